This design comes from an exercise in tuning for small area and a short achievable clock period on the open sky130 flow, not from production work. Function was checked by simulation only, so behaviour that the tests miss may differ from the original. Order is by start time. A run may have started before the one above it ended, and the first run may already hold edits. Some runs may be left out. An edit can pass the tests and still lose a function that they never use. The flow treats the clock pin as an ideal source, which a real chip does not have.

[flow/config.mk]
export PLATFORM = sky130hd
export DESIGN_NAME = fifo
export DESIGN_NICKNAME = fifo
export VERILOG_FILES = /design/flow/design.v
export SDC_FILE = /design/flow/constraint.sdc
export NUM_CORES = 4
export LEC_CHECK = 0
export CAP_MARGIN = 20
export CORE_MARGIN = 2
export CORE_UTILIZATION = 40
export PLACE_DENSITY = 0.5
export SETUP_SLACK_MARGIN = 0.2
export SLEW_MARGIN = 20
[flow/constraint.sdc]
create_clock -name core_clock -period 4.5 [get_ports {clk_i}]
set_input_delay 0.9000 -clock core_clock [delete_from_list [all_inputs] [get_ports {clk_i}]]
set_output_delay 0.9000 -clock core_clock [all_outputs]
set_load 0.01 [all_outputs]
[flow/design.v]
module mem #(
  parameter int DWIDTH = 32,
  parameter int AWIDTH = 8
)(
  input  logic              clk_i,
  input  logic [DWIDTH-1:0] data_i,
  input  logic [AWIDTH-1:0] wr_addr_i,
  input  logic              wr_ena_i,
  input  logic [AWIDTH-1:0] rd_addr_i,
  output logic [DWIDTH-1:0] data_o
);
  localparam int DEPTH = 2 ** AWIDTH;
  (* ramstyle = "M10K" *)
  logic [DWIDTH-1:0] mem [DEPTH-1:0];
  always_ff @( posedge clk_i ) 
    begin
      if ( wr_ena_i )
        mem[wr_addr_i] <= data_i;
      data_o <= mem[rd_addr_i];
    end
endmodule
module fifo #(
  parameter int DWIDTH = 32,
  parameter int AWIDTH = 7,
  parameter bit SHOWAHEAD = 1,
  parameter int ALMOST_FULL_VALUE  = 2 ** AWIDTH - 3,
  parameter int ALMOST_EMPTY_VALUE = 3,
  parameter bit REGISTER_OUTPUT = 0
)(
  input  logic              clk_i,
  input  logic              srst_i,
  input  logic [DWIDTH-1:0] data_i,
  input  logic              wrreq_i,
  input  logic              rdreq_i,
  output logic [DWIDTH-1:0] q_o,
  output logic              empty_o,
  output logic              full_o,
  output logic [AWIDTH-1:0] usedw_o,
  output logic              almost_full_o,
  output logic              almost_empty_o
);
  localparam PTR_W = AWIDTH + 1;
  logic              full_o_next;
  logic              empty_o_next;
  logic              almost_full_o_next;
  logic              almost_empty_o_next;
  logic              hold_last_q;
  logic [AWIDTH-1:0] usedw_next;
  logic [PTR_W-1:0]  wr_idx;
  logic [PTR_W-1:0]  rd_idx;
  logic [PTR_W-1:0]  wr_idx_next;
  logic [PTR_W-1:0]  rd_idx_next;
  logic [PTR_W-1:0]  mem_rd_idx;
  mem #(
    .DWIDTH    ( DWIDTH                 ),
    .AWIDTH    ( AWIDTH                 )
  ) mem (
    .clk_i     ( clk_i                  ),
    .data_i    ( data_i                 ),
    .wr_addr_i ( wr_idx[AWIDTH-1:0]     ),
    .wr_ena_i  ( wrreq_i                ),
    .rd_addr_i ( mem_rd_idx[AWIDTH-1:0] ),
    .data_o    ( q_o                    )
  );
  assign wr_idx_next = wr_idx + ( (wrreq_i && !full_o)  ? PTR_W'(1) : PTR_W'(0) );
  assign rd_idx_next = rd_idx + ( (rdreq_i && !empty_o) ? PTR_W'(1) : PTR_W'(0) );
  assign full_o_next  = ( rd_idx_next[AWIDTH-1:0] == wr_idx_next[AWIDTH-1:0] ) &&
                        ( rd_idx_next[PTR_W-1]    != wr_idx_next[PTR_W-1]   );
  assign empty_o_next = ( rd_idx_next == wr_idx );
  assign almost_full_o_next  = ( usedw_next >= ALMOST_FULL_VALUE )  || full_o_next;
  assign almost_empty_o_next = ( usedw_next <  ALMOST_EMPTY_VALUE ) && !full_o_next;
  always_ff @( posedge clk_i )
    begin
      if( srst_i )
        wr_idx <= '0;
      else
        wr_idx <= wr_idx_next;
    end
  always_ff @( posedge clk_i )
    begin
      if( srst_i )
        rd_idx <= '0;
      else
        rd_idx <= rd_idx_next;
    end
  always_comb
    begin
      if ( usedw_o == 1 && rdreq_i )
        mem_rd_idx = rd_idx;
      else if ( hold_last_q )
        mem_rd_idx = rd_idx - PTR_W'(1);
      else 
        mem_rd_idx = rd_idx_next;
    end
  always_ff @( posedge clk_i )
    begin
      if( srst_i )
        hold_last_q <= 1'b0;
      else
        if( ( usedw_o == 1 ) && ( rdreq_i ) && ( !wrreq_i ) )
          hold_last_q <= 1'b1;
        else if ( wrreq_i )
          hold_last_q <= 1'b0;
    end
  always_ff @( posedge clk_i )
    begin
      if( srst_i )
        usedw_o <= '0;
      else
        case ( { wrreq_i, rdreq_i } )
          2'b10: 
            begin
              if ( !full_o )
                usedw_o <= usedw_o + AWIDTH'(1);
            end
          2'b01:
            begin
              if( !empty_o )
                usedw_o <= usedw_o - AWIDTH'(1);
            end
          default: usedw_o <= usedw_o;
        endcase
    end
  always_comb
  begin
    usedw_next = usedw_o;
    case ( { wrreq_i, rdreq_i } )
      2'b10:   usedw_next = usedw_o + AWIDTH'(1);
      2'b01:   usedw_next = usedw_o - AWIDTH'(1);
      default: usedw_next = usedw_o;
    endcase
  end
  always_ff @( posedge clk_i )
    begin
      almost_full_o    <= almost_full_o_next;
      almost_empty_o   <= almost_empty_o_next;
      full_o           <= full_o_next;
      empty_o          <= empty_o_next;
    end
endmodule
[flow/run.sh]
#!/bin/bash
# synth_recipe.tcl (not shown) runs the flow's synth.tcl, then flattens the netlist and writes it again
# the make line also repeats each setting of config.mk as NAME=value (left out here)
make -C /OpenROAD-flow-scripts/flow DESIGN_CONFIG=/design/flow/config.mk WORK_HOME=/design/flow/orfs CLKGATE_MAP_FILE= SYNTH_SCRIPT=/design/flow/synth_recipe.tcl finish
==> impl_metrics.csv, run 1 <==
group,metric,value,unit
clocking,cts_buffers,441,
clocking,cts_buffer_depth,4,
grt,grt-ovfl-total,0,
drt,post-route-drc-count,0,
place,io_buffers,78,
timing,fmax,0.235,GHz
clocking,clock_latency,1.01,ns
yosys,synth_xor_xnor_area_share,0.207,%
layout,layout_commonest_cell,"edfxtp_1",
critical_path,cp.required,5.33,ns
yosys,syn_inst,10643,
yosys,synth_cell_types,89,
timing,tightest_slew,1.15,ns
die,die_w,643,microns
drt,vias,106018,
clocking,h-tree-depth,5,
yosys,syn_area,164000,sq um
layout,drive_gt1_share,20.5,%
yosys,synth_warnings,2,
critical_path,crit_chain,"inv_1, ha_1, nand4bb_4, or4_4, buf_12, and2_4, buf_4, buf_4, a211oi_1, a311oi_1, a31oi_1, o21ai_0, buf_4, a221oi_1, a22oi_1",
timing,finClkSkew,0.0546,ns
critical_path,cp_max_fo,15,
grt,grt_pass1_vias,101254,
timing,slew_headroom,23.2,%
clocking,clkTransAtPathRegs,0.06,ns
min_path,hold_class,"input port to register",
grt,gr-usage-all-layers,29.3,%
place,dpl.hpwl,388,mm
drt,drt_iter0_drc,15636,
layout,area_growth,20.3,%
yosys,synth_compound_area_share,6.23,%
drt,wire_per_inst,35.1,microns
grt,antenna_found_initial,63,
grt,grt_max_degree,129,
die,die_h,643,microns
yosys,synthAdderAreaFrac,0.0765,%
drt,totalWireLength,619,mm
critical_path,slowest_delay,0.61,ns
outcome,status,"no timing/DRC/antenna violations",
layout,nFillCells,34504,
yosys,synth_seq_cells,4156,
timing,final-hold-violation-count,0,
yosys,syn_area_per_cell,15.4,sq um
layout,num-nets-final,11848,
yosys,ys_async_sr_fraction,0,%
layout,final_cell_mix,"4,096 x edfxtp_1, 2,302 x nand2_1, 1,073 x buf_4",
critical_path,critPathArrivalTime,5.09,ns
die,io_pins,79,
yosys,synth.area.mux_share,5.22,%
critical_path,crit_path_end_kind,"register",
place,place.gp.congestion,0.904,
timing,report.final.slew_viol_count,0,
timing,timing.hold.ws,0.295,ns
yosys,synth_edf_count,4096,
critical_path,slowest_stage,"a221oi_1",
yosys,yosys.area_share.simple,9.90,%
clocking,cts_sinks,4156,
timing,fin_crit_sh,94.6,%
drt,viasPerCell,6.02,
grt,grt_pass1_wl,843,mm
run,maxCapViolCount,0,
critical_path,crit_path_frequent_cell,"buf_4",
clocking,clockRootBuffer,"clkbuf_16",
clocking,tritoncts,"built",
die,coreArea,407000,sq um
yosys,synth_flop_cell,"edfxtp_1",
yosys,synth_top_family_by_area,"simple AND/OR/NAND/NOR gates",
timing,grt_setup_unrepaired,"no",
drt,firstDrtPassIters,6,
critical_path,critPathKind,"register to register",
timing,final.min_clock_period,4.26,ns
critical_path,cp-start-kind,"register",
timing,finalSetupViolations,0,
drt,antenna_left,0,
die,die-area,414000,sq um
yosys,synth-seq-area-share,76.0,%
die,initial_core_util,40.2,%
die,num_rows,234,
## worst max-delay path: cells and delay by family (launching register included)
family          cells  cell delay (ns)
compound gates      6             1.51
buf+inv             5             0.98
simple gates        3             0.98
flops               1             0.36
fa+ha+maj           1             0.22
## layout make-up
cell class	instances	area, sq um	share of cell area, %
multi-input cells	5752	36900	18.8
clock buffers	542	11500	5.84
repair buffers	1439	14900	7.58
diodes	27	67.6	0.0343
inverters	12	45.0	0.0229
flip-flops and latches	4156	124000	63.1
clock inverters	251	2320	1.18
well taps	5428	6790	3.45
## Yosys cell counts (all sizes together) (5+ instances only)
cell,number,share of area [%]
mux2i,241,1.5
o2111ai,22,0.12
nand2,2312,5.3
a32oi,124,0.66
a32o,7,0.043
a21oi,271,0.83
nand4,44,0.17
nand2b,7,0.027
o22ai,43,0.17
or4,8,0.039
o21ai,115,0.35
buf,537,1.9
nand3,728,2.2
and3,296,1.1
edfxtp,4096,75
nor4,30,0.12
dfxtp,60,0.73
or3,8,0.031
a311o,6,0.037
clkbuf,186,0.43
o211ai,19,0.096
xnor2,17,0.096
nor2b,14,0.054
a211o,8,0.043
o221ai,10,0.054
a22oi,71,0.33
a221oi,24,0.13
ha,10,0.077
a31oi,275,1.1
nor3,54,0.17
o311ai,6,0.032
and2,5,0.019
inv,12,0.028
xor2,20,0.11
a311oi,134,0.72
mux4,270,3.7
a211oi,266,1.2
a2111oi,23,0.13
nor2,205,0.49
## flip-flops by register name, summed over array words and instances (netlist names)
register / flops
mem.data_o: 32
wr_idx: 8
hold_last_q: 1
rd_idx: 8
usedw_o: 7
empty_o: 1
almost_full_o: 1
mem.mem: 4096
almost_empty_o: 1
full_o: 1
## kinds of logic after synthesis
kind of cell	count (synthesis)
flops	4156
simple gates	3730
compound gates	1460
buf+inv	735
mux	515
xor+xnor	37
fa+ha+maj	10
## per-layer routing
metal	global-route usage, %	share of wire, %	up-vias
met5	0	0.019	-
met4	12.4	4.9	20
met3	5.19	9.6	1010
met2	45.6	45	5847
met1	40.6	40	55504
li1	-	-	43637
## timing repair
item	4_1_cts	5_1_grt
gates resized for setup	28	25
hold buffers	0	0
pin swaps	3	5
setup buffers	8	9
setup endpoints to repair	26	31
gates cloned	0	0
## worst paths after layout
check                          start                        end  slack, ns  cells past startpoint
max          usedw_o[1]$_SDFFE_PP0P_     mem.data_o[15]$_DFF_P_       0.24                     15
min reg2reg     rd_idx[7]$_SDFF_PP0_       rd_idx[7]$_SDFF_PP0_       0.53                      2
max reg2reg  usedw_o[1]$_SDFFE_PP0P_     mem.data_o[15]$_DFF_P_       0.24                     15
min                       data_i[15]  mem.mem[80][15]$_DFFE_PP_       0.29                      1
## metrics by stage
step           setup TNS (ns)  cell area (sq um)  std cells  setup slack (ns)  utilization, %
2_1_floorplan               0             164000      10643             0.331               -
3_5_place_dp           -32.31             182000      16770             -1.44            44.9
4_1_cts                     0             196000      17571             0.146            48.3
6_report                    0             197000      17607             0.243            48.4
5_1_grt                     0             197000      17583             0.188            48.4
3_3_place_gp           -35.55             182000      16768             -2.19            44.8
Power of run 1 is not shown: the default activity estimate is doubtful for this run.
==> inputs of run 2 (changes only) <==
==> flow/design.v (replaced) <==
module mem #(
  parameter int DWIDTH = 32,
  parameter int AWIDTH = 7
)(
  input  logic                         clk_i,
  input  logic [DWIDTH-1:0]            data_i,
  input  logic [AWIDTH-1:0]            wr_addr_i,
  input  logic                         wr_ena_i,
  output logic [2**AWIDTH*DWIDTH-1:0]  words_o
);
  localparam int DEPTH = 2 ** AWIDTH;
  logic [DEPTH-1:0] wr_dec;
  always_comb
    for( int i = 0; i < DEPTH; i++ )
      wr_dec[i] = ( wr_addr_i == AWIDTH'(i) );
  for( genvar i = 0; i < DEPTH; i++ )
    begin : g_word
      always_ff @( posedge clk_i )
        if( wr_ena_i && wr_dec[i] )
          words_o[i*DWIDTH +: DWIDTH] <= data_i;
    end
endmodule
module fifo #(
  parameter int DWIDTH = 32,
  parameter int AWIDTH = 7,
  parameter bit SHOWAHEAD = 1,
  parameter int ALMOST_FULL_VALUE  = 2 ** AWIDTH - 3,
  parameter int ALMOST_EMPTY_VALUE = 3,
  parameter bit REGISTER_OUTPUT = 0
)(
  input  logic              clk_i,
  input  logic              srst_i,
  input  logic [DWIDTH-1:0] data_i,
  input  logic              wrreq_i,
  input  logic              rdreq_i,
  output logic [DWIDTH-1:0] q_o,
  output logic              empty_o,
  output logic              full_o,
  output logic [AWIDTH-1:0] usedw_o,
  output logic              almost_full_o,
  output logic              almost_empty_o
);
  localparam int PTR_W = AWIDTH + 1;
  localparam int DEPTH = 2 ** AWIDTH;
  localparam int ROWS  = DEPTH / 4;
  localparam int RW    = AWIDTH - 2;
  logic [PTR_W-1:0]        wr_idx;
  logic [PTR_W-1:0]        rd_idx;
  logic                    hold_last_q;
  logic [DEPTH*DWIDTH-1:0] words;
  mem #(
    .DWIDTH    ( DWIDTH             ),
    .AWIDTH    ( AWIDTH             )
  ) mem (
    .clk_i     ( clk_i              ),
    .data_i    ( data_i             ),
    .wr_addr_i ( wr_idx[AWIDTH-1:0] ),
    .wr_ena_i  ( wrreq_i            ),
    .words_o   ( words              )
  );
  logic              n_empty;      
  logic              n_full;       
  logic [AWIDTH-1:0] n_usedw;      
  logic              usedw_one;    
  logic [AWIDTH-1:0] usedw;
  assign usedw = ~n_usedw;
  logic wr_acc, rd_acc;
  assign wr_acc = wrreq_i && n_full;
  assign rd_acc = rdreq_i && n_empty;
  logic [PTR_W-1:0] wr_idx_inc, rd_idx_inc, ptr_diff;
  assign wr_idx_inc = wr_idx + PTR_W'(1);
  assign rd_idx_inc = rd_idx + PTR_W'(1);
  assign ptr_diff   = wr_idx - rd_idx;
  logic empty_same, empty_inc;
  logic full_same, full_wr, full_rd;
  assign empty_same = ( rd_idx     == wr_idx );
  assign empty_inc  = ( rd_idx_inc == wr_idx );
  assign full_same  = ( ptr_diff == PTR_W'(DEPTH)     );
  assign full_wr    = ( ptr_diff == PTR_W'(DEPTH - 1) );
  assign full_rd    = ( ptr_diff == PTR_W'(DEPTH + 1) );
  logic empty_o_next, full_o_next;
  assign empty_o_next = rd_acc ? empty_inc : empty_same;
  always_comb
    case( { wr_acc, rd_acc } )
      2'b10:   full_o_next = full_wr;
      2'b01:   full_o_next = full_rd;
      default: full_o_next = full_same;
    endcase
  logic [AWIDTH-1:0] usedw_inc, usedw_dec;
  assign usedw_inc = usedw + AWIDTH'(1);
  assign usedw_dec = usedw - AWIDTH'(1);
  logic af_inc, af_dec, af_same;
  logic ae_inc, ae_dec, ae_same;
  assign af_inc  = ( usedw_inc >= ALMOST_FULL_VALUE  );
  assign af_dec  = ( usedw_dec >= ALMOST_FULL_VALUE  );
  assign af_same = ( usedw     >= ALMOST_FULL_VALUE  );
  assign ae_inc  = ( usedw_inc <  ALMOST_EMPTY_VALUE );
  assign ae_dec  = ( usedw_dec <  ALMOST_EMPTY_VALUE );
  assign ae_same = ( usedw     <  ALMOST_EMPTY_VALUE );
  logic af_cnt, ae_cnt;
  always_comb
    case( { wrreq_i, rdreq_i } )
      2'b10:   begin af_cnt = af_inc;  ae_cnt = ae_inc;  end
      2'b01:   begin af_cnt = af_dec;  ae_cnt = ae_dec;  end
      default: begin af_cnt = af_same; ae_cnt = ae_same; end
    endcase
  logic [AWIDTH-1:0] usedw_next;
  always_comb
    if( srst_i )
      usedw_next = '0;
    else
      case( { wrreq_i, rdreq_i } )
        2'b10:   usedw_next = n_full  ? usedw_inc : usedw;
        2'b01:   usedw_next = n_empty ? usedw_dec : usedw;
        default: usedw_next = usedw;
      endcase
  always_ff @( posedge clk_i )
    if( srst_i )
      wr_idx <= '0;
    else if( wr_acc )
      wr_idx <= wr_idx_inc;
  always_ff @( posedge clk_i )
    if( srst_i )
      rd_idx <= '0;
    else if( rd_acc )
      rd_idx <= rd_idx_inc;
  always_ff @( posedge clk_i )
    begin
      usedw_o   <= usedw_next;
      n_usedw   <= ~usedw_next;
      usedw_one <= ( usedw_next == AWIDTH'(1) );
    end
  always_ff @( posedge clk_i )
    if( srst_i )
      hold_last_q <= 1'b0;
    else if( usedw_one && rdreq_i && !wrreq_i )
      hold_last_q <= 1'b1;
    else if( wrreq_i )
      hold_last_q <= 1'b0;
  always_ff @( posedge clk_i )
    begin
      almost_full_o  <= af_cnt || full_o_next;
      almost_empty_o <= ae_cnt && !full_o_next;
      full_o         <= full_o_next;
      empty_o        <= empty_o_next;
      n_full         <= !full_o_next;
      n_empty        <= !empty_o_next;
    end
  logic [PTR_W-1:0] rd_idx_next;
  assign rd_idx_next = srst_i ? PTR_W'(0) :
                       rd_acc ? rd_idx_inc : rd_idx;
  logic [AWIDTH-1:0] rd_nx, rd_nx_inc, rd_nx_dec;
  assign rd_nx     = rd_idx_next[AWIDTH-1:0];
  assign rd_nx_inc = rd_nx + AWIDTH'(1);
  assign rd_nx_dec = rd_nx - AWIDTH'(1);
  logic [ROWS-1:0] row_oh_q, row_inc_q, row_dec_q;
  logic [3:0]      lo_oh_q;    
  always_ff @( posedge clk_i )
    begin
      for( int i = 0; i < ROWS; i++ )
        begin
          row_oh_q[i]  <= ( rd_nx[AWIDTH-1:2]     == RW'(i) );
          row_inc_q[i] <= ( rd_nx_inc[AWIDTH-1:2] == RW'(i) );
          row_dec_q[i] <= ( rd_nx_dec[AWIDTH-1:2] == RW'(i) );
        end
      for( int b = 0; b < 4; b++ )
        lo_oh_q[b] <= ( rd_nx[1:0] == 2'(b) );
    end
  logic [ROWS-1:0] row_sel [4];
  assign row_sel[0] = row_inc_q;
  assign row_sel[1] = row_oh_q;
  assign row_sel[2] = row_oh_q;
  assign row_sel[3] = row_dec_q;
  logic [DWIDTH-1:0] bank_q [4];
  always_comb
    for( int b = 0; b < 4; b++ )
      begin
        bank_q[b] = '0;
        for( int i = 0; i < ROWS; i++ )
          bank_q[b] = bank_q[b] | ( words[(4*i+b)*DWIDTH +: DWIDTH] & {DWIDTH{row_sel[b][i]}} );
      end
  logic [3:0] lo_same, lo_inc, lo_dec;
  assign lo_same = lo_oh_q;
  assign lo_inc  = { lo_oh_q[2:0], lo_oh_q[3] };
  assign lo_dec  = { lo_oh_q[0],   lo_oh_q[3:1] };
  logic [3:0] bank_sel_rd, bank_sel_nord, bank_sel;
  assign bank_sel_nord = hold_last_q ? lo_dec : lo_same;
  assign bank_sel_rd   = usedw_one   ? lo_same :
                         hold_last_q ? lo_dec  :
                         n_empty     ? lo_inc  :
                                       lo_same;
  assign bank_sel = rdreq_i ? bank_sel_rd : bank_sel_nord;
  logic [DWIDTH-1:0] q_next;
  always_comb
    begin
      q_next = '0;
      for( int b = 0; b < 4; b++ )
        q_next = q_next | ( bank_q[b] & {DWIDTH{bank_sel[b]}} );
    end
  always_ff @( posedge clk_i )
    q_o <= q_next;
endmodule
--- a/flow/config.mk
+++ b/flow/config.mk
@@ -7,7 +7,9 @@
 export LEC_CHECK = 0
 export CAP_MARGIN = 20
 export CORE_MARGIN = 2
-export CORE_UTILIZATION = 40
+export CORE_UTILIZATION = 42
+export CTS_CLUSTER_DIAMETER = 80
+export CTS_CLUSTER_SIZE = 20
 export PLACE_DENSITY = 0.5
-export SETUP_SLACK_MARGIN = 0.2
+export SETUP_SLACK_MARGIN = 2.0
 export SLEW_MARGIN = 20
==> run 2 against run 1 <==
Net effect:
- die area down 11%
- fmax is 67% higher
- cell count decreased by 23%
- still clean on timing, DRC and antenna
- hold slack lost 0.022 ns
- first-iteration DRC count fell by 0.86%
- synthesized cell count shrank 23%
- via count fell by 13%
==> impl_metrics.csv, run 2 <==
group,metric,value,unit
die,coreArea,359000,sq um
place,dp.cells,13008,
grt,grt-ovfl-total,0,
grt,grt_pass1_vias,87327,
yosys,synth_top_area_share,81.0,%
timing,grt_setup_unrepaired,"yes",
place,dpl.hpwl,317,mm
yosys,synth_cell_types,73,
layout,final_cells,13520,
grt,gr-usage-all-layers,32.5,%
layout,regMostFlops,"mem.words_o",
yosys,synth_area_leaders,"edfxtp_1 81%, a22oi_1 10%, dfxtp_1 2.2%",
grt,top_usage_layer,"met2",
yosys,synth_edf_count,4096,
timing,slew_headroom,22.9,%
yosys,yosysMostFrequentCell,"edfxtp_1",
yosys,ys_async_sr_fraction,0,%
grt,grt_max_degree,115,
clocking,clockRootBuffer,"clkbuf_16",
drt,vias,92598,
critical_path,critPathKind,"register to register",
outcome,status,"no timing/DRC/antenna violations",
critical_path,critPathArrivalTime,3.19,ns
timing,fin_ws,1.94,ns
drt,firstDrtPassIters,7,
critical_path,cp_max_fo,24,
place,place_ws,0.276,ns
critical_path,reg2reg_depth,5,
place,placed_cell_area,163000,sq um
layout,final_cell_mix,"4,096 x edfxtp_1, 2,050 x a22oi_1, 523 x nand4_1",
yosys,synth-seq-area-share,83.2,%
drt,drt_iter0_drc,15502,
drt,totalWireLength,610,mm
drt,viasPerCell,6.85,
timing,finClkSkew,0.0583,ns
clocking,tritoncts,"built",
layout,layout_commonest_cell,"edfxtp_1",
drt,post-route-drc-count,0,
grt,grtUsageMet2,52.2,%
grt,gr-usage-met1,44.1,%
run,maxCapViolCount,0,
yosys,yosys-top-cells-count,"4,096 x edfxtp_1, 2,052 x a22oi_1, 523 x nand4_1",
drt,antenna_left,0,
yosys,synth_top_area_cell,"edfxtp_1",
critical_path,cp-start-kind,"register",
critical_path,path_delay_family,"simple AND/OR/NAND/NOR gates",
layout,largest_register_ffs,4096,
grt,grt_pass1_wl,800,mm
critical_path,crit_chain,"nor2b_2, buf_4, nand3_4, nor2_4, buf_12",
clocking,cts_sinks,4266,
critical_path,cp.required,5.13,ns
timing,finalSetupTns,0,ns
clocking,holdBufCountCts,0,
critical_path,crit_cells,5,
die,die_h,605,microns
layout,area_growth,13.7,%
timing,fmax,0.391,GHz
timing,tightest_slew,1.16,ns
timing,report.final.slew_viol_count,0,
critical_path,slowest_delay,0.49,ns
place,io_buffers,78,
critical_path,crit_path_end_kind,"register",
die,die_w,605,microns
layout,drive_gt1_share,16.1,%
layout,num-nets-final,8665,
yosys,syn_area,152000,sq um
die,io_pins,79,
timing,fin_crit_sh,56.8,%
clocking,h-tree-depth,4,
yosys,synth_seq_cells,4266,
clocking,cts_buffers,240,
yosys,syn_area_per_cell,18.6,sq um
yosys,synth_flop_cell,"edfxtp_1",
yosys,synth_warnings,4,
min_path,hold_class,"input port to register",
critical_path,cp.buffers_inverters,2,
min_path,whs_path_depth,1,
die,num_rows,220,
clocking,clock_latency,0.98,ns
timing,finalSetupViolations,0,
timing,final.min_clock_period,2.56,ns
clocking,cts_buffer_depth,4,
die,die-area,366000,sq um
grt,globalRouteMet3Util,5.93,%
drt,wire_per_inst,45.2,microns
grt,antenna_found_initial,47,
timing,final-hold-violation-count,0,
place,place.gp.congestion,0.865,
clocking,clkTransAtPathRegs,0.09,ns
yosys,syn_inst,8154,
die,initial_core_util,42.2,%
layout,final_area,173000,sq um
critical_path,slowest_stage,"nor2_4",
==> run 2: final timing paths <==
| path | startpoint | endpoint | slack (ns) |
|---|---|---|---|
| worst min-delay path | data_i[4] | mem.words_o[644]$_DFFE_PP_ | 0.27 |
| worst min register to register | rd_idx[7]$_SDFFE_PP0P_ | rd_idx[7]$_SDFFE_PP0P_ | 0.54 |
| worst max register to register | wr_idx[2]$_SDFFE_PP0P_ | mem.words_o[3305]$_DFFE_PP_ | 1.94 |
| worst max-delay path | wr_idx[2]$_SDFFE_PP0P_ | mem.words_o[3305]$_DFFE_PP_ | 1.94 |
==> run 2: area by class of cell <==
type,instances,area [sq um]
antenna,24,60.1
sequential,4266,127000
tap,4773,5970
timing repair buffer,696,7270
multi-input combinational,3367,25600
fill,30087,187000
clock buffer,334,6420
inverter,37,158
clock inverter,23,274
==> run 2: what timing repair did <==
action | 4_1_cts | 5_1_grt
gates resized for setup | 361 | 46
setup buffers | 87 | 42
pin swaps | 31 | 14
setup endpoints to repair | 3331 | 596
cloned | 0 | 1
==> run 2: kinds of logic (layout without fill, tap and decap cells) <==
| logic type | Yosys count | count (layout) | share of synthesized area [%] |
|---|---|---|---|
| simple gates | 1078 | 1078 | 3.95 |
| mux | 10 | 10 | 0.0766 |
| other cells | 0 | 24 | 0 |
| flops | 4266 | 4266 | 83.2 |
| buf+inv | 521 | 1090 | 1.31 |
| fa+ha+maj | 21 | 21 | 0.178 |
| xor+xnor | 33 | 33 | 0.190 |
| compound gates | 2225 | 2225 | 11.1 |
==> run 2: per-stage QoR <==
stage / util (%) / hold WS (ns)
floorplan: - / 0.470
global placement: 45.5 / 0.508
detailed placement: 45.5 / 0.509
CTS: 47.8 / 0.220
global route: 48.0 / 0.275
finish: 48.0 / 0.273
==> run 2: per-layer routing <==
metal	up-vias	share of wire, %	wire [microns]
met2	6060	46	284000
met4	24	5.0	30600
li1	35269	-	-
met3	1131	10	62400
met1	50114	38	234000
met5	-	0.033	204
Power of run 2 is not shown: the default activity estimate is doubtful for this run.
==> inputs of run 3 (changes only) <==
--- a/flow/design.v
+++ b/flow/design.v
@@ -4,19 +4,16 @@
 )(
   input  logic                         clk_i,
   input  logic [DWIDTH-1:0]            data_i,
-  input  logic [AWIDTH-1:0]            wr_addr_i,
+  input  logic [2**(AWIDTH-2)-1:0]     wr_row_i,
+  input  logic [3:0]                   wr_bank_i,
   input  logic                         wr_ena_i,
   output logic [2**AWIDTH*DWIDTH-1:0]  words_o
 );
   localparam int DEPTH = 2 ** AWIDTH;
-  logic [DEPTH-1:0] wr_dec;
-  always_comb
-    for( int i = 0; i < DEPTH; i++ )
-      wr_dec[i] = ( wr_addr_i == AWIDTH'(i) );
   for( genvar i = 0; i < DEPTH; i++ )
     begin : g_word
       always_ff @( posedge clk_i )
-        if( wr_ena_i && wr_dec[i] )
+        if( wr_ena_i && wr_row_i[i/4] && wr_bank_i[i%4] )
           words_o[i*DWIDTH +: DWIDTH] <= data_i;
     end
 endmodule
@@ -44,17 +41,21 @@
   localparam int DEPTH = 2 ** AWIDTH;
   localparam int ROWS  = DEPTH / 4;
   localparam int RW    = AWIDTH - 2;
-  logic [PTR_W-1:0]        wr_idx;
-  logic [PTR_W-1:0]        rd_idx;
+  localparam logic [ROWS-1:0] ROW_FIRST     = 1;
+  localparam logic [ROWS-1:0] ROW_FIRST_N   = ~ROW_FIRST;
+  localparam logic [ROWS-1:0] ROW_LAST_N    = ~( ROW_FIRST << ( ROWS - 1 ) );
   logic                    hold_last_q;
   logic [DEPTH*DWIDTH-1:0] words;
+  logic [ROWS-1:0]         wr_row_q;
+  logic [3:0]              wr_bank_q;
   mem #(
     .DWIDTH    ( DWIDTH             ),
     .AWIDTH    ( AWIDTH             )
   ) mem (
     .clk_i     ( clk_i              ),
     .data_i    ( data_i             ),
-    .wr_addr_i ( wr_idx[AWIDTH-1:0] ),
+    .wr_row_i  ( wr_row_q           ),
+    .wr_bank_i ( wr_bank_q          ),
     .wr_ena_i  ( wrreq_i            ),
     .words_o   ( words              )
   );
@@ -67,14 +68,13 @@
   logic wr_acc, rd_acc;
   assign wr_acc = wrreq_i && n_full;
   assign rd_acc = rdreq_i && n_empty;
-  logic [PTR_W-1:0] wr_idx_inc, rd_idx_inc, ptr_diff;
-  assign wr_idx_inc = wr_idx + PTR_W'(1);
-  assign rd_idx_inc = rd_idx + PTR_W'(1);
-  assign ptr_diff   = wr_idx - rd_idx;
+  logic [PTR_W-1:0] ptr_diff, ptr_diff_inc, ptr_diff_dec;
+  assign ptr_diff_inc = ptr_diff + PTR_W'(1);
+  assign ptr_diff_dec = ptr_diff - PTR_W'(1);
   logic empty_same, empty_inc;
   logic full_same, full_wr, full_rd;
-  assign empty_same = ( rd_idx     == wr_idx );
-  assign empty_inc  = ( rd_idx_inc == wr_idx );
+  assign empty_same = ( ptr_diff == PTR_W'(0) );
+  assign empty_inc  = ( ptr_diff == PTR_W'(1) );
   assign full_same  = ( ptr_diff == PTR_W'(DEPTH)     );
   assign full_wr    = ( ptr_diff == PTR_W'(DEPTH - 1) );
   assign full_rd    = ( ptr_diff == PTR_W'(DEPTH + 1) );
@@ -86,6 +86,15 @@
       2'b01:   full_o_next = full_rd;
       default: full_o_next = full_same;
     endcase
+  always_ff @( posedge clk_i )
+    if( srst_i )
+      ptr_diff <= '0;
+    else
+      case( { wr_acc, rd_acc } )
+        2'b10:   ptr_diff <= ptr_diff_inc;
+        2'b01:   ptr_diff <= ptr_diff_dec;
+        default: ;
+      endcase
   logic [AWIDTH-1:0] usedw_inc, usedw_dec;
   assign usedw_inc = usedw + AWIDTH'(1);
   assign usedw_dec = usedw - AWIDTH'(1);
@@ -115,16 +124,6 @@
         default: usedw_next = usedw;
       endcase
   always_ff @( posedge clk_i )
-    if( srst_i )
-      wr_idx <= '0;
-    else if( wr_acc )
-      wr_idx <= wr_idx_inc;
-  always_ff @( posedge clk_i )
-    if( srst_i )
-      rd_idx <= '0;
-    else if( rd_acc )
-      rd_idx <= rd_idx_inc;
-  always_ff @( posedge clk_i )
     begin
       usedw_o   <= usedw_next;
       n_usedw   <= ~usedw_next;
@@ -146,38 +145,48 @@
       n_full         <= !full_o_next;
       n_empty        <= !empty_o_next;
     end
-  logic [PTR_W-1:0] rd_idx_next;
-  assign rd_idx_next = srst_i ? PTR_W'(0) :
-                       rd_acc ? rd_idx_inc : rd_idx;
-  logic [AWIDTH-1:0] rd_nx, rd_nx_inc, rd_nx_dec;
-  assign rd_nx     = rd_idx_next[AWIDTH-1:0];
-  assign rd_nx_inc = rd_nx + AWIDTH'(1);
-  assign rd_nx_dec = rd_nx - AWIDTH'(1);
-  logic [ROWS-1:0] row_oh_q, row_inc_q, row_dec_q;
-  logic [3:0]      lo_oh_q;    
-  always_ff @( posedge clk_i )
-    begin
-      for( int i = 0; i < ROWS; i++ )
-        begin
-          row_oh_q[i]  <= ( rd_nx[AWIDTH-1:2]     == RW'(i) );
-          row_inc_q[i] <= ( rd_nx_inc[AWIDTH-1:2] == RW'(i) );
-          row_dec_q[i] <= ( rd_nx_dec[AWIDTH-1:2] == RW'(i) );
-        end
-      for( int b = 0; b < 4; b++ )
-        lo_oh_q[b] <= ( rd_nx[1:0] == 2'(b) );
-    end
-  logic [ROWS-1:0] row_sel [4];
-  assign row_sel[0] = row_inc_q;
-  assign row_sel[1] = row_oh_q;
-  assign row_sel[2] = row_oh_q;
-  assign row_sel[3] = row_dec_q;
+  always_ff @( posedge clk_i )
+    if( srst_i )
+      begin
+        wr_bank_q <= 4'b0001;
+        wr_row_q  <= ROW_FIRST;
+      end
+    else if( wr_acc )
+      begin
+        wr_bank_q <= { wr_bank_q[2:0], wr_bank_q[3] };
+        if( wr_bank_q[3] )
+          wr_row_q <= { wr_row_q[ROWS-2:0], wr_row_q[ROWS-1] };
+      end
+  logic [ROWS-1:0] row_n_q, row_inc_n_q, row_dec_n_q;
+  logic [3:0]      lo_oh_q;
+  always_ff @( posedge clk_i )
+    if( srst_i )
+      begin
+        lo_oh_q     <= 4'b0001;
+        row_n_q     <= ROW_FIRST_N;
+        row_inc_n_q <= ROW_FIRST_N;
+        row_dec_n_q <= ROW_LAST_N;
+      end
+    else if( rd_acc )
+      begin
+        lo_oh_q     <= { lo_oh_q[2:0], lo_oh_q[3] };
+        row_n_q     <= row_inc_n_q;
+        row_dec_n_q <= row_n_q;
+        if( lo_oh_q[2] )
+          row_inc_n_q <= { row_inc_n_q[ROWS-2:0], row_inc_n_q[ROWS-1] };
+      end
+  logic [ROWS-1:0] row_n [4];
+  assign row_n[0] = row_inc_n_q;
+  assign row_n[1] = row_n_q;
+  assign row_n[2] = row_n_q;
+  assign row_n[3] = row_dec_n_q;
   logic [DWIDTH-1:0] bank_q [4];
   always_comb
     for( int b = 0; b < 4; b++ )
       begin
-        bank_q[b] = '0;
+        bank_q[b] = '1;
         for( int i = 0; i < ROWS; i++ )
-          bank_q[b] = bank_q[b] | ( words[(4*i+b)*DWIDTH +: DWIDTH] & {DWIDTH{row_sel[b][i]}} );
+          bank_q[b] = bank_q[b] & ( words[(4*i+b)*DWIDTH +: DWIDTH] | {DWIDTH{row_n[b][i]}} );
       end
   logic [3:0] lo_same, lo_inc, lo_dec;
   assign lo_same = lo_oh_q;
==> flow/flow/run.sh (new file) <==
#!/bin/bash
# Standard ORFS layout (standard.sh), with these changes:
#  - no timing repair at floorplan (REMOVE_ABC_BUFFERS=1): without placement
#    and clock tree its estimates mislead, and it stalls with a large margin;
#    timing is repaired after clock tree synthesis and global routing;
#  - ports are buffered with buf_4 instead of the resizer's default pick
#    (a delay cell), so the output ports are not slowed by their buffers;
#  - clock tree synthesis without dummy loads, clustering 20 sinks / 80 um,
#    and a wire unit of 8 um, which gives a 3-level H-tree instead of 4.
set -euo pipefail
bash standard.sh \
  'REMOVE_ABC_BUFFERS=1' \
  'BUFFER_PORTS_ARGS=-buffer_cell sky130_fd_sc_hd__buf_4' \
  'CTS_ARGS=-sink_clustering_enable -repair_clock_nets -dont_use_dummy_load -sink_clustering_size 20 -sink_clustering_max_diameter 80 -wire_unit 8' \
  finish > orfs_make.log 2>&1
==> flow/standard.sh (new file) <==
#!/bin/bash
# synth_recipe.tcl (not shown) runs the flow's synth.tcl, then flattens the netlist and writes it again
# the make line also repeats each setting of config.mk as NAME=value (left out here)
make -C /OpenROAD-flow-scripts/flow DESIGN_CONFIG=/design/flow/config.mk WORK_HOME=/design/flow/orfs CLKGATE_MAP_FILE= SYNTH_SCRIPT=/design/flow/synth_recipe.tcl "${@:-finish}"
--- a/flow/config.mk
+++ b/flow/config.mk
@@ -8,8 +8,7 @@
 export CAP_MARGIN = 20
 export CORE_MARGIN = 2
 export CORE_UTILIZATION = 42
-export CTS_CLUSTER_DIAMETER = 80
-export CTS_CLUSTER_SIZE = 20
 export PLACE_DENSITY = 0.5
-export SETUP_SLACK_MARGIN = 2.0
+export SETUP_SLACK_MARGIN = 2.2
 export SLEW_MARGIN = 20
+export TNS_END_PERCENT = 10
removed: flow/run.sh
==> run 3 against run 2 <==
Net effect:
- still clean on timing, DRC and antenna
- sequential cell count up 28
- final area up 1.4%
- critical path depth up 2
- register-to-register slack better by 0.04 ns
- clock-buffer cell count down 96
- fmax up 1.5%
- largest cell class unchanged
==> impl_metrics.csv, run 3 <==
group,metric,value,unit
critical_path,rr_startpoint,"row_n_q[14]$_SDFFE_PP1P_",
clocking,cts_buffers,238,
run,maxCapViolCount,0,
layout,area_growth,15.0,%
timing,tightest_slew,1.23,ns
critical_path,crit_cells,7,
yosys,synth_warnings,4,
critical_path,slowest_delay,0.59,ns
clocking,cts_buffer_depth,3,
layout,final_cell_mix,"4,096 x edfxtp_1, 2,028 x o22ai_1, 941 x nor2_1",
timing,finClkSkew,0.196,ns
min_path,hold_class,"input port to register",
grt,antenna_found_initial,57,
critical_path,path_delay_family,"simple AND/OR/NAND/NOR gates",
die,coreArea,360000,sq um
yosys,synth_edf_count,4096,
timing,slew_headroom,17.7,%
timing,final.min_clock_period,2.52,ns
yosys,synth-seq-area-share,83.5,%
layout,regMostFlops,"mem.words_o",
place,io_buffers,78,
clocking,tritoncts,"built",
grt,grt_pass1_wl,880,mm
critical_path,crit_path_end_kind,"register",
critical_path,crit_end,"q_o[15]$_DFF_P_",
critical_path,critPathKind,"register to register",
clocking,clkTransAtPathRegs,0.09,ns
timing,final-hold-violation-count,0,
die,die-area,367000,sq um
critical_path,cp.required,5.29,ns
critical_path,cp-start-kind,"register",
clocking,clockRootBuffer,"clkbuf_16",
die,io_pins,79,
yosys,synth_flop_cell,"edfxtp_1",
timing,fin_crit_sh,56.0,%
timing,finalSetupViolations,0,
grt,grt-ovfl-total,0,
yosys,syn_area,152000,sq um
layout,nFillCells,29961,
clocking,cts_sinks,4294,
layout,drive_gt1_share,16.4,%
grt,grt_pass1_vias,90516,
clocking,clock_latency,0.93,ns
layout,area.sequential,127000,sq um
die,initial_core_util,42.3,%
outcome,status,"no timing/DRC/antenna violations",
timing,grt_setup_unrepaired,"yes",
critical_path,cp_max_fo,7,
critical_path,crit_chain,"buf_6, buf_4, o22ai_1, nor2_1, nand4_1, nor3_2, or4_1",
critical_path,cp.buffers_inverters,2,
grt,grt_max_degree,129,
clocking,holdBufCountCts,0,
yosys,synth_area_leaders,"edfxtp_1 81%, o22ai_1 8.4%, dfxtp_1 2.6%",
die,num_rows,220,
clocking,h-tree-depth,4,
critical_path,rr_endpoint,"q_o[15]$_DFF_P_",
timing,fmax,0.397,GHz
drt,antenna_left,0,
critical_path,slowest_stage,"nor3_2",
grt,gr-usage-all-layers,36.2,%
place,dpl.hpwl,364,mm
die,die_h,606,microns
layout,num-nets-final,9742,
yosys,syn_area_per_cell,16.8,sq um
layout,layout_commonest_cell,"edfxtp_1",
critical_path,reg2reg_depth,7,
yosys,synth_cell_types,58,
yosys,synth_top_area_share,80.9,%
die,die_w,606,microns
yosys,synth_seq_cells,4294,
drt,vias,100637,
drt,wire_per_inst,46.8,microns
drt,post-route-drc-count,0,
layout,largest_register_ffs,4096,
drt,drt_iter0_drc,20026,
yosys,yosys-top-cells-count,"4,096 x edfxtp_1, 2,051 x o22ai_1, 953 x nor2_1",
layout,multiInputGateArea,23800,sq um
timing,finalSetupTns,0,ns
critical_path,r2r_slack,1.98,ns
yosys,syn_inst,9052,
timing,report.final.slew_viol_count,0,
drt,firstDrtPassIters,6,
critical_path,critPathArrivalTime,3.31,ns
place,place.gp.congestion,0.892,
drt,viasPerCell,6.95,
critical_path,crit_start,"row_n_q[14]$_SDFFE_PP1P_",
drt,totalWireLength,678,mm
yosys,yosysMostFrequentCell,"edfxtp_1",
yosys,synth_top_area_cell,"edfxtp_1",
yosys,ys_async_sr_fraction,0,%
-- run 3: cell count changes after synthesis, sizes merged, moves of 95 or more --
cell and delta:
a22oi -2050, o22ai +2047, nor2 +701, nand4 -276
nand2 +249, and3 +129, nor3 +95
-- run 3: layer usage --
| metal | vias up | global-route usage, % | part of all wire (%) |
|---|---|---|---|
| met1 | 52977 | 49.8 | 36 |
| met2 | 8555 | 53.4 | 43 |
| met3 | 1551 | 8.48 | 14 |
| li1 | 37534 | - | - |
| met5 | - | 0 | 0.019 |
| met4 | 20 | 19.6 | 7.0 |
-- run 3: kinds of logic after synthesis --
family | count (synthesis) | share of synthesized area [%]
AOI/OAI and AO/OA | 2155 | 8.88
xor gates and xnor gates | 10 | 0.0576
adders and majority gates | 14 | 0.115
buffers and inverters | 604 | 1.53
DFF | 4294 | 83.5
muxes | 4 | 0.0263
and+or+nand+nor | 1971 | 5.92
-- run 3: how the worst min path moves through the flow --
| stage | from | to | slack (ns) | depth (start not counted) |
|---|---|---|---|---|
| finish | data_i[28] | mem.words_o[4028]$_DFFE_PP_ | 0.44 | 1 |
| global route | data_i[28] | mem.words_o[4028]$_DFFE_PP_ | 0.41 | 1 |
| CTS | row_inc_n_q[14]$_SDFFE_PP1P_ | row_inc_n_q[15]$_SDFFE_PP1P_ | 0.46 | 2 |
| detailed placement | lo_oh_q[0]$_SDFFE_PP1P_ | lo_oh_q[1]$_SDFFE_PP0P_ | 0.51 | 2 |
| global placement | row_inc_n_q[21]$_SDFFE_PP1P_ | row_inc_n_q[22]$_SDFFE_PP1P_ | 0.51 | 2 |
| floorplan | wr_row_q[30]$_SDFFE_PP0P_ | wr_row_q[31]$_SDFFE_PP0P_ | 0.46 | 2 |
-- run 3: cell type report --
class	instances	share of cell area [%]
clock buffers	238	3.40
well taps	4773	3.41
inverters	24	0.0522
multi-input cells	4157	13.6
diodes	20	0.0286
repair buffers	977	6.72
flip-flops and latches	4294	72.8
-- run 3: through the flow --
| stage | instance area (sq um) | hold slack [ns] | worst slack, ns | utilization (%) | std cells |
|---|---|---|---|---|---|
| floorplan | 150000 | 0.460 | 0.353 | - | 8472 |
| global placement | 162000 | 0.508 | 0.927 | 45.1 | 13803 |
| detailed placement | 162000 | 0.507 | 1.11 | 45.1 | 13805 |
| CTS | 174000 | 0.462 | 2.07 | 48.4 | 14431 |
| global route | 175000 | 0.410 | 2.02 | 48.6 | 14464 |
| finish | 175000 | 0.436 | 1.98 | 48.6 | 14483 |
-- run 3: timing repair --
item                       CTS  global route
gates resized for setup    270            78
setup buffers              381            29
setup endpoints to repair  157           123
pin swaps                   65            40
gates cloned                 7             2
Power of run 3 is not shown: the default activity estimate is doubtful for this run.
==> inputs of run 4 (changes only) <==
==> flow/run.sh (new file) <==
#!/bin/bash
# synth_recipe.tcl (not shown) runs the flow's synth.tcl, then flattens the netlist and writes it again
# the make line also repeats each setting of config.mk as NAME=value (left out here)
make -C /OpenROAD-flow-scripts/flow DESIGN_CONFIG=/design/flow/config.mk WORK_HOME=/design/flow/orfs CLKGATE_MAP_FILE= SYNTH_SCRIPT=/design/flow/synth_recipe.tcl finish
--- a/flow/config.mk
+++ b/flow/config.mk
@@ -8,7 +8,9 @@
 export CAP_MARGIN = 20
 export CORE_MARGIN = 2
 export CORE_UTILIZATION = 42
+export CTS_CLUSTER_DIAMETER = 80
+export CTS_CLUSTER_SIZE = 20
 export PLACE_DENSITY = 0.5
-export SETUP_SLACK_MARGIN = 2.2
+export SETUP_SLACK_MARGIN = 2.1
 export SLEW_MARGIN = 20
 export TNS_END_PERCENT = 10
removed: flow/flow/run.sh
removed: flow/standard.sh
==> run 4 against run 3 <==
Net effect:
- still clean
- hold slack lost 0.18 ns
- critical path depth is the same
- clock-buffer cell count grew 88
- area after synthesis is the same
- global-route usage shrank 1.0 points
- final area shrank 0.35%
- synthesized cell count is the same
- sequential share of layout area grew 0.29 points
- utilization shrank 0.17 points
- non-clock buffer count shrank 118
- cell count is essentially flat
- wire length shrank 1.6%
- largest cell class unchanged
==> impl_metrics.csv, run 4 <==
group,metric,value,unit
yosys,synth_top_family_by_area,"compound AO/OA/AOI/OAI gates",
critical_path,critPathKind,"register to register",
clocking,h-tree-depth,4,
die,die-area,367000,sq um
critical_path,cp.required,5.49,ns
timing,grt_setup_unrepaired,"yes",
clocking,cts_buffers,240,
yosys,synth_seq_cells,4294,
yosys,synth_top_area_cell,"edfxtp_1",
critical_path,crit_path_end_kind,"register",
clocking,cts_buffer_depth,4,
layout,drive_gt1_share,15.2,%
timing,final-hold-violation-count,0,
yosys,yosys-top-cells-count,"4,096 x edfxtp_1, 2,051 x o22ai_1, 953 x nor2_1",
critical_path,reg2reg_depth,7,
yosys,syn_area,152000,sq um
grt,grt_pass1_wl,855,mm
grt,antenna_found_initial,45,
layout,layout_commonest_cell,"edfxtp_1",
yosys,syn_area_per_cell,16.8,sq um
yosys,yosysMostFrequentCell,"edfxtp_1",
timing,finalSetupTns,0,ns
grt,gr-usage-all-layers,35.2,%
yosys,synth-seq-area-share,83.5,%
layout,area_growth,14.6,%
grt,grt_pass1_vias,88334,
critical_path,crit_chain,"buf_4, buf_12, o22ai_1, nor2_1, nand4_1, nor3_1, or4_1",
critical_path,path_delay_family,"simple AND/OR/NAND/NOR gates",
yosys,yosys.area_share.simple,5.92,%
clocking,cts_sinks,4294,
drt,antenna_left,0,
drt,firstDrtPassIters,6,
drt,post-route-drc-count,0,
layout,largest_register_ffs,4096,
critical_path,slowest_delay,0.68,ns
timing,fin_crit_sh,58.6,%
critical_path,slowest_stage,"nand4_1",
yosys,ys_async_sr_fraction,0,%
die,initial_core_util,42.3,%
yosys,synth_xor_xnor_area_share,0.0576,%
critical_path,cp.buffers_inverters,2,
drt,vias,98113,
clocking,holdBufCountCts,0,
outcome,status,"no timing/DRC/antenna violations",
yosys,syn_inst,9052,
critical_path,r2r_slack,1.86,ns
critical_path,crit_start,"row_n_q[6]$_SDFFE_PP1P_",
timing,fmax,0.379,GHz
drt,viasPerCell,6.78,
critical_path,rr_endpoint,"q_o[31]$_DFF_P_",
critical_path,crit_cells,7,
place,io_buffers,78,
timing,report.final.slew_viol_count,0,
yosys,synth_top_area_share,80.9,%
min_path,hold_class,"input port to register",
die,io_pins,79,
drt,totalWireLength,667,mm
layout,final_cell_mix,"4,096 x edfxtp_1, 2,042 x o22ai_1, 942 x nor2_1",
drt,drt_iter0_drc,17922,
layout,final_core_util,48.5,%
timing,finalSetupViolations,0,
clocking,clockRootBuffer,"clkbuf_16",
yosys,synth_compound_area_share,8.88,%
yosys,synth_edf_count,4096,
timing,slew_headroom,24.2,%
timing,finClkSkew,0.126,ns
die,num_rows,220,
yosys,synth_warnings,4,
die,die_h,606,microns
grt,grt_max_degree,129,
place,dpl.hpwl,370,mm
yosys,synth_area_leaders,"edfxtp_1 81%, o22ai_1 8.4%, dfxtp_1 2.6%",
die,die_w,606,microns
critical_path,cp-start-kind,"register",
critical_path,rr_startpoint,"row_n_q[6]$_SDFFE_PP1P_",
yosys,synthAdderAreaFrac,0.115,%
place,place.gp.congestion,0.939,
yosys,synth_cell_types,58,
layout,regMostFlops,"mem.words_o",
yosys,synth.area.mux_share,0.0263,%
timing,tightest_slew,1.14,ns
grt,grt-ovfl-total,0,
clocking,clock_latency,1.04,ns
clocking,tritoncts,"built",
drt,wire_per_inst,46.1,microns
critical_path,cp_max_fo,25,
critical_path,crit_end,"q_o[31]$_DFF_P_",
clocking,clkTransAtPathRegs,0.10,ns
yosys,synth_flop_cell,"edfxtp_1",
critical_path,critPathArrivalTime,3.63,ns
run,maxCapViolCount,0,
die,coreArea,360000,sq um
layout,num-nets-final,9623,
timing,final.min_clock_period,2.64,ns
==> run 4: cell counts after synthesis <==
No cell type changed its count.
==> run 4: metrics by stage <==
step                setup slack [ns]  hold WS (ns)  cell area, sq um  cells
CTS                             1.93         0.204            172000  14309
global placement               0.769         0.491            163000  13804
floorplan                       1.87         0.466            152000   9052
detailed placement             0.793         0.487            163000  13804
global route                    1.89         0.241            174000  14455
finish                          1.86         0.251            174000  14476
==> run 4: kinds of logic after synthesis <==
logic type | count (synthesis)
compound gates | 2155
flops | 4294
simple gates | 1971
fa+ha+maj | 14
xor+xnor | 10
buf+inv | 604
mux | 4
==> run 4: how the worst min path moves through the flow <==
stage	cells past startpoint	slack, ns	from	to
floorplan	2	0.47	wr_row_q[30]$_SDFFE_PP0P_	wr_row_q[31]$_SDFFE_PP0P_
global placement	2	0.49	row_dec_n_q[11]$_SDFFE_PP1P_	row_dec_n_q[11]$_SDFFE_PP1P_
detailed placement	2	0.49	row_dec_n_q[11]$_SDFFE_PP1P_	row_dec_n_q[11]$_SDFFE_PP1P_
CTS	1	0.20	data_i[27]	mem.words_o[3387]$_DFFE_PP_
global route	1	0.24	data_i[27]	mem.words_o[2875]$_DFFE_PP_
finish	1	0.25	data_i[27]	mem.words_o[1211]$_DFFE_PP_
==> run 4: final cells by class <==
| type | count | area [sq um] |
|---|---|---|
| Antenna cell | 24 | 60.1 |
| Clock buffer | 326 | 6420 |
| Clock inverter | 22 | 288 |
| Fill cell | 30035 | 185000 |
| Inverter | 24 | 91.3 |
| Multi-Input combinational cell | 4154 | 23400 |
| Sequential cell | 4294 | 127000 |
| Tap cell | 4773 | 5970 |
| Timing Repair Buffer | 859 | 10700 |
==> run 4: layer usage <==
layer | share of wire [%] | up-vias | track usage, %
li1 | - | 37377 | -
met1 | 36 | 52030 | 46.9
met2 | 44 | 7367 | 53.7
met3 | 13 | 1311 | 9.03
met4 | 6.2 | 28 | 17.7
met5 | 0.042 | - | 0
==> run 4: what timing repair did <==
| action | 4_1_cts | 5_1_grt |
|---|---|---|
| endpoints found under the hold margin | 0 | 0 |
| gates cloned | 1 | 14 |
| endpoints found under the setup margin | 212 | 513 |
| gates resized for setup | 316 | 143 |
| pin swaps | 37 | 83 |
| buffers inserted | 156 | 129 |
Power of run 4 is not shown: the default activity estimate is doubtful for this run.
==> inputs of run 5 (changes only) <==
==> flow/flow/run.sh (new file) <==
#!/bin/bash
# Standard ORFS layout (standard.sh), with these changes:
#  - no timing repair at floorplan (REMOVE_ABC_BUFFERS=1): without placement
#    and clock tree its estimates mislead, and it stalls with a large margin;
#    timing is repaired after clock tree synthesis and global routing;
#  - ports are buffered with buf_4 instead of the resizer's default pick
#    (a delay cell), so the output ports are not slowed by their buffers;
#  - before clock tree synthesis, flip-flops driving output ports get the
#    strongest drive of their type (flow/pre_cts.tcl);
#  - clock tree synthesis without dummy loads, clustering 20 sinks / 80 um,
#    and a wire unit of 8 um, which gives a 3-level H-tree instead of 4.
set -euo pipefail
here=$(cd "$(dirname "$0")" && pwd)
bash standard.sh \
  'REMOVE_ABC_BUFFERS=1' \
  'BUFFER_PORTS_ARGS=-buffer_cell sky130_fd_sc_hd__buf_4' \
  "PRE_CTS_TCL=$here/pre_cts.tcl" \
  'CTS_ARGS=-sink_clustering_enable -repair_clock_nets -dont_use_dummy_load -sink_clustering_size 20 -sink_clustering_max_diameter 80 -wire_unit 8' \
  finish > orfs_make.log 2>&1
==> flow/flow/pre_cts.tcl (new file) <==
# Before clock tree synthesis: give the flip-flops that drive output ports
# (through their port buffers) the strongest drive of their cell type, since
# their wire to the port buffer is long and the timing repair after clock
# tree synthesis does not resize flip-flops.
set n 0
foreach port [get_ports -filter "direction==output"] {
  set net [get_nets [get_name $port]]
  foreach drv [get_pins -of_objects $net -filter "direction==output"] {
    set buf [get_cells -of_objects $drv]
    foreach in [get_pins -of_objects $buf -filter "direction==input"] {
      set n2 [get_nets -of_objects $in]
      foreach d2 [get_pins -of_objects $n2 -filter "direction==output"] {
        set ff [get_cells -of_objects $d2]
        set m [get_property [get_lib_cells -of_objects $ff] name]
        if {[regexp {^sky130_fd_sc_hd__dfxtp_[12]$} $m]} {
          replace_cell $ff sky130_fd_sc_hd__dfxtp_4
          incr n
        }
      }
    }
  }
}
puts "pre_cts.tcl: resized $n output flip-flops to dfxtp_4"
==> flow/standard.sh (new file) <==
#!/bin/bash
# synth_recipe.tcl (not shown) runs the flow's synth.tcl, then flattens the netlist and writes it again
# the make line also repeats each setting of config.mk as NAME=value (left out here)
make -C /OpenROAD-flow-scripts/flow DESIGN_CONFIG=/design/flow/config.mk WORK_HOME=/design/flow/orfs CLKGATE_MAP_FILE= SYNTH_SCRIPT=/design/flow/synth_recipe.tcl "${@:-finish}"
--- a/flow/config.mk
+++ b/flow/config.mk
@@ -8,9 +8,7 @@
 export CAP_MARGIN = 20
 export CORE_MARGIN = 2
 export CORE_UTILIZATION = 42
-export CTS_CLUSTER_DIAMETER = 80
-export CTS_CLUSTER_SIZE = 20
 export PLACE_DENSITY = 0.5
-export SETUP_SLACK_MARGIN = 2.1
+export SETUP_SLACK_MARGIN = 2.2
 export SLEW_MARGIN = 20
 export TNS_END_PERCENT = 10
removed: flow/run.sh
==> run 5 against run 4 <==
Net effect:
- register-to-register slack hardly changed
- sequential share of layout area fell by 0.42 points
- fmax is essentially flat
- area after synthesis is the same
- global-route usage grew 1.0 points
==> impl_metrics.csv, run 5 <==
group,metric,value,unit
layout,area.sequential,127000,sq um
clocking,clock_latency,0.93,ns
layout,largest_register_ffs,4096,
critical_path,critPathArrivalTime,3.38,ns
min_path,hold_class,"input port to register",
clocking,clkTransAtPathRegs,0.09,ns
critical_path,reg2reg_depth,7,
place,place.gp.congestion,0.892,
critical_path,critPathKind,"register to register",
timing,tightest_slew,1.21,ns
die,die_h,606,microns
layout,final_cell_mix,"4,096 x edfxtp_1, 2,023 x o22ai_1, 941 x nor2_1",
yosys,synth_edf_count,4096,
timing,final.min_clock_period,2.64,ns
yosys,ys_async_sr_fraction,0,%
yosys,synth_cell_types,58,
timing,slew_headroom,19.3,%
yosys,synth_xor_xnor_area_share,0.0576,%
grt,grt-ovfl-total,0,
yosys,synth_seq_cells,4294,
drt,antenna_left,0,
layout,final_area,175000,sq um
yosys,syn_area_per_cell,16.8,sq um
timing,report.final.slew_viol_count,0,
die,initial_core_util,42.3,%
critical_path,cp_max_fo,8,
clocking,cts_buffers,238,
die,die_w,606,microns
min_path,whs_path_depth,1,
timing,finalSetupTns,0,ns
yosys,yosys.area_share.simple,5.92,%
layout,final_cells,14518,
clocking,tritoncts,"built",
drt,post-route-drc-count,0,
yosys,synth_compound_area_share,8.88,%
die,die-area,367000,sq um
yosys,synth_top_family_by_area,"compound AO/OA/AOI/OAI gates",
critical_path,cp.required,5.24,ns
yosys,yosys-top-cells-count,"4,096 x edfxtp_1, 2,051 x o22ai_1, 953 x nor2_1",
die,coreArea,360000,sq um
drt,viasPerCell,6.96,
timing,final-hold-violation-count,0,
layout,final_core_util,48.8,%
yosys,synth_flop_cell,"edfxtp_1",
yosys,syn_inst,9052,
place,placed_cell_area,162000,sq um
critical_path,rr_endpoint,"q_o[29]$_DFF_P_",
yosys,synth-seq-area-share,83.5,%
timing,fin_crit_sh,58.6,%
outcome,status,"no timing/DRC/antenna violations",
yosys,synth_area_leaders,"edfxtp_1 81%, o22ai_1 8.4%, dfxtp_1 2.6%",
timing,fmax,0.379,GHz
layout,nFillCells,29940,
layout,num-nets-final,9779,
critical_path,rr_startpoint,"row_dec_n_q[21]$_SDFFE_PP1P_",
drt,totalWireLength,679,mm
critical_path,crit_path_end_kind,"register",
place,io_buffers,78,
drt,wire_per_inst,46.8,microns
die,num_rows,220,
min_path,whs_endpoint,"mem.words_o[4028]$_DFFE_PP_",
yosys,synthAdderAreaFrac,0.115,%
run,maxCapViolCount,0,
layout,multiInputGateArea,23800,sq um
yosys,yosysMostFrequentCell,"edfxtp_1",
critical_path,cp-start-kind,"register",
grt,gr-usage-all-layers,36.2,%
yosys,syn_area,152000,sq um
clocking,cts_sinks,4294,
layout,drive_gt1_share,17.0,%
layout,area_growth,15.3,%
grt,grt_max_degree,129,
place,dp.cells,13805,
yosys,synth.area.mux_share,0.0263,%
min_path,hp-start,"data_i[28]",
yosys,synth_warnings,4,
place,dpl.hpwl,364,mm
yosys,synth_top_area_share,80.9,%
drt,vias,101052,
clocking,holdBufCountCts,0,
layout,regMostFlops,"mem.words_o",
drt,firstDrtPassIters,6,
grt,antenna_found_initial,69,
layout,layout_commonest_cell,"edfxtp_1",
critical_path,r2r_slack,1.86,ns
timing,grt_setup_unrepaired,"yes",
die,io_pins,79,
timing,finalSetupViolations,0,
yosys,synth_top_area_cell,"edfxtp_1",
timing,finClkSkew,0.192,ns
grt,grt_pass1_wl,880,mm
drt,drt_iter0_drc,20258,
grt,grt_pass1_vias,90398,
run 5: cell counts after synthesis:
Identical to the previous run, type by type.
run 5: area by class of cell:
class	instances	share of cell area, %
timing repair buffer	1014	6.91
sequential	4294	72.7
tap	4773	3.40
clock buffer	238	3.39
antenna	18	0.0257
inverter	24	0.0521
multi-input combinational	4157	13.6
run 5: worst max-delay path by stage:
stage / end / from / slack (ns) / cells past startpoint
CTS: q_o[3] / q_o[3]$_DFF_P_ / 2.09 / 1
floorplan: ptr_diff[7]$_SDFFE_PP0N_ / rdreq_i / 0.35 / 8
detailed placement: q_o[23]$_DFF_P_ / rdreq_i / 1.11 / 6
finish: q_o[29]$_DFF_P_ / row_dec_n_q[21]$_SDFFE_PP1P_ / 1.86 / 7
global placement: q_o[16]$_DFF_P_ / rdreq_i / 0.93 / 6
global route: q_o[31]$_DFF_P_ / row_dec_n_q[23]$_SDFFE_PP1P_ / 2.04 / 7
run 5: kinds of logic after synthesis:
kind of cell    count (synthesis)
flops                        4294
compound gates               2155
fa+ha+maj                      14
simple gates                 1971
buf+inv                       604
xor+xnor                       10
mux                             4
run 5: layer usage:
metal | global-route usage [%] | up-vias | share of wire, %
met5 | 0 | - | 0.033
met4 | 19.5 | 34 | 6.8
met3 | 8.54 | 1563 | 14
met2 | 53.2 | 8703 | 43
met1 | 50.0 | 53153 | 36
li1 | - | 37599 | -
run 5: worst max-delay path, cell delays in order, from the launching register on:
cell	delay, ns
dfxtp_4	0.37
buf_4	0.13
buf_4	0.24
o22ai_1	0.13
nor4_2	0.43
nand4_1	0.64
o22ai_2	0.34
or3_1	0.16
run 5: timing repair:
| action | CTS | global route |
|---|---|---|
| gates resized for setup | 233 | 112 |
| buffers inserted | 373 | 73 |
| endpoints found under the setup margin | 133 | 103 |
| gates cloned | 7 | 3 |
| pin swaps | 58 | 47 |
run 5: through the flow:
step / hold WS, ns / setup WS (ns)
2_1_floorplan: 0.460 / 0.353
3_3_place_gp: 0.508 / 0.927
3_5_place_dp: 0.507 / 1.11
4_1_cts: 0.462 / 2.09
5_1_grt: 0.410 / 2.04
6_report: 0.423 / 1.86
Power of run 5 is not shown: the default activity estimate is doubtful for this run.
==> inputs of run 6 (changes only) <==
--- a/flow/config.mk
+++ b/flow/config.mk
@@ -7,8 +7,8 @@
 export LEC_CHECK = 0
 export CAP_MARGIN = 20
 export CORE_MARGIN = 2
-export CORE_UTILIZATION = 42
-export PLACE_DENSITY = 0.5
+export CORE_UTILIZATION = 50
+export PLACE_DENSITY = 0.6
 export SETUP_SLACK_MARGIN = 2.2
 export SLEW_MARGIN = 20
 export TNS_END_PERCENT = 10
==> run 6 against run 5 <==
Net effect:
- global-route usage rose by 3.9 points
- area after synthesis did not move
- non-clock buffer count fell by 19
- die area fell by 16%
- largest cell class unchanged
- utilization rose by 8.8 points
==> impl_metrics.csv, run 6 <==
group,metric,value,unit
drt,vias,101940,
min_path,hold_class,"register to register",
die,io_pins,79,
outcome,status,"no timing/DRC/antenna violations",
drt,wire_per_inst,46.5,microns
yosys,synth_area_leaders,"edfxtp_1 81%, o22ai_1 8.4%, dfxtp_1 2.6%",
layout,layout_commonest_cell,"edfxtp_1",
yosys,synth_seq_cells,4294,
critical_path,critPathArrivalTime,3.31,ns
drt,drt_iter0_drc,22613,
grt,grt_max_degree,129,
layout,num-nets-final,9755,
critical_path,critPathKind,"register to register",
die,coreArea,303000,sq um
die,num_rows,202,
yosys,synth_top_area_cell,"edfxtp_1",
timing,final-hold-violation-count,0,
timing,timing.hold.ws,0.495,ns
die,die_h,556,microns
place,dpl.hpwl,348,mm
layout,largest_register_ffs,4096,
run,maxCapViolCount,0,
die,die-area,309000,sq um
timing,finalSetupViolations,0,
grt,grt_pass1_wl,829,mm
yosys,syn_inst,9052,
yosys,synth_warnings,4,
grt,grt_pass1_vias,90733,
layout,nFillCells,22768,
yosys,synth_flop_cell,"edfxtp_1",
yosys,synth_top_area_share,80.9,%
yosys,syn_area,152000,sq um
timing,finalSetupTns,0,ns
grt,grt-ovfl-total,0,
yosys,yosys-top-cells-count,"4,096 x edfxtp_1, 2,051 x o22ai_1, 953 x nor2_1",
die,initial_core_util,50.2,%
clocking,clkTransAtPathRegs,0.09,ns
place,io_buffers,78,
critical_path,crit_path_end_kind,"register",
yosys,ys_async_sr_fraction,0,%
timing,slew_headroom,20.0,%
drt,post-route-drc-count,0,
critical_path,cp-start-kind,"register",
die,die_w,556,microns
place,place.gp.congestion,0.943,
grt,gr-usage-all-layers,40.1,%
drt,firstDrtPassIters,8,
yosys,synth_cell_types,58,
layout,area_growth,14.6,%
timing,tightest_slew,1.20,ns
layout,regMostFlops,"mem.words_o",
timing,fin_crit_sh,58.0,%
layout,final_cell_mix,"4,096 x edfxtp_1, 2,006 x o22ai_1, 939 x nor2_1",
timing,finClkSkew,0.176,ns
critical_path,cp_max_fo,9,
min_path,whs_path_depth,2,
timing,grt_setup_unrepaired,"yes",
timing,final.min_clock_period,2.61,ns
clocking,tritoncts,"built",
clocking,clock_latency,0.90,ns
critical_path,reg2reg_depth,7,
drt,viasPerCell,7.43,
drt,totalWireLength,638,mm
clocking,cts_sinks,4294,
layout,final_core_util,57.5,%
layout,drive_gt1_share,17.0,%
drt,antenna_left,0,
yosys,yosysMostFrequentCell,"edfxtp_1",
yosys,synth_edf_count,4096,
critical_path,cp.required,5.20,ns
clocking,holdBufCountCts,0,
clocking,cts_buffers,235,
grt,antenna_found_initial,50,
yosys,syn_area_per_cell,16.8,sq um
timing,fmax,0.383,GHz
timing,report.final.slew_viol_count,0,
yosys,synth-seq-area-share,83.5,%
-- run 6: cell counts after synthesis --
No cell type changed its count.
-- run 6: cells by family after synthesis --
group | Yosys count | synth area share [%]
flip-flops | 4294 | 83.5
AO/OA/AOI/OAI | 2155 | 8.88
AND/OR/NAND/NOR | 1971 | 5.92
buffers and inverters | 604 | 1.53
adder cells (fa/ha/maj) | 14 | 0.115
XOR/XNOR | 10 | 0.0576
multiplexers | 4 | 0.0263
-- run 6: path summary, 6_finish.rpt --
kind                                          startpoint                            to  slack, ns
worst max-delay path            row_n_q[17]$_SDFFE_PP1P_               q_o[30]$_DFF_P_       1.89
worst min-delay path            row_n_q[31]$_SDFFE_PP1P_  row_dec_n_q[31]$_SDFFE_PP0P_       0.50
worst max register to register  row_n_q[17]$_SDFFE_PP1P_               q_o[30]$_DFF_P_       1.89
worst min register to register  row_n_q[31]$_SDFFE_PP1P_  row_dec_n_q[31]$_SDFFE_PP0P_       0.50
-- run 6: cell type report --
type	count	area (sq um)	area share, %
flip-flops and latches	4294	128000	73.2
multi-input cells	4155	24000	13.7
repair buffers	995	11700	6.73
clock buffers	235	5880	3.37
well taps	3978	4980	2.86
diodes	42	105	0.0603
inverters	24	91.3	0.0524
-- run 6: critical path, stage by stage, from the launching register on --
cell and delay [ns]:
dfxtp_4 0.38, buf_12 0.18, buf_4 0.31, o22ai_1 0.12, nor2_1 0.13, nand4_1 0.82
nor3_2 0.41, or4_1 0.16
-- run 6: stage by stage --
step / std cells / setup WS [ns] / area, sq um
after floorplan: 8472 / 0.353 / 150000
after global routing: 13684 / 2.06 / 174000
after detailed placement: 12996 / 1.19 / 161000
after CTS: 13526 / 2.03 / 171000
after global placement: 12994 / 1.09 / 161000
final: 13723 / 1.89 / 174000
-- run 6: layer usage --
| layer | part of all wire, % | vias up | global-route usage, % | wire length [microns] |
|---|---|---|---|---|
| li1 | - | 37579 | - | - |
| met1 | 33 | 51295 | 52.8 | 208000 |
| met2 | 41 | 10871 | 56.1 | 262000 |
| met3 | 18 | 2169 | 15.3 | 115000 |
| met4 | 8.3 | 26 | 25.4 | 53000 |
| met5 | 0.063 | - | 0.563 | 399 |
-- run 6: repair_timing --
action,in CTS,in global routing
setup buffers,289,144
setup endpoints to repair,2039,650
gates resized for setup,211,219
pin swaps,60,103
gates cloned,6,11
Power of run 6 is not shown: the default activity estimate is doubtful for this run.
==> inputs of run 7 (changes only) <==
--- a/flow/design.v
+++ b/flow/design.v
@@ -157,13 +157,14 @@
         if( wr_bank_q[3] )
           wr_row_q <= { wr_row_q[ROWS-2:0], wr_row_q[ROWS-1] };
       end
-  logic [ROWS-1:0] row_n_q, row_inc_n_q, row_dec_n_q;
+  logic [ROWS-1:0] row_n_q, row_p_q, row_inc_n_q, row_dec_n_q;
   logic [3:0]      lo_oh_q;
   always_ff @( posedge clk_i )
     if( srst_i )
       begin
         lo_oh_q     <= 4'b0001;
         row_n_q     <= ROW_FIRST_N;
+        row_p_q     <= ROW_FIRST;
         row_inc_n_q <= ROW_FIRST_N;
         row_dec_n_q <= ROW_LAST_N;
       end
@@ -171,23 +172,26 @@
       begin
         lo_oh_q     <= { lo_oh_q[2:0], lo_oh_q[3] };
         row_n_q     <= row_inc_n_q;
+        row_p_q     <= ~row_inc_n_q;
         row_dec_n_q <= row_n_q;
         if( lo_oh_q[2] )
           row_inc_n_q <= { row_inc_n_q[ROWS-2:0], row_inc_n_q[ROWS-1] };
       end
-  logic [ROWS-1:0] row_n [4];
-  assign row_n[0] = row_inc_n_q;
-  assign row_n[1] = row_n_q;
-  assign row_n[2] = row_n_q;
-  assign row_n[3] = row_dec_n_q;
   logic [DWIDTH-1:0] bank_q [4];
   always_comb
-    for( int b = 0; b < 4; b++ )
-      begin
-        bank_q[b] = '1;
-        for( int i = 0; i < ROWS; i++ )
-          bank_q[b] = bank_q[b] & ( words[(4*i+b)*DWIDTH +: DWIDTH] | {DWIDTH{row_n[b][i]}} );
-      end
+    begin
+      bank_q[0] = '1;
+      bank_q[1] = '1;
+      bank_q[2] = '0;
+      bank_q[3] = '1;
+      for( int i = 0; i < ROWS; i++ )
+        begin
+          bank_q[0] = bank_q[0] & ( words[(4*i+0)*DWIDTH +: DWIDTH] | {DWIDTH{row_inc_n_q[i]}} );
+          bank_q[1] = bank_q[1] & ( words[(4*i+1)*DWIDTH +: DWIDTH] | {DWIDTH{row_n_q[i]}}     );
+          bank_q[2] = bank_q[2] | ( words[(4*i+2)*DWIDTH +: DWIDTH] & {DWIDTH{row_p_q[i]}}     );
+          bank_q[3] = bank_q[3] & ( words[(4*i+3)*DWIDTH +: DWIDTH] | {DWIDTH{row_dec_n_q[i]}} );
+        end
+    end
   logic [3:0] lo_same, lo_inc, lo_dec;
   assign lo_same = lo_oh_q;
   assign lo_inc  = { lo_oh_q[2:0], lo_oh_q[3] };
--- a/flow/config.mk
+++ b/flow/config.mk
@@ -7,8 +7,8 @@
 export LEC_CHECK = 0
 export CAP_MARGIN = 20
 export CORE_MARGIN = 2
-export CORE_UTILIZATION = 50
-export PLACE_DENSITY = 0.6
+export CORE_UTILIZATION = 42
+export PLACE_DENSITY = 0.5
 export SETUP_SLACK_MARGIN = 2.2
 export SLEW_MARGIN = 20
 export TNS_END_PERCENT = 10
==> run 7 against run 6 <==
Net effect:
- cell count increased by 3.4%
- utilization decreased by 8.2 points
- first-iteration DRC count decreased by 17%
- via count decreased by 3.3%
- synthesized cell count decreased by 6.0%
- worst setup slack improved by 0.072 ns
- sequential share of layout area decreased by 1.4 points
- area after synthesis increased by 0.32%
- clock skew increased by 0.041 ns
- hold slack improved by 0.024 ns
- wire length increased by 2.0%
- sequential cell count increased by 32
- highest routed layer unchanged
==> impl_metrics.csv, run 7 <==
group,metric,value,unit
place,dp.cells,13361,
layout,largest_register_ffs,4096,
die,io_pins,79,
clocking,tritoncts,"built",
layout,regMostFlops,"mem.words_o",
layout,nFillCells,29502,
critical_path,cp.required,5.14,ns
place,dpl.hpwl,365,mm
timing,final-hold-violation-count,0,
place,placed_cell_area,163000,sq um
layout,final_cell_mix,"4,096 x edfxtp_1, 1,505 x o22ai_1, 824 x buf_4",
critical_path,critPathArrivalTime,3.18,ns
run,maxCapViolCount,0,
yosys,synth_cell_types,64,
drt,drt_iter0_drc,18773,
drt,vias,98536,
timing,slew_headroom,18.8,%
drt,totalWireLength,651,mm
layout,final_area,179000,sq um
die,die_h,607,microns
critical_path,critPathKind,"register to register",
timing,final.min_clock_period,2.54,ns
yosys,synth_edf_count,4096,
yosys,ys_async_sr_fraction,0,%
yosys,syn_area_per_cell,17.9,sq um
layout,area_growth,17.1,%
grt,grt_pass1_wl,848,mm
layout,final_core_util,49.4,%
grt,grt_pass1_vias,89380,
die,coreArea,362000,sq um
drt,wire_per_inst,45.9,microns
timing,finalSetupViolations,0,
yosys,synth_flop_cell,"edfxtp_1",
drt,antenna_left,0,
grt,gr-usage-all-layers,34.5,%
place,place.gp.congestion,0.891,
yosys,synth_area_leaders,"edfxtp_1 81%, o22ai_1 6.3%, dfxtp_1 3.0%",
drt,firstDrtPassIters,7,
die,die-area,368000,sq um
critical_path,cp-start-kind,"register",
die,die_w,607,microns
critical_path,slowest_stage,"nand4_1",
yosys,synth_seq_cells,4326,
yosys,yosysMostFrequentCell,"edfxtp_1",
critical_path,crit_path_end_kind,"register",
grt,grt_max_degree,98,
timing,grt_setup_unrepaired,"yes",
grt,antenna_found_initial,55,
die,num_rows,221,
clocking,cts_sinks,4326,
timing,fmax,0.394,GHz
timing,fin_crit_sh,56.4,%
critical_path,crit_chain,"buf_12, buf_16, buf_12, buf_12, buf_8, o22ai_4, nor4_2, nand4_1, o221ai_2",
drt,post-route-drc-count,0,
min_path,hold_class,"input port to register",
clocking,clock_latency,0.92,ns
yosys,yosys-top-cells-count,"4,096 x edfxtp_1, 1,539 x o22ai_1, 515 x a22oi_1",
outcome,status,"no timing/DRC/antenna violations",
critical_path,cp_max_fo,3,
layout,layout_commonest_cell,"edfxtp_1",
layout,final_cells,14195,
clocking,clkTransAtPathRegs,0.09,ns
timing,finClkSkew,0.217,ns
yosys,syn_area,153000,sq um
drt,viasPerCell,6.94,
layout,drive_gt1_share,22.0,%
grt,grt-ovfl-total,0,
die,initial_core_util,42.2,%
clocking,cts_buffers,240,
place,io_buffers,78,
timing,report.final.slew_viol_count,0,
timing,tightest_slew,1.22,ns
yosys,synth_top_area_share,80.6,%
yosys,synth_warnings,3,
yosys,synth_top_area_cell,"edfxtp_1",
yosys,syn_inst,8513,
yosys,synth-seq-area-share,83.6,%
layout,num-nets-final,9431,
critical_path,crit_path_frequent_cell,"buf_12",
critical_path,slowest_delay,0.58,ns
run 7: worst max-delay path: cells and delay by family, from the launching register on:
family / cells / cell delay [ns]
buffers and inverters: 5 / 0.58
AOI/OAI and AO/OA: 2 / 0.50
DFF: 1 / 0.38
and+or+nand+nor: 2 / 0.86
run 7: cell families (layout without fill, tap and decap cells):
group | count (synthesis) | count (layout) | share of synthesized area [%]
other | 0 | 22 | 0
multiplexers | 5 | 5 | 0.0336
buffers and inverters | 639 | 1503 | 1.70
adder cells (fa/ha/maj) | 14 | 14 | 0.115
AO/OA/AOI/OAI | 2277 | 2277 | 9.87
AND/OR/NAND/NOR | 1239 | 1241 | 4.58
flip-flops | 4326 | 4326 | 83.6
XOR/XNOR | 13 | 13 | 0.0746
run 7: repair_timing:
action | in CTS | in global routing
gates cloned | 7 | 6
gates resized for setup | 527 | 213
pin swaps | 125 | 98
hold buffers | 0 | 0
setup endpoints to repair | 1613 | 481
buffers inserted | 402 | 157
run 7: cell type report:
cell class	instances	area, sq um	area share (%)
inverters	24	90.1	0.0504
well taps	4794	6000	3.36
diodes	22	55.1	0.0308
repair buffers	1239	13800	7.70
flip-flops and latches	4326	128000	71.8
clock buffers	240	6010	3.36
multi-input cells	3550	24600	13.8
run 7: final timing paths:
path	start	cells after the start	to	slack (ns)
min reg2reg	row_p_q[30]$_SDFFE_PP0P_	2	row_p_q[30]$_SDFFE_PP0P_	0.55
max	row_n_q[8]$_SDFFE_PP1P_	9	q_o[26]$_DFF_P_	1.96
min	data_i[28]	1	mem.words_o[3004]$_DFFE_PP_	0.52
max reg2reg	row_n_q[8]$_SDFFE_PP1P_	9	q_o[26]$_DFF_P_	1.96
run 7: routing by layer:
| layer | share of wire [%] | routed length [microns] | global-route usage (%) | vias up |
|---|---|---|---|---|
| li1 | - | - | - | 37031 |
| met1 | 37 | 243000 | 48.0 | 52217 |
| met2 | 44 | 289000 | 52.4 | 7965 |
| met3 | 13 | 83400 | 7.48 | 1309 |
| met4 | 5.4 | 35300 | 15.0 | 14 |
| met5 | 0.013 | 83 | 0 | - |
run 7: per-stage QoR:
stage | setup WS (ns) | hold WS, ns | TNS [ns]
after floorplan | -0.328 | 0.460 | -2.78
after global placement | 0.553 | 0.504 | 0
after detailed placement | 0.678 | 0.521 | 0
after CTS | 1.92 | 0.499 | 0
after global routing | 2.05 | 0.527 | 0
final | 1.96 | 0.520 | 0
Power of run 7 is not shown: the default activity estimate is doubtful for this run.

## separate check: timing with driven ports
Ports are ideal in the flow. The routed layouts listed here were re-timed in OpenROAD.
Step 1: set_driving_cell puts a clkbuf_16 on clk_i and a buf_2 on each other input, an assumption about the parent block.
Step 2, shift: input delay + t, output delay - t, t = (earliest + latest rising clock arrival at the registers) / 2. This alone moves slack from input paths to output paths.
Slacks: no drivers / after step 1 / after step 2; pairs: no drivers / after step 1.
| run | t (ns) | setup slack, ns | worst slew at a driven data input, ns |
|---|---|---|---|
| run 1 | 1.100 | 0.243 / 0.243 / -0.520 | 0.12 |
| run 2 | 1.062 | 1.945 / 1.912 / 1.114 | 0.12 |
| run 3 | 0.938 | 1.981 / 1.946 / 1.237 | 0.11 |
| run 4 | 1.115 | 1.862 / 1.800 / 1.347 | 0.14 |
| run 5 | 0.940 | 1.864 / 1.864 / 1.201 | 0.12 |
| run 6 | 0.916 | 1.892 / 1.892 / 1.252 | 0.09 |
| run 7 | 0.937 | 1.964 / 1.959 / 1.287 | 0.15 |
Met with ideal ports but missed after step 2: setup timing in run 1. The setup slack of run 2, which loses most, moves by -0.033 ns with the drivers and by -0.831 ns with both steps.
